From an optimization exercise on the open Yosys and OpenROAD flow, aimed at a short achievable clock period and few clock cycles; shortcuts taken in it are not production practice.
At most, simulation tests tie the RTL to the original design; equivalence was not proved.
Order is by start time. A run may have started before the one above it ended, and the first run may already hold edits.
The series may have gaps, and a smaller design here may also do less where the tests do not look.
For run 5, only the layout was checked, not whether the RTL still works.
Power figures rest on the tool's default switching activity, not on a simulated workload.

--- design/flow/config.mk ---
export PLATFORM = sky130hd
export DESIGN_NAME = gpu_core
export DESIGN_NICKNAME = gpu_core
export VERILOG_FILES = /design/flow/design.v
export SDC_FILE = /design/flow/constraint.sdc
export NUM_CORES = 4
export LEC_CHECK = 0
export CAP_MARGIN = 20
export CORE_MARGIN = 2
export CORE_UTILIZATION = 40
export SLEW_MARGIN = 20
--- design/flow/constraint.sdc ---
create_clock -name core_clock -period 10.0 [get_ports {clk}]
set_input_delay 2.0000 -clock core_clock [delete_from_list [all_inputs] [get_ports {clk}]]
set_output_delay 2.0000 -clock core_clock [all_outputs]
set_load 0.01 [all_outputs]
--- design/flow/design.v ---
module regs(input clk, input rst,
            input [3:0] rin0, output reg[31:0] rout0,
            input [3:0] rin1, output reg[31:0] rout1,
            input       wen0, input[3:0] win0, input[31:0] wdata0,
            input [1:0] rpred, output reg predout,
            input       wpreden, input[1:0] wpred, input write_pred_value,
            input       writing_regs, input[255:0] change_me,
            input       give_me, output reg [255:0] the_regs
            );
   reg [31:0]           data[0:15];
   reg                  pred[3:0];
   integer              i;
   always @(posedge clk) begin
      if (writing_regs) begin
         for (i = 0; i < 8; i = i + 1) begin
            data[i] <= change_me[(32*(8 - i - 1)+31)-:32];
         end
         i = 0;
      end
      for (i = 0; i < 8; i = i + 1) begin
        the_regs[(32*(8 - i - 1)+31)-:32] <= data[i];
      end
      i = 0;
      rout0 <= data[rin0];
      rout1 <= data[rin1];
      predout <= pred[rpred];
      if (wen0) begin
         data[win0] <= wdata0;
      end
      if (rst) begin
         pred[0] <= 1;
         pred[1] <= 1;
         pred[2] <= 1;
         pred[3] <= 1;
      end
      else if (wpreden) begin
         pred[wpred] <= write_pred_value;
      end
   end
endmodule
module processor(input            clk,
                 input         rst,
                 output [15:0] curr_pc, input [31:0] instr,
                 output [3:0]  readreg0, input signed [31:0] in_reg0,
                 output [3:0]  readreg1, input signed [31:0] in_reg1,
                 output        reg_wen, output [3:0] reg_waddr, output [31:0] reg_wval,
                 output [1:0]  pred, input pred_val,
                 output        pred_wen, output [1:0] pred_waddr, output pred_wval,
                 output        mem_ren, output [15:0] readmem0, input [31:0] in_mem0,
                 output        mem_wen, output [15:0] mem_waddr, output [31:0] mem_wval,
                 output        queue_wen, output[3:0] queue_number,
                 output        request_new_pc, input set_pc, input[15:0] new_pc);
   reg                         request_new_pc_;
   assign request_new_pc = request_new_pc_;
   reg [15:0]                  pc;
   assign curr_pc = (set_pc ? new_pc : continue_on ? pc + 1 : pc);
   reg [2:0] stage;
   reg [31:0] saved_ins;
   wire [31:0] ins = stage == 0 ? instr : saved_ins;
   assign pred = ins[31:30];
   wire        optype = ins[29];
   wire [4:0]  opcode = ins[28:24];
   assign readreg0 = ins[23:20];
   assign readreg1 = ins[19:16];
   wire [3:0]  tgtreg = (opcode == 0 || opcode == 5 || opcode == 6 || opcode == 8) ? ins[19:16] :
               (opcode == 12) ? ins[23:20] : ins[15:12];
   wire [15:0] constant = ins[15:0];
   wire        dont_write = (stage == 1 && (pred_val == 0 && pred != 0)) || request_new_pc;
   wire        continue_on = (stage == 1 && (pred_val == 0 && pred != 0)) ||
               (stage == 1 && (opcode == 1 || opcode == 2 || opcode == 3 || opcode == 4 || opcode == 5 || opcode == 6 || opcode == 7 || opcode == 8 || opcode == 9 || opcode == 10 || opcode == 11 || opcode == 12 || opcode == 13 || opcode == 14 || opcode == 15 || opcode == 16)) ||
               (stage == 2 && (opcode == 0));
   assign mem_ren = !request_new_pc && stage == 1 && opcode == 0;
   assign readmem0 = in_reg0[15:0];
   assign mem_wen = !dont_write && (stage == 1 && opcode == 1);
   assign mem_waddr = in_reg1[15:0];
   assign mem_wval = in_reg0;
   assign queue_wen = !dont_write && ((stage == 1 && opcode == 15) || (stage == 1 && opcode == 14));
   assign queue_number = opcode == 15 ? constant[3:0] : in_reg0[3:0];
   assign pred_wen = !dont_write && (stage == 1 && opcode == 13);
   assign pred_waddr = tgtreg[1:0];
   assign pred_wval = in_reg0_tmp < in_reg1_tmp;
   wire signed [15:0] in_reg0_tmp = in_reg0[15:0];
   wire signed [15:0] in_reg1_tmp = in_reg1[15:0];
   wire signed [15:0] mult = in_reg0_tmp * in_reg1_tmp;
   assign reg_wen = !dont_write && ((stage == 1 && opcode == 12) || (stage == 1 && (opcode == 2 || opcode == 3 || opcode == 4 || opcode == 5 || opcode == 6 || opcode == 7 || opcode == 8 || opcode == 9 || opcode == 10 || opcode == 11)) || (stage == 2 && (opcode == 0)));
   assign reg_waddr = tgtreg;
   assign reg_wval = opcode == 2 ? ({{16{1'b0}}, mult}) :
                     opcode == 3 ? (in_reg0 + in_reg1) :
                     opcode == 4 ? (in_reg0 - in_reg1) :
                     opcode == 5 ? (in_reg0 >> constant) :
                     opcode == 6 ? (in_reg0 << constant) :
                     opcode == 7 ? (in_reg0 & in_reg1) :
                     opcode == 8 ? (~in_reg0) :
                     opcode == 9 ? (in_reg0 ^ in_reg1) :
                     opcode == 10 ? (in_reg0 | in_reg1) :
                     opcode == 11 ? (~(in_reg0 & in_reg1)) :
                     opcode == 12 ? ({{16{1'b0}}, constant}) :
                     opcode == 0 ? in_mem0 : 0;
   always @(posedge clk) begin
      if (rst) begin
         request_new_pc_ <= 1;
         stage <= 0;
         pc <= 0;
      end
      else if (set_pc && request_new_pc) begin
         pc <= new_pc;
         request_new_pc_ <= 0;
      end
      else if (!request_new_pc) begin
         if (stage == 0) begin
            saved_ins <= ins;
         end
         if (stage == 1) begin
            if (opcode == 16) begin
               request_new_pc_ <= 1;
            end
         end
         if (continue_on) begin
            pc <= pc + 1;
            stage <= 0;
         end
         else begin
            stage <= stage + 1;
         end
      end
   end
endmodule
module gpu_core(input          clk,
                input          rst,
                output         idle,
                input          start,
                input [15:0]   start_pc,
                input [255:0]  start_regs,
                output [15:0]  imem_addr,
                input [31:0]   imem_rdata,
                output         dmem_ren,
                output [15:0]  dmem_raddr,
                input [31:0]   dmem_rdata,
                output         dmem_wen,
                output [15:0]  dmem_waddr,
                output [31:0]  dmem_wdata,
                output         queue_wen,
                output [3:0]   queue_number,
                output [255:0] queue_regs);
   wire [3:0]                  readreg0;
   wire [3:0]                  readreg1;
   wire [31:0]                 reg0_output;
   wire [31:0]                 reg1_output;
   wire                        reg_wen;
   wire [3:0]                  reg_waddr;
   wire [31:0]                 reg_wval;
   wire [1:0]                  pred;
   wire                        pred_val;
   wire                        pred_wen;
   wire [1:0]                  pred_waddr;
   wire                        pred_wval;
   wire                        request_new_pc;
   wire                        writing_regs = start && request_new_pc;
   regs curr_regs(clk, rst,
                  readreg0, reg0_output,
                  readreg1, reg1_output,
                  reg_wen, reg_waddr, reg_wval,
                  pred, pred_val,
                  pred_wen, pred_waddr, pred_wval,
                  writing_regs, start_regs,
                  queue_wen, queue_regs);
   processor proc1(clk, rst,
                   imem_addr, imem_rdata,
                   readreg0, reg0_output,
                   readreg1, reg1_output,
                   reg_wen, reg_waddr, reg_wval,
                   pred, pred_val,
                   pred_wen, pred_waddr, pred_wval,
                   dmem_ren, dmem_raddr, dmem_rdata,
                   dmem_wen, dmem_waddr, dmem_wdata,
                   queue_wen, queue_number,
                   request_new_pc, start, start_pc);
   assign idle = request_new_pc;
endmodule
--- design/flow/run.sh ---
#!/bin/bash
# synth_recipe.tcl (not shown) runs the flow's synth.tcl, then flattens the netlist and writes it again
# the make line also repeats each setting of config.mk as NAME=value (left out here)
make -C /OpenROAD-flow-scripts/flow DESIGN_CONFIG=/design/flow/config.mk WORK_HOME=/design/flow/orfs CLKGATE_MAP_FILE= SYNTH_SCRIPT=/design/flow/synth_recipe.tcl finish
==> results of run 1 <==
power by group:
part	internal [uW]	leakage, uW	switching, uW	total [uW]
logic	4120	0.0156	7380	11500
registers	4280	0.00797	325	4610
clock network	2180	0.00164	1630	3800
layer usage:
metal / track usage [%] / vias to the layer above / part of all wire, %
met2: 59.90 / 3636 / 43
met3: 9.928 / 648 / 12
met1: 50.77 / 24553 / 37
met4: 25.16 / 16 / 7.5
met5: 0 / - / 0.038
li1: - / 21042 / -
logic make-up (layout without fill, tap and decap cells):
family,Yosys count,in the layout
compound gates,926,926
other cells,0,16
xor+xnor,80,80
flops,888,888
buf+inv,674,1250
mux,301,301
simple gates,2511,2511
fa+ha+maj,242,242
critical path: stages:
cell and delay, ns:
clkdlybuf4s50_1 0.44, mux2i_1 0.84, inv_2 0.48, nor3_4 0.28
buf_4 0.43, nand2_1 0.10, o21a_1 0.24, nand2_1 0.57
nand2_1 0.14, xor2_1 0.16, o21ai_0 0.23, clkdlybuf4s50_1 0.59
cells in the mapped netlist, types with 84 or more instances:
cell	instances	share of area (%)
nand3_1	571	5.5
a311oi_1	136	2.3
o21ai_0	119	1.1
a21oi_1	129	1.2
a31oi_1	84	1.0
edfxtp_1	544	31
inv_1	236	1.7
mux2_2	97	2.1
and3_1	86	1.0
mux2i_1	102	2.0
nor2_1	206	1.5
clkbuf_1	274	2.0
ha_1	161	3.9
nand2_1	1426	10
dfxtp_1	344	13
sequential cells by signal, summed over array words and instances, names as in the netlist:
| register | cells |
|---|---|
| curr_regs.predout | 1 |
| queue_regs | 256 |
| proc1.pc | 16 |
| proc1.stage | 3 |
| curr_regs.pred | 4 |
| proc1.request_new_pc_ | 1 |
| curr_regs.rout0 | 32 |
| curr_regs.data | 512 |
| proc1.saved_ins | 31 |
| curr_regs.rout1 | 32 |
metrics by stage:
step	util (%)	worst slack [ns]	hold slack (ns)	power [uW]	cells
after detailed placement	46.80	1.524	0.3824	15930	7753
after global placement	46.79	1.582	0.3773	15790	7752
after CTS	49.40	1.514	0.3755	19740	7939
after global routing	49.43	1.202	0.4049	20920	7948
final	49.44	1.468	0.3933	19920	7956
after floorplan	-	3.534	0.3696	11810	5622
how the worst min path moves through the flow:
| stage | from | slack, ns | depth (start not counted) | to |
|---|---|---|---|---|
| after floorplan | curr_regs.data[7][0] | 0.37 | 0 | queue_regs[0] |
| after global placement | curr_regs.data[3][9] | 0.38 | 0 | queue_regs[137] |
| after detailed placement | curr_regs.data[6][9] | 0.38 | 0 | queue_regs[41] |
| after CTS | curr_regs.data[3][9] | 0.38 | 0 | queue_regs[137] |
| after global routing | curr_regs.data[5][6] | 0.40 | 0 | queue_regs[70] |
| final | curr_regs.data[3][9] | 0.39 | 0 | queue_regs[137] |
cell type report:
type / instances / area, um^2 / area share [%]
multi-input combinational: 4060 / 26180 / 41.00
sequential: 888 / 23220 / 36.37
timing repair buffer: 816 / 7920 / 12.40
clock buffer: 138 / 2839 / 4.446
tap: 1742 / 2180 / 3.413
inverter: 248 / 950.9 / 1.489
clock inverter: 48 / 526.8 / 0.8249
antenna: 16 / 40.04 / 0.06270
==> impl_metrics.env, run 1 <==
export IMPL_netlist_area_um2=51950
export IMPL_synthFlopType="edfxtp_1"
export IMPL_io_pins=683
export IMPL_yosysWarningCount=2
export IMPL_core_um2=129200
export IMPL_synth_edf_count=544
export IMPL_drt_initial_drc_count=7648
export IMPL_die_w_um=364.4
export IMPL_hold_viol_final=0
export IMPL_cp_endpoint="imem_addr[2]"
export IMPL_muxShareOfSynthArea_pct=7.098
export IMPL_reg2regPathDepth=20
export IMPL_final_cell_mix="1419 x nand2_1, 680 x clkdlybuf4s50_1, 571 x nand3_1, 544 x edfxtp_1, 344 x dfxtp_1"
export IMPL_num_nets_final=6694
export IMPL_hp_class="flip-flop to flip-flop"
export IMPL_gp_congestion=1.025
export IMPL_wl_um=271900
export IMPL_initial_utilization_pct=40.22
export IMPL_synth_top_family_by_area="simple AND/OR/NAND/NOR gates"
export IMPL_ir_worst_vdd_v=0.001282
export IMPL_r2r_slack_ns=2.51
export IMPL_crit_fanout=33
export IMPL_synthToLayoutAreaGrowth_pct=22.92
export IMPL_fin_crit_sh_pct=85.32
export IMPL_die_area_um2=132800
export IMPL_worstReg2RegStart="curr_regs.rout0[3]"
export IMPL_finalSetupTns_ns=0
export IMPL_n_fill_cell=12150
export IMPL_syn_num_nets=6203
export IMPL_cp_data_arrival_time_ns=6.53
export IMPL_grt_overflow_total=0
export IMPL_worst_slew_pin_slew_ns=1.167
export IMPL_p_leak_uw=0.02519
export IMPL_synth_xor_area_share_pct=1.349
export IMPL_synthSimpleGateAreaFrac_pct=21.28
export IMPL_antenna_found_initial=30
export IMPL_cts_root_buf="clkbuf_16"
export IMPL_antenna_left=0
export IMPL_start_kind="input pin"
export IMPL_r2r_end="curr_regs.data[9][14]"
export IMPL_holdBufCountCts=0
export IMPL_synthCells=5622
export IMPL_period_minus_slack_ns=8.532
export IMPL_finClkSkew_ns=0.03844
export IMPL_ys_seq_area_share_pct=44.70
export IMPL_vias=49895
export IMPL_ys_seq_elements=888
export IMPL_vias_per_cell=6.271
export IMPL_outcome="no timing/DRC/antenna violations"
export IMPL_avgRoutedWirePerCell_um=34.17
export IMPL_postCtsResizedCells=0
export IMPL_cts_tree="yes"
export IMPL_die_y_um=364.4
export IMPL_synth_compound_area_share_pct=13.04
export IMPL_grt_pass1_wl_um=368300
export IMPL_slew_headroom_pct=22.21
export IMPL_grt_max_degree=148
export IMPL_drc=0
export IMPL_clkLatencyLatePin_ns=0.73
export IMPL_avgSynthCellArea_um2=9.240
export IMPL_grt_pass1_vias=46143
export IMPL_endpoint_kind="output pin"
export IMPL_place_area_um2=60440
export IMPL_final_common_cell="nand2_1"
export IMPL_synthAdderAreaFrac_pct=6.999
export IMPL_dp_hpwl_um=194800
export IMPL_drive_gt1_share_pct=9.309
export IMPL_path_class="input pin to output pin"
export IMPL_power_density_nw_per_um2=311.9
export IMPL_clk_pin_slew_ns=0.06
export IMPL_cts_htree_levels=3
export IMPL_portBuffers=681
export IMPL_numCtsBuffers=99
export IMPL_rows=132
export IMPL_synthArstFlopShare_pct=0
export IMPL_ys_types=116
export IMPL_rsz0062_at_grt="false"
export IMPL_dr_pass1_iters=10
export IMPL_drv_cap=0
export IMPL_setup_viol=0
export IMPL_clockBufferDepth=3
export IMPL_clkSinkCount=888
export IMPL_slew_viol_final=0
export IMPL_grt_usage_pct=39.67
export IMPL_crit_start="imem_rdata[27]"
export IMPL_cts_setup_buffers=0
export IMPL_crit_required_ns=8.00
export IMPL_fin_area_um2=63860
export IMPL_fmax_mhz=117.2
Testbench counts, summed over its fixed seeds: cycles 60,178.
==> run 2, diff against run 1 <==
==> design/flow/design.v (replaced) <==
module regs(input          clk,
            input          rst,
            input          load_start,
            input [255:0]  start_regs,
            input          e_wen,
            input [3:0]    e_waddr,
            input [31:0]   e_wdata,
            input          l_wen,
            input [3:0]    l_waddr,
            input [31:0]   l_wdata,
            input          p_wen,
            input [1:0]    p_waddr,
            input          p_wdata,
            output [511:0] r_flat,      
            output [3:0]   p_flat);
   reg [31:0] r [0:15];
   reg [3:0]  p;
   integer    i;
   always @(posedge clk) begin
      for (i = 0; i < 16; i = i + 1) begin
         if (load_start && i < 8)
           r[i] <= start_regs[32*(7-i) +: 32];
         else if (e_wen && e_waddr == i)
           r[i] <= e_wdata;
         else if (l_wen && l_waddr == i)
           r[i] <= l_wdata;
      end
      if (rst)
        p <= 4'b1111;
      else if (p_wen)
        p[p_waddr] <= p_wdata;
   end
   genvar g;
   generate
      for (g = 0; g < 16; g = g + 1) begin : flat
         assign r_flat[32*g +: 32] = r[g];
      end
   endgenerate
   assign p_flat = p;
endmodule
module mul_csa4(input [15:0] a, input [15:0] b,
                output [15:0] s0, output [15:0] s1,
                output [15:0] s2, output [15:0] s3);
   wire [15:0] pp [0:15];
   genvar g;
   generate
      for (g = 0; g < 16; g = g + 1) begin : gen_pp
         assign pp[g] = ({16{b[g]}} & a) << g;
      end
   endgenerate
   function [31:0] csa(input [15:0] x, input [15:0] y, input [15:0] z);
      csa = {(x ^ y ^ z), (((x & y) | (x & z) | (y & z)) << 1)};
   endfunction
   wire [31:0] l1a = csa(pp[0], pp[1], pp[2]);
   wire [31:0] l1b = csa(pp[3], pp[4], pp[5]);
   wire [31:0] l1c = csa(pp[6], pp[7], pp[8]);
   wire [31:0] l1d = csa(pp[9], pp[10], pp[11]);
   wire [31:0] l1e = csa(pp[12], pp[13], pp[14]);
   wire [31:0] l2a = csa(l1a[31:16], l1a[15:0], l1b[31:16]);
   wire [31:0] l2b = csa(l1b[15:0], l1c[31:16], l1c[15:0]);
   wire [31:0] l2c = csa(l1d[31:16], l1d[15:0], l1e[31:16]);
   wire [31:0] l3a = csa(l2a[31:16], l2a[15:0], l2b[31:16]);
   wire [31:0] l3b = csa(l2b[15:0], l2c[31:16], l2c[15:0]);
   wire [31:0] l4a = csa(l3a[31:16], l3a[15:0], l3b[31:16]);
   wire [31:0] l4b = csa(l3b[15:0], l1e[15:0], pp[15]);
   assign s0 = l4a[31:16];
   assign s1 = l4a[15:0];
   assign s2 = l4b[31:16];
   assign s3 = l4b[15:0];
endmodule
module mul_fin(input [15:0] s0, input [15:0] s1, input [15:0] s2, input [15:0] s3,
               output [15:0] y);
   wire [15:0] t0 = s0 ^ s1 ^ s2;
   wire [15:0] t1 = ((s0 & s1) | (s0 & s2) | (s1 & s2)) << 1;
   wire [15:0] u0 = t0 ^ t1 ^ s3;
   wire [15:0] u1 = ((t0 & t1) | (t0 & s3) | (t1 & s3)) << 1;
   assign y = u0 + u1;
endmodule
module processor(input          clk,
                 input          rst,
                 output         idle,
                 input          start,
                 input [15:0]   start_pc,
                 output         load_start,
                 output [15:0]  imem_addr,
                 input [31:0]   imem_rdata,
                 output         dmem_ren,
                 output [15:0]  dmem_raddr,
                 input [31:0]   dmem_rdata,
                 output         dmem_wen,
                 output [15:0]  dmem_waddr,
                 output [31:0]  dmem_wdata,
                 output         queue_wen,
                 output [3:0]   queue_number,
                 input [511:0]  r_flat,
                 input [3:0]    p_flat,
                 output         e_wen,
                 output [3:0]   e_waddr,
                 output [31:0]  e_wdata,
                 output         l_wen,
                 output [3:0]   l_waddr,
                 output [31:0]  l_wdata,
                 output         p_wen,
                 output [1:0]   p_waddr,
                 output         p_wdata);
   localparam D_HALT = 0, D_LOAD = 1, D_STORE = 2, D_MUL = 3, D_PUSH = 4,
              D_PUSHK = 5, D_CMP = 6, D_WR = 7, D_LATE = 8, D_RA = 9, D_RB = 10,
              D_ADD = 11, D_SUB = 12, D_AND = 13, D_XOR = 14, D_OR = 15,
              D_NAND = 16, D_NOT = 17, D_SHR = 18, D_SHL = 19, D_CNST = 20,
              D_BIG = 21, D_RD = 22, DW = 26;
   function [DW-1:0] predecode(input [31:0] w);
      reg [3:0] o;
      reg [DW-1:0] d;
      begin
         o = w[27:24];
         d = 0;
         d[D_HALT]  = w[28];
         d[D_LOAD]  = !w[28] && o == 0;
         d[D_STORE] = !w[28] && o == 1;
         d[D_MUL]   = !w[28] && o == 2;
         d[D_ADD]   = !w[28] && o == 3;
         d[D_SUB]   = !w[28] && o == 4;
         d[D_SHR]   = !w[28] && o == 5;
         d[D_SHL]   = !w[28] && o == 6;
         d[D_AND]   = !w[28] && o == 7;
         d[D_NOT]   = !w[28] && o == 8;
         d[D_XOR]   = !w[28] && o == 9;
         d[D_OR]    = !w[28] && o == 10;
         d[D_NAND]  = !w[28] && o == 11;
         d[D_CNST]  = !w[28] && o == 12;
         d[D_CMP]   = !w[28] && o == 13;
         d[D_PUSH]  = !w[28] && (o == 14 || o == 15);
         d[D_PUSHK] = !w[28] && o == 15;
         d[D_LATE]  = d[D_LOAD] | d[D_MUL];
         d[D_WR]    = d[D_LOAD] | d[D_MUL] | d[D_ADD] | d[D_SUB] | d[D_SHR] |
                      d[D_SHL] | d[D_AND] | d[D_NOT] | d[D_XOR] | d[D_OR] |
                      d[D_NAND] | d[D_CNST];
         d[D_RA]    = !w[28] && !(o == 12 || o == 15);
         d[D_RB]    = d[D_STORE] | d[D_MUL] | d[D_ADD] | d[D_SUB] | d[D_AND] |
                      d[D_XOR] | d[D_OR] | d[D_NAND] | d[D_CMP];
         d[D_BIG]   = |w[15:5];
         d[D_RD+3:D_RD] = (d[D_LOAD] | d[D_SHR] | d[D_SHL] | d[D_NOT]) ? w[19:16] :
                          d[D_CNST] ? w[23:20] : w[15:12];
         predecode = d;
      end
   endfunction
   reg         idle_q;
   reg [15:0]  pc_q;
   reg         f_valid_q;       
   reg         arr_q;           
   reg         halt_seen_q;     
   wire        go = start && idle_q;
   assign load_start = go;
   assign idle = idle_q;
   assign imem_addr = pc_q;
   reg [31:0]   qw [0:3];
   reg [DW-1:0] qd [0:3];
   reg [3:0]    qv;
   wire [31:0]   hw = qw[0];
   wire [DW-1:0] hd = qd[0];
   wire [DW-1:0] in_d = predecode(imem_rdata);
   wire          app = arr_q && !halt_seen_q && !idle_q;
   reg         e_we, e_lv, e_pw, e_mul;
   reg [3:0]   e_rd;
   reg [1:0]   e_pidx;
   reg [31:0]  e_a, e_b;
   reg [15:0]  e_k;
   reg         e_big;
   reg         e_add, e_sub, e_and, e_xor, e_or, e_nand, e_not, e_shr, e_shl, e_cnst;
   reg         l_we, l_mul;
   reg [3:0]   l_rd;
   reg [15:0]  m0, m1, m2, m3;
   wire [31:0] add_r = e_a + e_b;
   wire [31:0] sub_r = e_a - e_b;
   wire [31:0] shr_r = e_big ? 32'd0 : (e_a >> e_k[4:0]);
   wire [31:0] shl_r = e_big ? 32'd0 : (e_a << e_k[4:0]);
   wire [31:0] e_res = ({32{e_add}} & add_r) |
                       ({32{e_sub}} & sub_r) |
                       ({32{e_and}} & (e_a & e_b)) |
                       ({32{e_xor}} & (e_a ^ e_b)) |
                       ({32{e_or}} & (e_a | e_b)) |
                       ({32{e_nand}} & ~(e_a & e_b)) |
                       ({32{e_not}} & ~e_a) |
                       ({32{e_shr}} & shr_r) |
                       ({32{e_shl}} & shl_r) |
                       ({32{e_cnst}} & {16'd0, e_k});
   wire        e_lt = (e_a[15] != e_b[15]) ? e_a[15] : (e_a[14:0] < e_b[14:0]);
   wire [15:0] c0, c1, c2, c3;
   mul_csa4 mul_e(e_a[15:0], e_b[15:0], c0, c1, c2, c3);
   wire [15:0] mul_y;
   mul_fin mul_l(m0, m1, m2, m3, mul_y);
   wire [31:0] l_res = l_mul ? {16'd0, mul_y} : dmem_rdata;
   assign e_wen = e_we;
   assign e_waddr = e_rd;
   assign e_wdata = e_res;
   assign l_wen = l_we;
   assign l_waddr = l_rd;
   assign l_wdata = l_res;
   assign p_wen = e_pw;
   assign p_waddr = e_pidx;
   assign p_wdata = e_lt;
   wire [3:0] ra = hw[23:20];
   wire [3:0] rb = hw[19:16];
   wire [31:0] rf_a = r_flat[32*ra +: 32];
   wire [31:0] rf_b = r_flat[32*rb +: 32];
   wire [31:0] op_a = (e_we && e_rd == ra) ? e_res :
                      (l_we && l_rd == ra) ? l_res : rf_a;
   wire [31:0] op_b = (e_we && e_rd == rb) ? e_res :
                      (l_we && l_rd == rb) ? l_res : rf_b;
   wire [3:0]  p_eff;
   genvar      gp;
   generate
      for (gp = 0; gp < 4; gp = gp + 1) begin : gen_peff
         assign p_eff[gp] = (e_pw && e_pidx == gp) ? e_lt : p_flat[gp];
      end
   endgenerate
   wire        pred_ok = (hw[31:30] == 2'd0) || p_eff[hw[31:30]];
   wire        haz = e_lv && ((hd[D_RA] && e_rd == ra) ||
                              (hd[D_RB] && e_rd == rb) ||
                              (hd[D_PUSH] && !e_rd[3]));
   wire        d_go = !idle_q && qv[0] && !hd[D_HALT] && !haz;
   wire        x_ok = d_go && pred_ok;
   reg         ren_q, wen_q, qwen_q;
   reg [15:0]  raddr_q, waddr_q;
   reg [31:0]  wdata_q;
   reg [3:0]   qnum_q;
   assign dmem_ren = ren_q;
   assign dmem_raddr = raddr_q;
   assign dmem_wen = wen_q;
   assign dmem_waddr = waddr_q;
   assign dmem_wdata = wdata_q;
   assign queue_wen = qwen_q;
   assign queue_number = qnum_q;
   reg [3:0]   src_v;
   reg [3:0]   nv;
   reg         placed;
   integer     j;
   always @(*) begin
      placed = 1'b0;
      for (j = 0; j < 4; j = j + 1) begin
         src_v[j] = d_go ? ((j < 3) ? qv[j+1] : 1'b0) : qv[j];
         nv[j] = src_v[j];
         if (!src_v[j] && !placed) begin
            placed = 1'b1;
            nv[j] = app;
         end
      end
   end
   integer     i;
   wire halt_next = halt_seen_q || (app && in_d[D_HALT]);
   wire [2:0] inflight = qv[0] + qv[1] + qv[2] + qv[3] + arr_q + f_valid_q;
   always @(posedge clk) begin
      for (i = 0; i < 4; i = i + 1) begin
         if (src_v[i]) begin
            if (d_go && i < 3) begin
               qw[i] <= qw[(i < 3) ? i + 1 : i];
               qd[i] <= qd[(i < 3) ? i + 1 : i];
            end
         end
         else begin
            qw[i] <= imem_rdata;
            qd[i] <= in_d;
         end
      end
   end
   always @(posedge clk) begin
      if (rst) begin
         idle_q <= 1'b1;
         pc_q <= 16'd0;
         f_valid_q <= 1'b0;
         arr_q <= 1'b0;
         halt_seen_q <= 1'b0;
         qv <= 4'd0;
      end
      else if (go) begin
         idle_q <= 1'b0;
         pc_q <= start_pc;
         f_valid_q <= 1'b1;
         arr_q <= 1'b0;
         halt_seen_q <= 1'b0;
         qv <= 4'd0;
      end
      else begin
         idle_q <= idle_q || (nv == 4'b0001 && halt_next);
         pc_q <= pc_q + {15'd0, f_valid_q};
         f_valid_q <= !idle_q && !halt_next && (inflight < 3'd4);
         arr_q <= f_valid_q;
         halt_seen_q <= halt_next;
         qv <= nv;
      end
   end
   always @(posedge clk) begin
      if (rst) begin
         e_we <= 1'b0;
         e_lv <= 1'b0;
         e_pw <= 1'b0;
         l_we <= 1'b0;
         ren_q <= 1'b0;
         wen_q <= 1'b0;
         qwen_q <= 1'b0;
      end
      else begin
         e_we <= x_ok && hd[D_WR] && !hd[D_LATE];
         e_lv <= x_ok && hd[D_LATE];
         e_pw <= x_ok && hd[D_CMP];
         l_we <= e_lv && !(go && !e_rd[3]);
         ren_q <= x_ok && hd[D_LOAD];
         wen_q <= x_ok && hd[D_STORE];
         qwen_q <= x_ok && hd[D_PUSH];
      end
      e_rd <= hd[D_RD+3:D_RD];
      e_pidx <= hw[13:12];
      e_mul <= hd[D_MUL];
      e_a <= op_a;
      e_b <= op_b;
      e_k <= hw[15:0];
      e_big <= hd[D_BIG];
      e_add <= hd[D_ADD];
      e_sub <= hd[D_SUB];
      e_and <= hd[D_AND];
      e_xor <= hd[D_XOR];
      e_or <= hd[D_OR];
      e_nand <= hd[D_NAND];
      e_not <= hd[D_NOT];
      e_shr <= hd[D_SHR];
      e_shl <= hd[D_SHL];
      e_cnst <= hd[D_CNST];
      l_rd <= e_rd;
      l_mul <= e_mul;
      m0 <= c0;
      m1 <= c1;
      m2 <= c2;
      m3 <= c3;
      raddr_q <= op_a[15:0];
      waddr_q <= op_b[15:0];
      wdata_q <= op_a;
      qnum_q <= hd[D_PUSHK] ? hw[3:0] : op_a[3:0];
   end
endmodule
module gpu_core(input          clk,
                input          rst,
                output         idle,
                input          start,
                input [15:0]   start_pc,
                input [255:0]  start_regs,
                output [15:0]  imem_addr,
                input [31:0]   imem_rdata,
                output         dmem_ren,
                output [15:0]  dmem_raddr,
                input [31:0]   dmem_rdata,
                output         dmem_wen,
                output [15:0]  dmem_waddr,
                output [31:0]  dmem_wdata,
                output         queue_wen,
                output [3:0]   queue_number,
                output [255:0] queue_regs);
   wire [511:0] r_flat;
   wire [3:0]   p_flat;
   wire         load_start;
   wire         e_wen, l_wen, p_wen;
   wire [3:0]   e_waddr, l_waddr;
   wire [31:0]  e_wdata, l_wdata;
   wire [1:0]   p_waddr;
   wire         p_wdata;
   regs curr_regs(.clk(clk), .rst(rst),
                  .load_start(load_start), .start_regs(start_regs),
                  .e_wen(e_wen), .e_waddr(e_waddr), .e_wdata(e_wdata),
                  .l_wen(l_wen), .l_waddr(l_waddr), .l_wdata(l_wdata),
                  .p_wen(p_wen), .p_waddr(p_waddr), .p_wdata(p_wdata),
                  .r_flat(r_flat), .p_flat(p_flat));
   processor proc1(.clk(clk), .rst(rst),
                   .idle(idle), .start(start), .start_pc(start_pc),
                   .load_start(load_start),
                   .imem_addr(imem_addr), .imem_rdata(imem_rdata),
                   .dmem_ren(dmem_ren), .dmem_raddr(dmem_raddr), .dmem_rdata(dmem_rdata),
                   .dmem_wen(dmem_wen), .dmem_waddr(dmem_waddr), .dmem_wdata(dmem_wdata),
                   .queue_wen(queue_wen), .queue_number(queue_number),
                   .r_flat(r_flat), .p_flat(p_flat),
                   .e_wen(e_wen), .e_waddr(e_waddr), .e_wdata(e_wdata),
                   .l_wen(l_wen), .l_waddr(l_waddr), .l_wdata(l_wdata),
                   .p_wen(p_wen), .p_waddr(p_waddr), .p_wdata(p_wdata));
   genvar g;
   generate
      for (g = 0; g < 8; g = g + 1) begin : gen_q
         assign queue_regs[32*(7-g) +: 32] = r_flat[32*g +: 32];
      end
   endgenerate
endmodule
==> run 2 against run 1 <==
Sequential power hardly changed. Still clean on timing, DRC and antenna. Sequential share of layout area is 0.88 points lower. Combinational power is 56% lower. Clock-buffer cell count is 5 higher. Largest cell class unchanged. Power is 32% lower. Sequential cell count is 5 higher. Critical endpoint is now curr_regs.r[2][29].
==> impl_metrics.env, run 2 <==
export IMPL_outcome="no timing/DRC/antenna violations"
export IMPL_vias_per_cell=6.504
export IMPL_min_delay_start="proc1.qd[0][18]"
export IMPL_drv_cap=0
export IMPL_crit_fanout=18
export IMPL_die_w_um=386.4
export IMPL_synthCells=5513
export IMPL_clkLatencyLatePin_ns=0.78
export IMPL_synthArstFlopShare_pct=0
export IMPL_largest_reg_flops=512
export IMPL_setup_viol=0
export IMPL_yosysTopAreaCellShare_pct=36.96
export IMPL_synth_area_leaders="edfxtp_1 37%, mux4_2 13%, dfxtp_1 5.9%, nand2_1 4.0%, o21ai_0 3.8%"
export IMPL_portBuffers=681
export IMPL_slew_headroom_pct=13.96
export IMPL_grt_max_degree=178
export IMPL_p_leak_uw=0.02637
export IMPL_rsz0062_at_grt="false"
export IMPL_drive_gt1_share_pct=16.01
export IMPL_slew_viol_final=0
export IMPL_cts_root_buf="clkbuf_16"
export IMPL_gp_congestion=1.025
export IMPL_num_nets_final=6530
export IMPL_dr_pass1_iters=8
export IMPL_switching_share_pct=37.27
export IMPL_initial_utilization_pct=40.24
export IMPL_rows=140
export IMPL_crit_required_ns=10.44
export IMPL_path_class="flip-flop to flip-flop"
export IMPL_ys_types=105
export IMPL_dp_hpwl_um=206000
export IMPL_power_density_nw_per_um2=192.4
export IMPL_whs_path_depth=0
export IMPL_die_y_um=386.4
export IMPL_worstReg2RegStart="proc1.e_b[3]"
export IMPL_syn_num_nets=6087
export IMPL_vias=51861
export IMPL_hp_class="flip-flop to flip-flop"
export IMPL_postLayoutCoreUtil_pct=48.64
export IMPL_fmax_mhz=170.2
export IMPL_grt_overflow_total=0
export IMPL_regMostFlops="curr_regs.r"
export IMPL_avgRoutedWirePerCell_um=36.08
export IMPL_holdBufCountCts=0
export IMPL_cts_setup_buffers=0
export IMPL_cp_data_arrival_time_ns=6.32
export IMPL_synth_commonest_cells="720 x edfxtp_1, 626 x nand2_1, 566 x nor2_1"
export IMPL_numCtsBuffers=102
export IMPL_grt_pass1_vias=49821
export IMPL_cts_htree_levels=3
export IMPL_synth_edf_count=720
export IMPL_finClkSkew_ns=0.04702
export IMPL_clk_pin_slew_ns=0.07
export IMPL_drt_initial_drc_count=8041
export IMPL_period_minus_slack_ns=5.874
export IMPL_reg2regPathDepth=11
export IMPL_yosysWarningCount=14
export IMPL_clockBufferDepth=3
export IMPL_synthToLayoutAreaGrowth_pct=20.89
export IMPL_cts_tree="yes"
export IMPL_clkSinkCount=893
export IMPL_synthFlopType="edfxtp_1"
export IMPL_final_common_cell="edfxtp_1"
export IMPL_fin_crit_sh_pct=58.74
export IMPL_wl_um=287700
export IMPL_io_pins=683
export IMPL_core_um2=145400
export IMPL_avgSynthCellArea_um2=10.61
export IMPL_finalSetupTns_ns=0
export IMPL_yosysMostFrequentCell="edfxtp_1"
export IMPL_ys_seq_area_share_pct=42.88
export IMPL_ys_seq_elements=893
export IMPL_antenna_left=0
export IMPL_ir_worst_vdd_v=0.0001522
export IMPL_worst_slew_pin_slew_ns=1.287
export IMPL_netlist_area_um2=58500
export IMPL_final_cell_mix="720 x edfxtp_1, 681 x clkdlybuf4s50_1, 608 x nand2_1, 563 x nor2_1, 438 x o21ai_0"
export IMPL_drc=0
export IMPL_antenna_found_initial=24
export IMPL_power_frac_seq_pct=33.7
export IMPL_holdPathEnd="proc1.e_shr"
export IMPL_p_comb_share_pct=36.9
export IMPL_start_kind="flip-flop"
export IMPL_total_power_uw=13600
export IMPL_p_switching_uw=5071
export IMPL_grt_usage_pct=37.66
export IMPL_grt_pass1_wl_um=397200
export IMPL_intPower_uw=8534
export IMPL_yosys_area_top_type="edfxtp_1"
export IMPL_n_fill_cell=13321
export IMPL_r2r_slack_ns=4.13
export IMPL_hold_viol_final=0
export IMPL_die_area_um2=149300
export IMPL_r2r_end="curr_regs.r[2][29]"
export IMPL_postCtsResizedCells=0
export IMPL_power_frac_clock_pct=29.4
export IMPL_endpoint_kind="flip-flop"
==> run 2: changes by cell type after synthesis, sizes merged, moves of 318 or more <==
cell	change
mux4	+328
nor2	+357
nand2	-808
nand3	-518
o21ai	+382
a21oi	+318
==> run 2: routing by layer <==
metal	share of wire (%)	wire length (um)	track usage [%]
met1	38	110400	49.54
met2	44	125600	57.01
met3	12	35390	11.02
met4	5.7	16290	17.91
met5	0.034	99	0
==> run 2: area by class of cell <==
class	instances	area, um^2	share of cell area [%]
diodes	11	27.53	0.03892
clock inverters	51	581.8	0.8227
multi-input cells	3874	30640	43.33
well taps	1917	2399	3.391
repair buffers	859	8194	11.59
flip-flops and latches	893	25100	35.49
inverters	226	848.3	1.199
clock buffers	143	2932	4.145
==> run 2: how the worst max path moves through the flow <==
stage / startpoint / end / slack, ns / cells past startpoint
floorplan: proc1.e_a[3] / curr_regs.r[0][29] / 5.86 / 14
global placement: proc1.e_a[8] / curr_regs.r[0][30] / 4.07 / 12
detailed placement: proc1.e_b[1] / curr_regs.r[2][29] / 4.29 / 11
CTS: proc1.e_b[1] / curr_regs.r[2][29] / 4.28 / 11
global route: proc1.e_b[1] / curr_regs.r[2][29] / 3.97 / 11
finish: proc1.e_b[3] / curr_regs.r[2][29] / 4.13 / 11
==> run 2: through the flow <==
| step | instance area [um^2] | instances | setup slack, ns | hold WS [ns] |
|---|---|---|---|---|
| after global placement | 67140 | 7765 | 4.072 | 0.3255 |
| after global routing | 70700 | 7966 | 3.974 | 0.3322 |
| final | 70720 | 7974 | 4.126 | 0.3085 |
| after detailed placement | 67160 | 7767 | 4.294 | 0.3268 |
| after CTS | 70670 | 7961 | 4.278 | 0.3214 |
| after floorplan | 58500 | 5513 | 5.855 | 0.3096 |
==> run 2: worst max-delay path, stage by stage, from the launching register on <==
cell	delay (ns)
dfxtp_1	0.33
buf_4	0.30
clkinv_1	0.46
ha_1	0.57
nor4_1	0.61
o41ai_2	0.23
or4_1	0.63
a31oi_2	0.52
mux2_2	0.40
a2111oi_0	0.27
a21boi_2	0.92
o21ai_0	0.25
==> run 2: kinds of logic (layout without fill, tap and decap cells) <==
kind of cell               count (synthesis)  in the layout  share of synthesized area, %
and+or+nand+nor                         1482           1482                         10.69
AOI/OAI and AO/OA                       1478           1478                         15.61
DFF                                      893            893                         42.88
buffers and inverters                    746           1279                         5.370
muxes                                    596            596                         18.08
adders and majority gates                235            235                         6.130
xor gates and xnor gates                  83             83                         1.243
other                                      0             11                             0
==> run 2: power by group through the flow <==
stage               clock, uW  combinational (uW)  sequential, uW
finish                   4010                5020            4580
global route             4160                5380            4600
CTS                      4020                4950            4570
detailed placement          0                4920            4650
global placement            0                4900            4640
floorplan                   0                2870            4600
Testbench counts for the RTL of run 2, summed over its fixed seeds: cycles 31,284.
==> run 3, diff against run 2 <==
--- a/design/flow/config.mk
+++ b/design/flow/config.mk
@@ -10,2 +10,4 @@
 export CORE_UTILIZATION = 40
+export SETUP_SLACK_MARGIN = 5
 export SLEW_MARGIN = 20
+export TNS_END_PERCENT = 100
==> run 3 against run 2 <==
Critical path depth unchanged. Non-clock buffer count increased by 6. Clock-buffer cell count unchanged. Cell count about the same. Sequential share of layout area decreased by 0.077 points. Largest cell class unchanged. Largest power group unchanged.
==> impl_metrics.env, run 3 <==
export IMPL_largest_reg_flops=512
export IMPL_top_usage_layer="met2"
export IMPL_p_leak_uw=0.02642
export IMPL_post_place_ws_ns=4.294
export IMPL_crit_required_ns=10.50
export IMPL_gp_congestion=1.025
export IMPL_hp_class="flip-flop to flip-flop"
export IMPL_fin_crit_sh_pct=49.15
export IMPL_yosys_area_top_type="edfxtp_1"
export IMPL_cts_tree="yes"
export IMPL_synthToLayoutAreaGrowth_pct=21.16
export IMPL_syn_num_nets=6087
export IMPL_num_nets_final=6536
export IMPL_portBuffers=681
export IMPL_grt_max_degree=178
export IMPL_synth_commonest_cells="720 x edfxtp_1, 626 x nand2_1, 566 x nor2_1"
export IMPL_finalSetupTns_ns=0
export IMPL_use_met3_pct=10.74
export IMPL_antenna_left=0
export IMPL_holdBufCountCts=0
export IMPL_final_common_cell="edfxtp_1"
export IMPL_numCtsBuffers=102
export IMPL_avgRoutedWirePerCell_um=36.10
export IMPL_clkLatencyLatePin_ns=0.77
export IMPL_ir_worst_vdd_v=0.0001516
export IMPL_wl_um=287900
export IMPL_drive_gt1_share_pct=16.39
export IMPL_fmax_mhz=203.5
export IMPL_slew_headroom_pct=17.04
export IMPL_met2_usage_pct=57.28
export IMPL_avgSynthCellArea_um2=10.61
export IMPL_clockBufferDepth=3
export IMPL_io_pins=683
export IMPL_regArea_um2=25100
export IMPL_yosysTopAreaCellShare_pct=36.96
export IMPL_vias_per_cell=6.507
export IMPL_synthFlopType="edfxtp_1"
export IMPL_slew_viol_final=0
export IMPL_grt_overflow_total=0
export IMPL_synthArstFlopShare_pct=0
export IMPL_hold_viol_final=0
export IMPL_grt_pass1_wl_um=397200
export IMPL_r2r_slack_ns=5.09
export IMPL_dp_hpwl_um=206000
export IMPL_power_density_nw_per_um2=192.5
export IMPL_multi_input_area_um2=30720
export IMPL_die_area_um2=149300
export IMPL_regMostFlops="curr_regs.r"
export IMPL_outcome="no timing/DRC/antenna violations"
export IMPL_cts_htree_levels=3
export IMPL_cts_root_buf="clkbuf_16"
export IMPL_yosysMostFrequentCell="edfxtp_1"
export IMPL_path_class="flip-flop to flip-flop"
export IMPL_worst_slew_pin_slew_ns=1.241
export IMPL_antenna_found_initial=24
export IMPL_ys_types=105
export IMPL_cp_data_arrival_time_ns=5.42
export IMPL_synth_edf_count=720
export IMPL_die_w_um=386.4
export IMPL_ys_seq_elements=893
export IMPL_vias=51898
export IMPL_synth_area_leaders="edfxtp_1 37%, mux4_2 13%, dfxtp_1 5.9%, nand2_1 4.0%, o21ai_0 3.8%"
export IMPL_setup_viol=0
export IMPL_postLayoutCoreUtil_pct=48.75
export IMPL_grt_usage_pct=37.66
export IMPL_die_y_um=386.4
export IMPL_clk_pin_slew_ns=0.07
export IMPL_start_kind="flip-flop"
export IMPL_finClkSkew_ns=0.04267
export IMPL_rows=140
export IMPL_endpoint_kind="flip-flop"
export IMPL_netlist_area_um2=58500
export IMPL_n_fill_cell=13316
export IMPL_drc=0
export IMPL_crit_fanout=18
export IMPL_hold_ws_ns=0.3109
export IMPL_dr_pass1_iters=6
export IMPL_rsz0062_at_grt="false"
export IMPL_worst_slack_ns=5.085
export IMPL_use_met1_pct=49.66
export IMPL_period_minus_slack_ns=4.915
export IMPL_yosysWarningCount=14
export IMPL_grt_pass1_vias=49797
export IMPL_drv_cap=0
export IMPL_ys_seq_area_share_pct=42.88
export IMPL_final_cell_mix="720 x edfxtp_1, 681 x clkdlybuf4s50_1, 608 x nand2_1, 563 x nor2_1, 437 x o21ai_0"
export IMPL_synthCells=5513
export IMPL_core_um2=145400
export IMPL_drt_initial_drc_count=7899
export IMPL_clkSinkCount=893
export IMPL_initial_utilization_pct=40.24
-- run 3: repair_timing --
action | 4_1_cts | 5_1_grt
setup endpoints to repair | 86 | 103
resized for setup | 12 | 14
endpoints found under the hold margin | 0 | 0
buffers inserted | 3 | 3
cloned | 0 | 0
pin swaps | 1 | 0
-- run 3: layout make-up --
class	instances	area share, %
tap	1917	3.384
timing repair buffer	865	11.66
antenna	7	0.02471
clock inverter	51	0.8208
clock buffer	143	4.136
inverter	226	1.225
sequential	893	35.41
multi-input combinational	3874	43.34
-- run 3: power by group --
group / total (uW) / internal, uW / switching (uW) / leakage (uW)
Combinational: 5060 / 1910 / 3160 / 0.0162
Sequential: 4580 / 4340 / 245 / 0.00849
Clock: 4000 / 2310 / 1690 / 0.00173
Total: 13600 / 8550 / 5090 / 0.0264
-- run 3: final timing paths --
path                                      start                 end  depth (start not counted)
worst max-delay path               proc1.e_a[5]  curr_regs.r[5][19]                         11
worst min-delay path            proc1.qd[0][18]         proc1.e_shr                          0
worst max register to register     proc1.e_a[5]  curr_regs.r[5][19]                         11
worst min register to register  proc1.qd[0][18]         proc1.e_shr                          0
-- run 3: logic make-up after synthesis --
| group | count (synthesis) | share of synthesized area (%) |
|---|---|---|
| adder cells (fa/ha/maj) | 235 | 6.130 |
| AO/OA/AOI/OAI | 1478 | 15.61 |
| XOR/XNOR | 83 | 1.243 |
| multiplexers | 596 | 18.08 |
| buffers and inverters | 746 | 5.370 |
| AND/OR/NAND/NOR | 1482 | 10.69 |
| flip-flops | 893 | 42.88 |
-- run 3: per-stage QoR --
| step | total power, uW | instances | cell area (um^2) |
|---|---|---|---|
| after floorplan | 7474 | 5513 | 58500 |
| after global placement | 9538 | 7765 | 67140 |
| after detailed placement | 9568 | 7767 | 67160 |
| after CTS | 13560 | 7964 | 70760 |
| after global routing | 14170 | 7972 | 70870 |
| final | 13650 | 7976 | 70880 |
-- run 3: critical path, stage by stage (launching register included) --
cell,delay (ns)
dfxtp_1,0.32
buf_4,0.34
clkinv_1,0.48
ha_1,0.72
nand4_1,0.22
a31oi_1,0.60
o21ai_2,0.30
and3_1,0.27
a221o_1,0.36
a221o_1,0.65
a21oi_1,0.26
nor2_1,0.07
-- run 3: metal layers --
metal	up-vias	share of wire (%)	wire length, um
met5	-	0.035	102
met4	16	5.5	15720
met3	696	13	36050
met2	3879	44	126200
met1	25932	38	109800
li1	21375	-	-
==> run 4, diff against run 3 <==
==> design/flow/flow/run.sh (new file) <==
#!/bin/bash
# Own flow: the standard layout (standard.sh) unchanged, except that timing
# repair (floorplan, CTS and global-route repair_timing) aims for extra setup
# slack, so the tools keep improving paths that already meet the 10 ns clock.
# The constraints (constraint.sdc) are the design's, unchanged.
set -euo pipefail
export SETUP_SLACK_MARGIN=7
bash standard.sh > standard_flow.log 2>&1
==> design/flow/standard.sh (new file) <==
#!/bin/bash
# synth_recipe.tcl (not shown) runs the flow's synth.tcl, then flattens the netlist and writes it again
# the make line also repeats each setting of config.mk as NAME=value (left out here)
make -C /OpenROAD-flow-scripts/flow DESIGN_CONFIG=/design/flow/config.mk WORK_HOME=/design/flow/orfs CLKGATE_MAP_FILE= SYNTH_SCRIPT=/design/flow/synth_recipe.tcl "${@:-finish}"
--- a/design/flow/config.mk
+++ b/design/flow/config.mk
@@ -10,3 +10,2 @@
 export CORE_UTILIZATION = 40
-export SETUP_SLACK_MARGIN = 5
 export SLEW_MARGIN = 20
removed: design/flow/run.sh
==> run 4 against run 3 <==
Cell area grew 23%. Sequential power grew 0.9%. Power grew 21%. Clock-buffer cell count grew 5. Worst hold slack barely moved. Synthesized cell count unchanged. Sequential cell count unchanged. First-iteration DRC count up 9.1%. Die area stayed put. Clock power barely moved. Wire length is 16% higher. Core utilization rose by 11 points. Critical path type unchanged. Largest cell class unchanged. Largest power group unchanged.
==> impl_metrics.env, run 4 <==
export IMPL_outcome="no timing/DRC/antenna violations"
export IMPL_yosys_area_top_type="edfxtp_1"
export IMPL_cp_data_arrival_time_ns=4.35
export IMPL_antenna_found_initial=29
export IMPL_ys_seq_elements=893
export IMPL_place_area_um2=67760
export IMPL_clkSinkCount=893
export IMPL_p_leak_uw=0.03364
export IMPL_yosysWarningCount=14
export IMPL_ir_worst_vdd_v=0.0001634
export IMPL_dr_pass1_iters=8
export IMPL_wl_um=334500
export IMPL_vias_per_cell=6.662
export IMPL_worst_slack_ns=6.132
export IMPL_avgSynthCellArea_um2=10.61
export IMPL_setup_viol=0
export IMPL_power_frac_seq_pct=28.1
export IMPL_vias=59047
export IMPL_grt_pass1_vias=55198
export IMPL_power_density_nw_per_um2=189.5
export IMPL_largest_reg_flops=512
export IMPL_rows=140
export IMPL_grt_usage_pct=41.99
export IMPL_core_um2=145400
export IMPL_post_place_ws_ns=4.606
export IMPL_die_w_um=386.4
export IMPL_syn_num_nets=6087
export IMPL_switching_share_pct=38.02
export IMPL_clockBufferDepth=3
export IMPL_crit_required_ns=10.48
export IMPL_drv_cap=0
export IMPL_antenna_left=0
export IMPL_synthCells=5513
export IMPL_final_cell_mix="720 x edfxtp_1, 653 x buf_4, 556 x nand2_1, 478 x nor2_1, 350 x mux4_2"
export IMPL_slew_headroom_pct=23.49
export IMPL_hp_class="flip-flop to flip-flop"
export IMPL_die_area_um2=149300
export IMPL_fin_area_um2=86840
export IMPL_regMostFlops="curr_regs.r"
export IMPL_synthToLayoutAreaGrowth_pct=48.44
export IMPL_power_frac_clock_pct=24.1
export IMPL_start_kind="flip-flop"
export IMPL_yosysTopAreaCellShare_pct=36.96
export IMPL_drc=0
export IMPL_clk_pin_slew_ns=0.06
export IMPL_drive_gt1_share_pct=45.47
export IMPL_grt_pass1_wl_um=438800
export IMPL_ys_types=105
export IMPL_grt_max_degree=71
export IMPL_fin_crit_sh_pct=38.68
export IMPL_final_common_cell="edfxtp_1"
export IMPL_path_class="flip-flop to flip-flop"
export IMPL_drt_initial_drc_count=8618
export IMPL_cts_htree_levels=3
export IMPL_initial_utilization_pct=40.24
export IMPL_synth_area_leaders="edfxtp_1 37%, mux4_2 13%, dfxtp_1 5.9%, nand2_1 4.0%, o21ai_0 3.8%"
export IMPL_synth_commonest_cells="720 x edfxtp_1, 626 x nand2_1, 566 x nor2_1"
export IMPL_gp_congestion=1.034
export IMPL_dp_hpwl_um=201900
export IMPL_avgRoutedWirePerCell_um=37.74
export IMPL_io_pins=683
export IMPL_p_switching_uw=6258
export IMPL_yosysMostFrequentCell="edfxtp_1"
export IMPL_num_nets_final=7410
export IMPL_total_power_uw=16460
export IMPL_fmax_mhz=258.5
export IMPL_synth_edf_count=720
export IMPL_hold_viol_final=0
export IMPL_period_minus_slack_ns=3.868
export IMPL_portBuffers=681
export IMPL_synthFlopType="edfxtp_1"
export IMPL_cts_root_buf="clkbuf_16"
export IMPL_netlist_area_um2=58500
export IMPL_intPower_uw=10200
export IMPL_numCtsBuffers=102
export IMPL_finClkSkew_ns=0.06557
export IMPL_finalSetupTns_ns=0
export IMPL_endpoint_kind="flip-flop"
export IMPL_worst_slew_pin_slew_ns=1.143
export IMPL_p_comb_share_pct=47.8
export IMPL_synthArstFlopShare_pct=0
export IMPL_cts_tree="yes"
export IMPL_slew_viol_final=0
export IMPL_die_y_um=386.4
export IMPL_clkLatencyLatePin_ns=0.77
export IMPL_ys_seq_area_share_pct=42.88
export IMPL_rsz0062_at_grt="true"
export IMPL_grt_overflow_total=0
export IMPL_crit_fanout=5
## run 4: cell counts after synthesis
No cell type changed its count.
## run 4: through the flow
step	hold WS [ns]	util, %	instances
final	0.3109	59.73	8863
after CTS	0.3235	56.20	8604
after global routing	0.3266	59.70	8847
after detailed placement	0.3181	46.61	7722
after global placement	0.3128	46.60	7722
after floorplan	0.3096	-	5513
## run 4: layout make-up
class / instances / area, um^2
diodes: 21 / 52.55
clock buffers: 148 / 2898
clock inverters: 45 / 580.6
fillers: 11829 / 58550
inverters: 226 / 1030
multi-input cells: 3893 / 36600
flip-flops and latches: 893 / 25300
well taps: 1917 / 2399
repair buffers: 1720 / 17980
## run 4: path summary, 6_finish.rpt
check                  start                  to  slack [ns]  depth (start not counted)
max            proc1.e_a[15]  curr_regs.r[6][28]        6.13                         17
max reg2reg    proc1.e_a[15]  curr_regs.r[6][28]        6.13                         17
min reg2reg  proc1.qd[0][19]         proc1.e_shl        0.31                          0
min          proc1.qd[0][19]         proc1.e_shl        0.31                          0
## run 4: power groups by stage
stage	clock network (uW)	logic, uW	registers, uW
2_1_floorplan	0	3070	4610
4_1_cts	3960	6800	4590
3_5_place_dp	0	4810	4740
6_report	3970	7870	4620
5_1_grt	4090	8150	4620
3_3_place_gp	0	4790	4740
## run 4: worst max-delay path, stage by stage (launching register included)
cell        delay [ns]
dfxtp_2           0.34
buf_12            0.14
clkinvlp_4        0.22
ha_4              0.34
or2_4             0.24
or3_4             0.36
buf_6             0.14
nor3_4            0.21
a21boi_4          0.27
buf_6             0.13
nor2_4            0.05
a21oi_4           0.22
mux2i_1           0.13
a221oi_2          0.28
buf_6             0.20
buf_6             0.11
buf_8             0.12
a21oi_1           0.07
## run 4: cell families (layout without fill, tap and decap cells)
logic type | Yosys count | in the layout | share of synthesized area, %
AO/OA/AOI/OAI | 1478 | 1485 | 15.61
buffers and inverters | 746 | 2139 | 5.370
other | 0 | 21 | 0
flip-flops | 893 | 893 | 42.88
multiplexers | 596 | 597 | 18.08
adder cells (fa/ha/maj) | 235 | 235 | 6.130
AND/OR/NAND/NOR | 1482 | 1493 | 10.69
XOR/XNOR | 83 | 83 | 1.243
## run 4: per-layer routing
layer	GRT usage [%]	vias to the layer above	part of all wire, %
met4	34.57	16	11
met3	14.19	1509	14
met2	62.53	5159	43
met1	49.08	29062	33
li1	-	23301	-
met5	0.5844	-	0.034
## run 4: timing repair
item                                    4_1_cts  5_1_grt
hold buffers                                  0        0
resized for setup                          2714      749
pin swaps                                   226      268
buffers inserted                            616      205
endpoints found under the setup margin     1650     1392
gates cloned                                 73       33
==> run 5, diff against run 4 <==
--- a/design/flow/design.v
+++ b/design/flow/design.v
@@ -94,2 +94,3 @@
                  output [3:0]   queue_number,
+                 output [255:0] queue_regs,
                  input [511:0]  r_flat,
@@ -167,3 +168,7 @@
    reg [15:0]  e_k;
-   reg         e_big;
+   reg [31:0]  s_a;
+   reg [4:0]   s_k;
+   reg         s_big;
+   reg [15:0]  c_a, c_b;
+   reg [15:0]  m_a, m_b;
    reg         e_add, e_sub, e_and, e_xor, e_or, e_nand, e_not, e_shr, e_shl, e_cnst;
@@ -174,4 +179,4 @@
    wire [31:0] sub_r = e_a - e_b;
-   wire [31:0] shr_r = e_big ? 32'd0 : (e_a >> e_k[4:0]);
-   wire [31:0] shl_r = e_big ? 32'd0 : (e_a << e_k[4:0]);
+   wire [31:0] shr_r = s_big ? 32'd0 : (s_a >> s_k);
+   wire [31:0] shl_r = s_big ? 32'd0 : (s_a << s_k);
    wire [31:0] e_res = ({32{e_add}} & add_r) |
@@ -186,5 +191,5 @@
                        ({32{e_cnst}} & {16'd0, e_k});
-   wire        e_lt = (e_a[15] != e_b[15]) ? e_a[15] : (e_a[14:0] < e_b[14:0]);
+   wire        e_lt = (c_a[15] != c_b[15]) ? c_a[15] : (c_a[14:0] < c_b[14:0]);
    wire [15:0] c0, c1, c2, c3;
-   mul_csa4 mul_e(e_a[15:0], e_b[15:0], c0, c1, c2, c3);
+   mul_csa4 mul_e(m_a, m_b, c0, c1, c2, c3);
    wire [15:0] mul_y;
@@ -226,2 +231,4 @@
    reg [3:0]   qnum_q;
+   reg [255:0] qregs_q;      
+   assign queue_regs = qregs_q;
    assign dmem_ren = ren_q;
@@ -316,3 +323,15 @@
       e_k <= hw[15:0];
-      e_big <= hd[D_BIG];
+      if (hd[D_SHR] | hd[D_SHL]) begin
+         s_a <= op_a;
+         s_k <= hw[4:0];
+         s_big <= hd[D_BIG];
+      end
+      if (hd[D_CMP]) begin
+         c_a <= op_a[15:0];
+         c_b <= op_b[15:0];
+      end
+      if (hd[D_MUL]) begin
+         m_a <= op_a[15:0];
+         m_b <= op_b[15:0];
+      end
       e_add <= hd[D_ADD];
@@ -333,6 +352,14 @@
       m3 <= c3;
-      raddr_q <= op_a[15:0];
-      waddr_q <= op_b[15:0];
-      wdata_q <= op_a;
-      qnum_q <= hd[D_PUSHK] ? hw[3:0] : op_a[3:0];
+      if (hd[D_LOAD])
+        raddr_q <= op_a[15:0];
+      if (hd[D_STORE]) begin
+         waddr_q <= op_b[15:0];
+         wdata_q <= op_a;
+      end
+      if (hd[D_PUSH]) begin
+         qnum_q <= hd[D_PUSHK] ? hw[3:0] : op_a[3:0];
+         for (i = 0; i < 8; i = i + 1)
+           qregs_q[32*(7-i) +: 32] <= (e_we && e_rd == i) ? e_res :
+                                      (l_we && l_rd == i) ? l_res : r_flat[32*i +: 32];
+      end
    end
@@ -376,3 +403,3 @@
                    .dmem_wen(dmem_wen), .dmem_waddr(dmem_waddr), .dmem_wdata(dmem_wdata),
-                   .queue_wen(queue_wen), .queue_number(queue_number),
+                   .queue_wen(queue_wen), .queue_number(queue_number), .queue_regs(queue_regs),
                    .r_flat(r_flat), .p_flat(p_flat),
@@ -381,8 +408,2 @@
                    .p_wen(p_wen), .p_waddr(p_waddr), .p_wdata(p_wdata));
-   genvar g;
-   generate
-      for (g = 0; g < 8; g = g + 1) begin : gen_q
-         assign queue_regs[32*(7-g) +: 32] = r_flat[32*g +: 32];
-      end
-   endgenerate
 endmodule
==> run 5 against run 4 <==
Non-clock buffer count down 113. Critical path depth down 16. Area after synthesis up 25%.
==> impl_metrics.env, run 5 <==
export IMPL_outcome="no timing/DRC/antenna violations"
export IMPL_crit_chain="buf_2"
export IMPL_largest_reg_flops=512
export IMPL_avgRoutedWirePerCell_um=35.34
export IMPL_hold_viol_final=0
export IMPL_synth_commonest_cells="890 x edfxtp_1, 739 x nand2_1, 578 x nor2_1"
export IMPL_crit_buf_inv=1
export IMPL_core_um2=181300
export IMPL_ys_seq_area_share_pct=48.13
export IMPL_antenna_left=0
export IMPL_n_fill_cell=14325
export IMPL_hp_class="flip-flop to flip-flop"
export IMPL_crit_fanout=1
export IMPL_start_kind="flip-flop"
export IMPL_ys_types=104
export IMPL_clkLatencyLatePin_ns=0.85
export IMPL_min_delay_start="proc1.e_mul"
export IMPL_use_met1_pct=47.57
export IMPL_regMostFlops="curr_regs.r"
export IMPL_netlist_area_um2=73170
export IMPL_met2_usage_pct=55.80
export IMPL_worst_slack_ns=6.124
export IMPL_rsz0062_at_grt="true"
export IMPL_top_usage_layer="met2"
export IMPL_period_minus_slack_ns=3.876
export IMPL_synthArstFlopShare_pct=0
export IMPL_critPathMaxStageDelay_ns=0.78
export IMPL_grt_pass1_wl_um=494300
export IMPL_dr_pass1_iters=7
export IMPL_reg2regPathDepth=16
export IMPL_drv_cap=0
export IMPL_synth_area_leaders="edfxtp_1 37%, dfxtp_1 12%, mux4_2 12%, mux2_2 3.9%, o21ai_0 3.9%"
export IMPL_post_place_ws_ns=4.667
export IMPL_vias_per_cell=6.466
export IMPL_final_common_cell="edfxtp_1"
export IMPL_yosys_area_top_type="edfxtp_1"
export IMPL_fin_crit_sh_pct=38.76
export IMPL_num_nets_final=8397
export IMPL_grt_usage_pct=37.79
export IMPL_power_density_nw_per_um2=188.4
export IMPL_finalSetupTns_ns=0
export IMPL_fmax_mhz=258.0
export IMPL_die_y_um=431.7
export IMPL_whs_path_depth=0
export IMPL_critical_path_top_delay_family="flip-flops"
export IMPL_endpoint_kind="output pin"
export IMPL_avgSynthCellArea_um2=11.14
export IMPL_holdBufCountCts=0
export IMPL_crit_required_ns=8.00
export IMPL_worstReg2RegStart="proc1.e_a[0]"
export IMPL_regArea_um2=35310
export IMPL_grt_overflow_total=0
export IMPL_total_power_uw=19880
export IMPL_rows=156
export IMPL_slew_viol_final=0
export IMPL_grt_pass1_vias=62923
export IMPL_postLayoutCoreUtil_pct=58.19
export IMPL_worst_slew_pin_slew_ns=1.202
export IMPL_setup_viol=0
export IMPL_finClkSkew_ns=0.09128
export IMPL_yosysTopAreaCellShare_pct=36.53
export IMPL_yosysMostFrequentCell="edfxtp_1"
export IMPL_r2r_end="proc1.qregs_q[94]"
export IMPL_ir_worst_vdd_v=0.0001464
export IMPL_drc=0
export IMPL_numCtsBuffers=149
export IMPL_grt_max_degree=129
export IMPL_drt_initial_drc_count=9780
export IMPL_slew_headroom_pct=19.88
export IMPL_synth_edf_count=890
export IMPL_r2r_slack_ns=6.37
export IMPL_die_w_um=431.7
export IMPL_dp_hpwl_um=231900
export IMPL_cts_root_buf="clkbuf_16"
export IMPL_synthToLayoutAreaGrowth_pct=44.22
export IMPL_cp_data_arrival_time_ns=1.88
export IMPL_wl_um=365900
export IMPL_clk_pin_slew_ns=0.06
export IMPL_initial_utilization_pct=40.35
export IMPL_vias=66944
export IMPL_synthFlopType="edfxtp_1"
export IMPL_io_pins=683
export IMPL_clockBufferDepth=3
export IMPL_die_area_um2=186400
export IMPL_holdPathEnd="proc1.l_mul"
export IMPL_ys_seq_elements=1314
export IMPL_portBuffers=681
export IMPL_drive_gt1_share_pct=43.56
export IMPL_syn_num_nets=7155
export IMPL_cts_htree_levels=4
export IMPL_multi_input_area_um2=43930
export IMPL_clkSinkCount=1314
export IMPL_antenna_found_initial=62
export IMPL_placedCellCount=9247
export IMPL_use_met3_pct=11.24
export IMPL_final_cell_mix="890 x edfxtp_1, 642 x nand2_1, 471 x nor2_1, 393 x buf_4, 386 x mux4_2"
export IMPL_cts_tree="yes"
export IMPL_cpMaxStageDelayCell="edfxtp_1"
export IMPL_synthCells=6568
export IMPL_gp_congestion=0.9917
export IMPL_yosysWarningCount=14
export IMPL_instances_no_fill=10353
export IMPL_p_leak_uw=0.04016
export IMPL_path_class="flip-flop to output pin"
## run 5: repair_timing
item / in CTS / in global routing
cloned: 71 / 6
buffers inserted: 577 / 127
gates resized for setup: 3343 / 719
endpoints found under the setup margin: 1755 / 1613
pin swaps: 414 / 279
hold endpoints to repair: 0 / 0
## run 5: per-stage QoR
step / cell area, um^2 / hold WS (ns)
after floorplan: 74560 / 0.3096
after CTS: 101300 / 0.3240
after global placement: 83260 / 0.3103
final: 105500 / 0.3196
after detailed placement: 83270 / 0.3215
after global routing: 105500 / 0.3317
## run 5: how the worst max path moves through the flow
stage,startpoint,end,slack (ns),depth (start not counted)
global placement,proc1.s_k[1],proc1.wdata_q[27],4.73,11
CTS,proc1.qregs_q[193],queue_regs[193],6.32,1
finish,proc1.qregs_q[44],queue_regs[44],6.12,1
detailed placement,proc1.s_k[1],proc1.wdata_q[27],4.67,11
floorplan,proc1.qd[0][4],proc1.qw[1][0],2.30,9
global route,proc1.qregs_q[44],queue_regs[44],6.10,1
## run 5: routing by layer
layer	part of all wire (%)	vias to the layer above
li1	-	26990
met4	9.0	16
met2	43	5071
met1	35	33487
met5	0.029	-
met3	13	1380
## run 5: power by group
group          switching, uW  total, uW  leakage (uW)  internal (uW)
clock network           2460       5730       0.00243           3270
logic                   4090       7560        0.0257           3480
registers                345       6600        0.0120           6250
total                   6890      19900        0.0402          13000
## run 5: cells by family after synthesis
logic type	after synthesis	synth area share [%]
xor+xnor	88	1.053
compound gates	1641	13.73
simple gates	1762	10.42
flops	1314	48.13
fa+ha+maj	248	5.133
mux	740	17.33
buf+inv	775	4.212
## run 5: final cells by class
class / instances / share of cell area (%)
antenna: 44 / 0.1043
clock buffer: 211 / 3.967
tap: 2370 / 2.810
multi-input combinational: 4493 / 41.63
inverter: 244 / 0.9343
sequential: 1314 / 33.46
clock inverter: 69 / 0.7873
timing repair buffer: 1607 / 16.29
timing repair inverter: 1 / 0.01541
==> run 6, diff against run 5 <==
--- a/design/flow/design.v
+++ b/design/flow/design.v
@@ -174,4 +174,5 @@
    reg         e_add, e_sub, e_and, e_xor, e_or, e_nand, e_not, e_shr, e_shl, e_cnst;
-   reg         l_we, l_mul;
+   reg         w_we, l_we, l_mul;
    reg [3:0]   l_rd;
+   reg [31:0]  w_val;
    reg [15:0]  m0, m1, m2, m3;
@@ -197,5 +198,7 @@
    wire [31:0] l_res = l_mul ? {16'd0, mul_y} : dmem_rdata;
-   assign e_wen = e_we;
-   assign e_waddr = e_rd;
-   assign e_wdata = e_res;
+   wire        p_we = w_we | l_we;
+   wire [31:0] p_res = w_we ? w_val : l_res;
+   assign e_wen = w_we;
+   assign e_waddr = l_rd;
+   assign e_wdata = w_val;
    assign l_wen = l_we;
@@ -211,5 +214,5 @@
    wire [31:0] op_a = (e_we && e_rd == ra) ? e_res :
-                      (l_we && l_rd == ra) ? l_res : rf_a;
+                      (p_we && l_rd == ra) ? p_res : rf_a;
    wire [31:0] op_b = (e_we && e_rd == rb) ? e_res :
-                      (l_we && l_rd == rb) ? l_res : rf_b;
+                      (p_we && l_rd == rb) ? p_res : rf_b;
    wire [3:0]  p_eff;
@@ -304,2 +307,3 @@
          l_we <= 1'b0;
+         w_we <= 1'b0;
          ren_q <= 1'b0;
@@ -313,2 +317,3 @@
          l_we <= e_lv && !(go && !e_rd[3]);
+         w_we <= e_we && !(go && !e_rd[3]);
          ren_q <= x_ok && hd[D_LOAD];
@@ -347,2 +352,3 @@
       l_rd <= e_rd;
+      w_val <= e_res;
       l_mul <= e_mul;
@@ -358,8 +364,7 @@
       end
-      if (hd[D_PUSH]) begin
-         qnum_q <= hd[D_PUSHK] ? hw[3:0] : op_a[3:0];
-         for (i = 0; i < 8; i = i + 1)
-           qregs_q[32*(7-i) +: 32] <= (e_we && e_rd == i) ? e_res :
-                                      (l_we && l_rd == i) ? l_res : r_flat[32*i +: 32];
-      end
+      if (hd[D_PUSH])
+        qnum_q <= hd[D_PUSHK] ? hw[3:0] : op_a[3:0];
+      for (i = 0; i < 8; i = i + 1)
+        qregs_q[32*(7-i) +: 32] <= (e_we && e_rd == i) ? e_res :
+                                   (p_we && l_rd == i) ? p_res : r_flat[32*i +: 32];
    end
==> run 6 against run 5 <==
The layout now fails its checks (capacitance limit, slew limit). Synthesized cell count grew 13%. Core utilization shrank 2.3 points. Non-clock buffer count shrank 193. Fmax grew 2.0%. Critical endpoint is now proc1.qregs_q[239]. Sequential share of layout area grew 1.2 points. Clock skew shrank 0.033 ns. Setup slack gained 0.076 ns. Critical path depth grew 15.
==> impl_metrics.env, run 6 <==
export IMPL_outcome="finished with violations"
export IMPL_violations="capacitance limit, slew limit"
export IMPL_antenna_left=0
export IMPL_yosysWarningCount=14
export IMPL_grt_max_degree=115
export IMPL_drv_cap=1
export IMPL_finalSetupTns_ns=0
export IMPL_final_cell_mix="901 x nand2_1, 890 x edfxtp_1, 676 x nor2_1, 533 x a21oi_1, 428 x buf_6"
export IMPL_die_y_um=437.5
export IMPL_num_nets_final=8926
export IMPL_vias_per_cell=6.408
export IMPL_cts_tree="yes"
export IMPL_worstReg2RegStart="proc1.m0[7]"
export IMPL_dp_hpwl_um=237600
export IMPL_fmax_mhz=263.2
export IMPL_synthArstFlopShare_pct=0
export IMPL_crit_buf_inv=3
export IMPL_initial_utilization_pct=40.16
export IMPL_netlist_area_um2=75180
export IMPL_whs_path_depth=0
export IMPL_cp_depth=16
export IMPL_dr_pass1_iters=7
export IMPL_rows=159
export IMPL_clkLatencyLatePin_ns=0.87
export IMPL_ys_types=95
export IMPL_finClkSkew_ns=0.05780
export IMPL_regMostFlops="curr_regs.r"
export IMPL_clk_pin_slew_ns=0.09
export IMPL_n_fill_cell=15512
export IMPL_portBuffers=681
export IMPL_grt_overflow_total=0
export IMPL_path_common_cell="ha_4"
export IMPL_final_common_cell="nand2_1"
export IMPL_cp_data_arrival_time_ns=4.50
export IMPL_grt_pass1_vias=66230
export IMPL_grt_pass1_wl_um=510700
export IMPL_placedCellCount=10082
export IMPL_synth_commonest_cells="1088 x nand2_1, 890 x edfxtp_1, 747 x nor2_1"
export IMPL_drive_gt1_share_pct=36.80
export IMPL_die_w_um=437.5
export IMPL_start_kind="flip-flop"
export IMPL_clkSinkCount=1347
export IMPL_crit_chain="ha_4, ha_4, ha_4, fa_2, a21o_1, a21o_1, a311oi_2, a21oi_2, xnor2_2, buf_6, nand3_2, o211ai_1, buf_4, buf_4, nand2_4, a21oi_4"
export IMPL_critPathMaxStageDelay_ns=0.40
export IMPL_largest_reg_flops=512
export IMPL_vias=70408
export IMPL_reg2regPathDepth=16
export IMPL_ir_worst_vdd_v=0.0002837
export IMPL_slew_headroom_pct=-10.07
export IMPL_yosys_area_top_type="edfxtp_1"
export IMPL_cpMaxStageDelayCell="a21oi_4"
export IMPL_hp_class="flip-flop to flip-flop"
export IMPL_core_um2=187200
export IMPL_slew_viol_final=25
export IMPL_critical_path_top_delay_family="compound AO/OA/AOI/OAI gates"
export IMPL_yosysTopAreaCellShare_pct=35.55
export IMPL_synth_edf_count=890
export IMPL_avgRoutedWirePerCell_um=34.36
export IMPL_ys_seq_elements=1347
export IMPL_yosysMostFrequentCell="nand2_1"
export IMPL_syn_num_nets=7994
export IMPL_clockBufferDepth=3
export IMPL_synthToLayoutAreaGrowth_pct=39.20
export IMPL_drc=0
export IMPL_gp_congestion=0.9844
export IMPL_hold_viol_final=0
export IMPL_crit_required_ns=10.70
export IMPL_path_class="flip-flop to flip-flop"
export IMPL_avgSynthCellArea_um2=10.15
export IMPL_rsz0062_at_grt="true"
export IMPL_io_pins=683
export IMPL_setup_viol=0
export IMPL_fin_crit_sh_pct=38.00
export IMPL_period_minus_slack_ns=3.800
export IMPL_p_leak_uw=0.03921
export IMPL_grt_usage_pct=37.76
export IMPL_cts_htree_levels=4
export IMPL_synthFlopType="edfxtp_1"
export IMPL_min_delay_start="proc1.qd[0][13]"
export IMPL_numCtsBuffers=151
export IMPL_instances_no_fill=10988
export IMPL_antenna_found_initial=48
export IMPL_drt_initial_drc_count=10422
export IMPL_power_density_nw_per_um2=178.5
export IMPL_cts_root_buf="clkbuf_16"
export IMPL_endpoint_kind="flip-flop"
export IMPL_ys_seq_area_share_pct=47.72
export IMPL_synthCells=7407
export IMPL_worst_slew_pin_slew_ns=1.649
export IMPL_crit_start="proc1.m0[7]"
export IMPL_wl_um=377500
export IMPL_synth_area_leaders="edfxtp_1 36%, dfxtp_1 12%, mux4_2 10%, nand2_1 5.4%, a21oi_1 4.7%"
export IMPL_total_power_uw=18680
export IMPL_crit_fanout=4
export IMPL_die_area_um2=191400
run 6: kinds of logic (layout without fill, tap and decap cells):
family / count (synthesis) / in the layout / synth area share (%)
other: 0 / 25 / 0
adders and majority gates: 249 / 249 / 5.009
AOI/OAI and AO/OA: 2033 / 2034 / 15.97
xor gates and xnor gates: 80 / 80 / 0.9320
and+or+nand+nor: 2241 / 2250 / 12.46
muxes: 537 / 554 / 13.05
DFF: 1347 / 1347 / 47.72
buffers and inverters: 920 / 1954 / 4.860
run 6: path summary, 6_finish.rpt:
path / to / slack [ns]
setup / recovery: proc1.qregs_q[239] / 6.20
hold / removal: proc1.e_and / 0.30
setup reg to reg: proc1.qregs_q[239] / 6.20
hold reg to reg: proc1.e_and / 0.30
run 6: per-layer routing:
| metal | share of wire [%] | track usage [%] | vias up | wire length, um |
|---|---|---|---|---|
| met3 | 13 | 12.75 | 1494 | 49270 |
| met1 | 34 | 44.77 | 34365 | 128400 |
| met5 | 0.084 | 0.2268 | - | 319 |
| li1 | - | - | 28791 | - |
| met2 | 42 | 55.77 | 5718 | 160200 |
| met4 | 10 | 30.46 | 40 | 39390 |
run 6: area by class of cell:
cell class / instances / area (um^2) / area share, %
multi-input combinational: 5167 / 43080 / 41.17
sequential: 1347 / 36270 / 34.66
timing repair buffer: 1414 / 15900 / 15.19
clock buffer: 223 / 4554 / 4.352
tap: 2495 / 3122 / 2.983
inverter: 257 / 987.2 / 0.9433
clock inverter: 59 / 668.1 / 0.6384
antenna: 25 / 62.56 / 0.05978
timing repair inverter: 1 / 7.507 / 0.007173
run 6: per-stage QoR:
| stage | utilization [%] | setup WS (ns) | area (um^2) | hold slack, ns |
|---|---|---|---|---|
| floorplan | - | 6.434 | 76470 | 0.3096 |
| global placement | 45.41 | 4.770 | 85000 | 0.3114 |
| CTS | 53.79 | 6.223 | 100700 | 0.3115 |
| detailed placement | 45.43 | 4.721 | 85040 | 0.3118 |
| global route | 55.88 | 6.190 | 104600 | 0.3241 |
| finish | 55.90 | 6.200 | 104700 | 0.3016 |
run 6: repair_timing:
| action | CTS | global route |
|---|---|---|
| setup buffers | 404 | 102 |
| gates resized for setup | 3143 | 694 |
| setup endpoints to repair | 1989 | 1342 |
| pin swaps | 293 | 249 |
| hold buffers | 0 | 0 |
| gates cloned | 70 | 23 |
run 6: power by group:
group / total (uW) / switching (uW) / internal (uW) / leakage, uW
clock: 5920 / 2520 / 3400 / 0.00257
sequential: 6870 / 503 / 6370 / 0.0124
combinational: 5900 / 3300 / 2590 / 0.0242
Testbench counts for the RTL of run 6, summed over its fixed seeds: cycles 31,284.
==> run 7, diff against run 6 <==
--- a/design/flow/design.v
+++ b/design/flow/design.v
@@ -18,11 +18,19 @@
    integer    i;
-   always @(posedge clk) begin
+   reg [31:0] nxt [0:15];
+   reg        s_st, s_e, s_l;
+   always @(*) begin
       for (i = 0; i < 16; i = i + 1) begin
-         if (load_start && i < 8)
-           r[i] <= start_regs[32*(7-i) +: 32];
-         else if (e_wen && e_waddr == i)
-           r[i] <= e_wdata;
-         else if (l_wen && l_waddr == i)
-           r[i] <= l_wdata;
+         s_st = load_start && i < 8;
+         s_e = !s_st && e_wen && e_waddr == i;
+         s_l = !s_st && !s_e && l_wen && l_waddr == i;
+         nxt[i] = ({32{s_st}} & start_regs[32*(7-(i%8)) +: 32]) |
+                  ({32{s_e}} & e_wdata) |
+                  ({32{s_l}} & l_wdata) |
+                  ({32{!s_st && !s_e && !s_l}} & r[i]);
       end
+   end
+   integer k;
+   always @(posedge clk) begin
+      for (k = 0; k < 16; k = k + 1)
+        r[k] <= nxt[k];
       if (rst)
@@ -164,2 +172,8 @@
    reg         e_we, e_lv, e_pw, e_mul;
+   reg         e_hw;            
+   reg         e_hm;            
+   reg [15:0]  pm_a, pm_b;      
+   reg [15:0]  hm0, hm1, hm2, hm3;
+   reg         h_hoist_q;       
+   reg         h_mhoist_q;      
    reg [3:0]   e_rd;
@@ -198,2 +212,8 @@
    wire [31:0] l_res = l_mul ? {16'd0, mul_y} : dmem_rdata;
+   wire [15:0] hc0, hc1, hc2, hc3;
+   mul_csa4 mul_hd(pm_a, pm_b, hc0, hc1, hc2, hc3);
+   wire [15:0] hmul_y;
+   mul_fin mul_he(hm0, hm1, hm2, hm3, hmul_y);
+   wire [31:0] e_alt = e_hw ? dmem_rdata : {16'd0, hmul_y};
+   wire        e_av = e_hw || e_hm;
    wire        p_we = w_we | l_we;
@@ -214,4 +234,6 @@
    wire [31:0] op_a = (e_we && e_rd == ra) ? e_res :
+                      (e_av && e_rd == ra) ? e_alt :
                       (p_we && l_rd == ra) ? p_res : rf_a;
    wire [31:0] op_b = (e_we && e_rd == rb) ? e_res :
+                      (e_av && e_rd == rb) ? e_alt :
                       (p_we && l_rd == rb) ? p_res : rf_b;
@@ -230,2 +252,23 @@
    wire        x_ok = d_go && pred_ok;
+   wire [31:0]   n_w = qv[1] ? qw[1] : imem_rdata;
+   wire [DW-1:0] n_d = qv[1] ? qd[1] : in_d;
+   wire          n_valid = (qv[1] || app) && (d_go || !qv[0]);
+   wire [3:0]    n_a = n_w[23:20];
+   wire          x_st = qv[0] && hd[D_STORE];
+   wire          x_ldn = qv[0] && hd[D_LOAD] && !h_hoist_q;
+   wire          x_wa = qv[0] && hd[D_WR] && hd[D_RD+3:D_RD] == n_a;
+   wire          g_wa = e_lv && e_rd == n_a;
+   wire          hoist = !idle_q && n_valid && n_d[D_LOAD] && !x_st && !x_ldn && !x_wa && !g_wa;
+   wire [3:0]    n_b = n_w[19:16];
+   wire          x_wb = qv[0] && hd[D_WR] && hd[D_RD+3:D_RD] == n_b;
+   wire          g_wb = e_lv && e_rd == n_b;
+   wire          mhoist = !idle_q && n_valid && n_d[D_MUL] && !x_wa && !g_wa && !x_wb && !g_wb;
+   wire [31:0]   rf_nb = r_flat[32*n_b +: 32];
+   wire [15:0]   pf_b = (e_we && e_rd == n_b) ? e_res[15:0] :
+                        (e_av && e_rd == n_b) ? e_alt[15:0] :
+                        (p_we && l_rd == n_b) ? p_res[15:0] : rf_nb[15:0];
+   wire [31:0]   rf_n = r_flat[32*n_a +: 32];
+   wire [15:0]   pf_a = (e_we && e_rd == n_a) ? e_res[15:0] :
+                        (e_av && e_rd == n_a) ? e_alt[15:0] :
+                        (p_we && l_rd == n_a) ? p_res[15:0] : rf_n[15:0];
    reg         ren_q, wen_q, qwen_q;
@@ -261,14 +304,19 @@
    wire [2:0] inflight = qv[0] + qv[1] + qv[2] + qv[3] + arr_q + f_valid_q;
+   reg [31:0]   nqw [0:3];
+   reg [DW-1:0] nqd [0:3];
+   reg          sh, kp;
+   always @(*) begin
+      for (j = 0; j < 4; j = j + 1) begin
+         sh = src_v[j] && d_go && j < 3;
+         kp = src_v[j] && !(d_go && j < 3);
+         nqw[j] = ({32{sh}} & qw[(j < 3) ? j + 1 : j]) | ({32{kp}} & qw[j]) |
+                  ({32{!src_v[j]}} & imem_rdata);
+         nqd[j] = ({DW{sh}} & qd[(j < 3) ? j + 1 : j]) | ({DW{kp}} & qd[j]) |
+                  ({DW{!src_v[j]}} & in_d);
+      end
+   end
    always @(posedge clk) begin
       for (i = 0; i < 4; i = i + 1) begin
-         if (src_v[i]) begin
-            if (d_go && i < 3) begin
-               qw[i] <= qw[(i < 3) ? i + 1 : i];
-               qd[i] <= qd[(i < 3) ? i + 1 : i];
-            end
-         end
-         else begin
-            qw[i] <= imem_rdata;
-            qd[i] <= in_d;
-         end
+         qw[i] <= nqw[i];
+         qd[i] <= nqd[i];
       end
@@ -305,2 +353,6 @@
          e_lv <= 1'b0;
+         e_hw <= 1'b0;
+         e_hm <= 1'b0;
+         h_hoist_q <= 1'b0;
+         h_mhoist_q <= 1'b0;
          e_pw <= 1'b0;
@@ -314,7 +366,11 @@
          e_we <= x_ok && hd[D_WR] && !hd[D_LATE];
-         e_lv <= x_ok && hd[D_LATE];
+         e_lv <= x_ok && hd[D_LATE] && !(hd[D_LOAD] && h_hoist_q) && !(hd[D_MUL] && h_mhoist_q);
+         e_hw <= x_ok && hd[D_LOAD] && h_hoist_q;
+         e_hm <= x_ok && hd[D_MUL] && h_mhoist_q;
+         h_hoist_q <= hoist;
+         h_mhoist_q <= mhoist;
          e_pw <= x_ok && hd[D_CMP];
          l_we <= e_lv && !(go && !e_rd[3]);
-         w_we <= e_we && !(go && !e_rd[3]);
-         ren_q <= x_ok && hd[D_LOAD];
+         w_we <= (e_we || e_av) && !(go && !e_rd[3]);
+         ren_q <= hoist || (x_ok && hd[D_LOAD] && !h_hoist_q);
          wen_q <= x_ok && hd[D_STORE];
@@ -328,15 +384,9 @@
       e_k <= hw[15:0];
-      if (hd[D_SHR] | hd[D_SHL]) begin
-         s_a <= op_a;
-         s_k <= hw[4:0];
-         s_big <= hd[D_BIG];
-      end
-      if (hd[D_CMP]) begin
-         c_a <= op_a[15:0];
-         c_b <= op_b[15:0];
-      end
-      if (hd[D_MUL]) begin
-         m_a <= op_a[15:0];
-         m_b <= op_b[15:0];
-      end
+      s_a <= op_a & {32{hd[D_SHR] | hd[D_SHL]}};
+      s_k <= hw[4:0];
+      s_big <= hd[D_BIG];
+      c_a <= op_a[15:0] & {16{hd[D_CMP]}};
+      c_b <= op_b[15:0] & {16{hd[D_CMP]}};
+      m_a <= op_a[15:0] & {16{hd[D_MUL]}};
+      m_b <= op_b[15:0] & {16{hd[D_MUL]}};
       e_add <= hd[D_ADD];
@@ -352,3 +402,9 @@
       l_rd <= e_rd;
-      w_val <= e_res;
+      w_val <= e_av ? e_alt : e_res;
+      pm_a <= pf_a;
+      pm_b <= pf_b;
+      hm0 <= hc0;
+      hm1 <= hc1;
+      hm2 <= hc2;
+      hm3 <= hc3;
       l_mul <= e_mul;
@@ -358,12 +414,9 @@
       m3 <= c3;
-      if (hd[D_LOAD])
-        raddr_q <= op_a[15:0];
-      if (hd[D_STORE]) begin
-         waddr_q <= op_b[15:0];
-         wdata_q <= op_a;
-      end
-      if (hd[D_PUSH])
-        qnum_q <= hd[D_PUSHK] ? hw[3:0] : op_a[3:0];
+      raddr_q <= hoist ? pf_a : (op_a[15:0] & {16{hd[D_LOAD]}});
+      waddr_q <= op_b[15:0] & {16{hd[D_STORE]}};
+      wdata_q <= op_a & {32{hd[D_STORE]}};
+      qnum_q <= hd[D_PUSHK] ? hw[3:0] : (op_a[3:0] & {4{hd[D_PUSH]}});
       for (i = 0; i < 8; i = i + 1)
         qregs_q[32*(7-i) +: 32] <= (e_we && e_rd == i) ? e_res :
+                                   (e_av && e_rd == i) ? e_alt :
                                    (p_we && l_rd == i) ? p_res : r_flat[32*i +: 32];
==> design/flow/flow/run.sh (replaced) <==
#!/bin/bash
# Own flow: the standard layout (standard.sh) unchanged, except that
# - timing repair (floorplan, CTS and global-route repair_timing) aims for
#   extra setup slack, so the tools keep improving paths that already meet
#   the 10 ns clock (the constraints in constraint.sdc are the design's);
# - after global-route timing repair, slew and capacitance are repaired once
#   more (flow/post_grt.tcl), since that timing repair can overload drivers.
set -euo pipefail
export SETUP_SLACK_MARGIN=7
export POST_GLOBAL_ROUTE_TCL="$PWD/flow/post_grt.tcl"
bash standard.sh > standard_flow.log 2>&1
==> design/flow/flow/post_grt.tcl (new file) <==
# Repair max slew and max capacitance again after global-route timing repair,
# then legalize and re-route the nets that changed.
log_cmd global_route -start_incremental
repair_design_helper
log_cmd detailed_placement
log_cmd global_route -end_incremental
log_cmd estimate_parasitics -global_routing
report_check_types -max_slew -max_capacitance -violators
==> run 7 against run 6 <==
Now clean on timing, DRC and antenna. Non-clock buffer count grew 449. Wire length grew 55%. Largest cell class unchanged. Fmax shrank 1.0%. Critical path depth shrank 5. Area after synthesis grew 15%. Sequential power grew 5.5%. Power grew 27%. Core utilization grew 2.3 points. Cell area grew 20%. Critical endpoint is now proc1.raddr_q[0]. Combinational power grew 66%. Clock skew grew 0.0044 ns.
==> impl_metrics.env, run 7 <==
export IMPL_rows=170
export IMPL_vias=100791
export IMPL_synthArstFlopShare_pct=0
export IMPL_slew_headroom_pct=14.72
export IMPL_grt_pass1_vias=90950
export IMPL_ys_seq_elements=1412
export IMPL_num_nets_final=11878
export IMPL_grt_max_degree=123
export IMPL_cts_htree_levels=4
export IMPL_synth_area_leaders="dfxtp_1 31%, mux4_2 10%, nand2_1 6.7%, o21ai_0 4.8%, fa_1 4.0%"
export IMPL_endpoint_kind="flip-flop"
export IMPL_critPathMaxStageDelay_ns=0.57
export IMPL_netlist_area_um2=86460
export IMPL_gp_congestion=1.076
export IMPL_synthToLayoutAreaGrowth_pct=44.73
export IMPL_core_um2=214800
export IMPL_cts_tree="yes"
export IMPL_cts_setup_buffers=633
export IMPL_clkSinkCount=1412
export IMPL_dr_pass1_iters=20
export IMPL_start_kind="input pin"
export IMPL_cpMaxStageDelayCell="a311oi_4"
export IMPL_holdBufCountCts=0
export IMPL_crit_required_ns=10.76
export IMPL_avgSynthCellArea_um2=8.553
export IMPL_io_pins=683
export IMPL_grt_overflow_total=0
export IMPL_portBuffers=681
export IMPL_clk_pin_slew_ns=0.06
export IMPL_vias_per_cell=7.108
export IMPL_ys_seq_area_share_pct=33.29
export IMPL_clockBufferDepth=3
export IMPL_synthFlopType="dfxtp_1"
export IMPL_synth_commonest_cells="1532 x nand2_1, 1360 x dfxtp_1, 823 x o21ai_0"
export IMPL_yosys_area_top_type="dfxtp_1"
export IMPL_die_w_um=468.9
export IMPL_avgRoutedWirePerCell_um=41.23
export IMPL_outcome="no timing/DRC/antenna violations"
export IMPL_synth_edf_count=52
export IMPL_drv_cap=0
export IMPL_period_minus_slack_ns=3.839
export IMPL_final_cell_mix="1386 x nand2_1, 990 x dfxtp_1, 561 x buf_6, 554 x buf_4, 540 x o21ai_0"
export IMPL_slew_viol_final=0
export IMPL_cts_root_buf="clkbuf_16"
export IMPL_post_place_ws_ns=3.697
export IMPL_drc=0
export IMPL_grt_pass1_wl_um=771500
export IMPL_hp_class="flip-flop to flip-flop"
export IMPL_initial_utilization_pct=40.25
export IMPL_yosysMostFrequentCell="nand2_1"
export IMPL_crit_chain="buf_12, mux2_4, buf_16, buf_16, nand2_4, a311oi_4, a311oi_4, a2111o_1, o211ai_1, buf_4, a22o_1"
export IMPL_fin_crit_sh_pct=38.39
export IMPL_hold_viol_final=0
export IMPL_finalSetupTns_ns=0
export IMPL_antenna_found_initial=76
export IMPL_grt_usage_pct=50.46
export IMPL_numCtsBuffers=164
export IMPL_ys_types=104
export IMPL_drive_gt1_share_pct=36.52
export IMPL_yosysTopAreaCellShare_pct=31.49
export IMPL_worst_slew_pin_slew_ns=1.279
export IMPL_synthCells=10109
export IMPL_ir_worst_vdd_v=0.0002717
export IMPL_setup_viol=0
export IMPL_path_class="input pin to flip-flop"
export IMPL_p_leak_uw=0.04808
export IMPL_largest_reg_flops=512
export IMPL_die_y_um=468.9
export IMPL_syn_num_nets=10820
export IMPL_cp_data_arrival_time_ns=4.59
export IMPL_final_common_cell="nand2_1"
export IMPL_drt_initial_drc_count=18161
export IMPL_worst_slack_ns=6.161
export IMPL_die_area_um2=219900
export IMPL_postLayoutCoreUtil_pct=58.25
export IMPL_dp_hpwl_um=384400
export IMPL_finClkSkew_ns=0.06215
export IMPL_yosysWarningCount=9
export IMPL_fmax_mhz=260.5
export IMPL_wl_um=584600
export IMPL_antenna_left=0
export IMPL_postCtsResizedCells=3998
export IMPL_power_density_nw_per_um2=189.1
export IMPL_crit_fanout=7
export IMPL_clkLatencyLatePin_ns=0.89
export IMPL_regMostFlops="curr_regs.r"
-- run 7: cell count changes after synthesis, sizes merged, moves of 127 or more --
cell / change
a221o: +149
a22oi: +328
and2: +165
clkbuf: +256
dfxtp: +903
edfxtp: -838
nand2: +444
nand3: +315
nor2: -127
o21ai: +130
o22ai: +281
-- run 7: final timing paths --
kind                                     start          endpoint  slack, ns  depth (start not counted)
worst max-delay path            imem_rdata[21]  proc1.raddr_q[0]       6.16                         11
worst min-delay path               proc1.e_mul       proc1.l_mul       0.33                          0
worst max register to register     proc1.qv[1]  proc1.raddr_q[0]       6.24                         14
worst min register to register     proc1.e_mul       proc1.l_mul       0.33                          0
-- run 7: cell type report --
cell class	instances	area (um^2)
fillers	18468	89690
multi-input cells	7389	63300
flip-flops and latches	1412	29510
clock inverters	90	1121
repair buffers	1863	21530
diodes	40	100.1
inverters	336	1313
repair inverters	1	7.507
well taps	2838	3551
clock buffers	211	4701
-- run 7: power by group --
part | switching (uW) | total, uW | internal, uW
Sequential | 991 | 7250 | 6260
Combinational | 5700 | 9790 | 4100
Clock | 2840 | 6620 | 3780
-- run 7: metal layers --
metal | GRT usage, % | share of wire (%)
met1 | 61.84 | 35
met2 | 67.41 | 38
met3 | 24.67 | 16
met4 | 37.19 | 10
met5 | 2.771 | 0.36
-- run 7: per-stage QoR --
step	area [um^2]	total power [uW]	hold slack, ns	instances
after floorplan	88570	10360	0.3096	10109
after global placement	96540	13520	0.3112	12898
after detailed placement	96570	13590	0.3127	12900
after CTS	119800	22300	0.3265	13923
final	125100	23660	0.3266	14180
-- run 7: cell families (layout without fill, tap and decap cells) --
family                     Yosys count  in the layout  synth area share [%]
AOI/OAI and AO/OA                 3147           3150                 24.21
xor gates and xnor gates           159            159                 1.611
adders and majority gates          372            372                 6.868
buffers and inverters             1326           2501                 6.043
DFF                               1412           1412                 33.29
muxes                              534            536                 11.84
other                                0             40                     0
and+or+nand+nor                   3159           3172                 16.13
-- run 7: critical path: cells and delay by family --
family | cells | cell delay (ns)
muxes | 1 | 0.39
and+or+nand+nor | 1 | 0.07
buffers and inverters | 4 | 0.68
AOI/OAI and AO/OA | 5 | 1.41
Testbench counts for the RTL of run 7, summed over its fixed seeds: cycles 30,564.
==> run 8, diff against run 7 <==
--- a/design/flow/design.v
+++ b/design/flow/design.v
@@ -196,5 +196,3 @@
    wire [31:0] shl_r = s_big ? 32'd0 : (s_a << s_k);
-   wire [31:0] e_res = ({32{e_add}} & add_r) |
-                       ({32{e_sub}} & sub_r) |
-                       ({32{e_and}} & (e_a & e_b)) |
+   wire [31:0] e_oth = ({32{e_and}} & (e_a & e_b)) |
                        ({32{e_xor}} & (e_a ^ e_b)) |
@@ -218,4 +216,5 @@
    wire        e_av = e_hw || e_hm;
-   wire        p_we = w_we | l_we;
-   wire [31:0] p_res = w_we ? w_val : l_res;
+   wire        p_any = w_we | l_we;
+   wire        p_we = w_we | (l_we & !l_mul);
+   wire [31:0] p_res = w_we ? w_val : dmem_rdata;
    assign e_wen = w_we;
@@ -233,6 +232,10 @@
    wire [31:0] rf_b = r_flat[32*rb +: 32];
-   wire [31:0] op_a = (e_we && e_rd == ra) ? e_res :
+   wire [31:0] op_a = (e_we && e_add && e_rd == ra) ? add_r :
+                      (e_we && e_sub && e_rd == ra) ? sub_r :
+                      (e_we && e_rd == ra) ? e_oth :
                       (e_av && e_rd == ra) ? e_alt :
                       (p_we && l_rd == ra) ? p_res : rf_a;
-   wire [31:0] op_b = (e_we && e_rd == rb) ? e_res :
+   wire [31:0] op_b = (e_we && e_add && e_rd == rb) ? add_r :
+                      (e_we && e_sub && e_rd == rb) ? sub_r :
+                      (e_we && e_rd == rb) ? e_oth :
                       (e_av && e_rd == rb) ? e_alt :
@@ -247,5 +250,9 @@
    wire        pred_ok = (hw[31:30] == 2'd0) || p_eff[hw[31:30]];
+   wire        lm = l_we && l_mul;
    wire        haz = e_lv && ((hd[D_RA] && e_rd == ra) ||
                               (hd[D_RB] && e_rd == rb) ||
-                              (hd[D_PUSH] && !e_rd[3]));
+                              (hd[D_PUSH] && !e_rd[3])) ||
+                     lm && ((hd[D_RA] && l_rd == ra) ||
+                            (hd[D_RB] && l_rd == rb) ||
+                            (hd[D_PUSH] && !l_rd[3]));
    wire        d_go = !idle_q && qv[0] && !hd[D_HALT] && !haz;
@@ -259,3 +266,3 @@
    wire          x_wa = qv[0] && hd[D_WR] && hd[D_RD+3:D_RD] == n_a;
-   wire          g_wa = e_lv && e_rd == n_a;
+   wire          g_wa = (e_lv || e_we || e_av) && e_rd == n_a || p_any && l_rd == n_a;
    wire          hoist = !idle_q && n_valid && n_d[D_LOAD] && !x_st && !x_ldn && !x_wa && !g_wa;
@@ -263,12 +270,8 @@
    wire          x_wb = qv[0] && hd[D_WR] && hd[D_RD+3:D_RD] == n_b;
-   wire          g_wb = e_lv && e_rd == n_b;
+   wire          g_wb = (e_lv || e_we || e_av) && e_rd == n_b || p_any && l_rd == n_b;
    wire          mhoist = !idle_q && n_valid && n_d[D_MUL] && !x_wa && !g_wa && !x_wb && !g_wb;
    wire [31:0]   rf_nb = r_flat[32*n_b +: 32];
-   wire [15:0]   pf_b = (e_we && e_rd == n_b) ? e_res[15:0] :
-                        (e_av && e_rd == n_b) ? e_alt[15:0] :
-                        (p_we && l_rd == n_b) ? p_res[15:0] : rf_nb[15:0];
+   wire [15:0]   pf_b = rf_nb[15:0];
    wire [31:0]   rf_n = r_flat[32*n_a +: 32];
-   wire [15:0]   pf_a = (e_we && e_rd == n_a) ? e_res[15:0] :
-                        (e_av && e_rd == n_a) ? e_alt[15:0] :
-                        (p_we && l_rd == n_a) ? p_res[15:0] : rf_n[15:0];
+   wire [15:0]   pf_a = rf_n[15:0];
    reg         ren_q, wen_q, qwen_q;
@@ -402,3 +405,3 @@
       l_rd <= e_rd;
-      w_val <= e_av ? e_alt : e_res;
+      w_val <= e_av ? e_alt : e_add ? add_r : e_sub ? sub_r : e_oth;
       pm_a <= pf_a;
@@ -419,3 +422,5 @@
       for (i = 0; i < 8; i = i + 1)
-        qregs_q[32*(7-i) +: 32] <= (e_we && e_rd == i) ? e_res :
+        qregs_q[32*(7-i) +: 32] <= (e_we && e_add && e_rd == i) ? add_r :
+                                   (e_we && e_sub && e_rd == i) ? sub_r :
+                                   (e_we && e_rd == i) ? e_oth :
                                    (e_av && e_rd == i) ? e_alt :
--- a/design/flow/config.mk
+++ b/design/flow/config.mk
@@ -9,3 +9,3 @@
 export CORE_MARGIN = 2
-export CORE_UTILIZATION = 40
+export CORE_UTILIZATION = 35
 export SLEW_MARGIN = 20
==> run 8 against run 7 <==
Sequential share of layout area fell by 0.076 points. First-iteration DRC count fell by 1.2%. Clock-buffer cell count rose by 15. Core utilization fell by 6.7 points. Global-route usage fell by 8.4 points. Fmax rose by 2.1%. Wire length fell by 4.5%. Critical endpoint is now proc1.qregs_q[247]. Largest power group unchanged. Highest routed layer unchanged.
==> impl_metrics.env, run 8 <==
export IMPL_start_kind="flip-flop"
export IMPL_wl_um=558500
export IMPL_critical_path_top_delay_family="compound AO/OA/AOI/OAI gates"
export IMPL_cts_htree_levels=4
export IMPL_drv_cap=0
export IMPL_clkSinkCount=1412
export IMPL_gp_congestion=1.063
export IMPL_crit_required_ns=10.71
export IMPL_dr_pass1_iters=14
export IMPL_vias=98675
export IMPL_holdPathEnd="proc1.l_mul"
export IMPL_grt_max_degree=157
export IMPL_fmax_mhz=265.9
export IMPL_die_area_um2=249500
export IMPL_clk_pin_slew_ns=0.07
export IMPL_reg2regPathDepth=11
export IMPL_vias_per_cell=7.011
export IMPL_syn_num_nets=10302
export IMPL_yosysTopAreaCellShare_pct=31.68
export IMPL_hp_class="flip-flop to flip-flop"
export IMPL_rows=181
export IMPL_core_um2=243700
export IMPL_synthCells=9591
export IMPL_synth_area_leaders="dfxtp_1 32%, mux4_2 13%, a21oi_1 5.7%, fa_1 4.0%, nand2_1 3.7%"
export IMPL_path_class="flip-flop to flip-flop"
export IMPL_ir_worst_vdd_v=0.0001760
export IMPL_clkLatencyLatePin_ns=0.91
export IMPL_crit_chain="inv_2, ha_4, or3_4, or4_4, a21oi_4, o311ai_4, a2111oi_4, o41ai_2, mux2i_2, a211o_4, a21oi_4"
export IMPL_portBuffers=681
export IMPL_r2r_slack_ns=6.24
export IMPL_ys_types=95
export IMPL_fin_crit_sh_pct=37.61
export IMPL_setup_viol=0
export IMPL_synthSimpleGateAreaFrac_pct=13.20
export IMPL_drt_initial_drc_count=17944
export IMPL_yosys_area_top_type="dfxtp_1"
export IMPL_crit_fanout=6
export IMPL_num_nets_final=11384
export IMPL_antenna_left=0
export IMPL_synthAdderAreaFrac_pct=6.909
export IMPL_grt_usage_pct=42.09
export IMPL_power_density_nw_per_um2=171.0
export IMPL_regMostFlops="curr_regs.r"
export IMPL_io_pins=683
export IMPL_synthArstFlopShare_pct=0
export IMPL_worstReg2RegStart="proc1.e_b[8]"
export IMPL_initial_utilization_pct=35.27
export IMPL_cts_root_buf="clkbuf_16"
export IMPL_cts_tree="yes"
export IMPL_clockBufferDepth=3
export IMPL_path_common_cell="a21oi_4"
export IMPL_hold_viol_final=0
export IMPL_synthFlopType="dfxtp_1"
export IMPL_netlist_area_um2=85950
export IMPL_synth_compound_area_share_pct=23.47
export IMPL_ys_seq_elements=1412
export IMPL_p_leak_uw=0.04608
export IMPL_ys_seq_area_share_pct=33.49
export IMPL_grt_overflow_total=0
export IMPL_outcome="no timing/DRC/antenna violations"
export IMPL_drc=0
export IMPL_cts_setup_buffers=570
export IMPL_worst_slew_pin_slew_ns=1.288
export IMPL_avgRoutedWirePerCell_um=39.69
export IMPL_numCtsBuffers=164
export IMPL_synthToLayoutAreaGrowth_pct=46.04
export IMPL_holdBufCountCts=0
export IMPL_finClkSkew_ns=0.07598
export IMPL_whs_path_depth=0
export IMPL_cp_data_arrival_time_ns=4.47
export IMPL_finalSetupTns_ns=0
export IMPL_yosysMostFrequentCell="dfxtp_1"
export IMPL_final_common_cell="dfxtp_1"
export IMPL_final_cell_mix="980 x dfxtp_1, 750 x nand2_1, 638 x a21oi_1, 619 x nor2_1, 539 x buf_4"
export IMPL_die_y_um=499.5
export IMPL_synth_commonest_cells="1360 x dfxtp_1, 982 x a21oi_1, 841 x nand2_1"
export IMPL_postLayoutCoreUtil_pct=51.51
export IMPL_endpoint_kind="flip-flop"
export IMPL_crit_buf_inv=1
export IMPL_avgSynthCellArea_um2=8.961
export IMPL_total_power_uw=21460
export IMPL_period_minus_slack_ns=3.761
export IMPL_synth_xor_area_share_pct=1.498
export IMPL_antenna_found_initial=90
export IMPL_dp_hpwl_um=354200
export IMPL_cpMaxStageDelayCell="a21oi_4"
export IMPL_r2r_end="proc1.qregs_q[247]"
export IMPL_yosysWarningCount=9
export IMPL_min_delay_start="proc1.e_mul"
export IMPL_synth_top_family_by_area="compound AO/OA/AOI/OAI gates"
export IMPL_drive_gt1_share_pct=39.29
export IMPL_slew_headroom_pct=13.24
export IMPL_grt_pass1_wl_um=739700
export IMPL_die_w_um=499.5
export IMPL_slew_viol_final=0
export IMPL_muxShareOfSynthArea_pct=15.52
export IMPL_largest_reg_flops=512
export IMPL_synth_edf_count=52
export IMPL_grt_pass1_vias=89320
export IMPL_critPathMaxStageDelay_ns=0.56
export IMPL_postCtsResizedCells=3932
## run 8: cell types whose count changed after synthesis, sizes merged, moves of 94 or more
cell / change
a22oi: -216
a21oi: +378
nand2: -691
o221ai: -99
nor2: +218
a211oi: +264
nand3: -94
o21ai: -240
mux4: +115
## run 8: cell families (layout without fill, tap and decap cells)
kind of cell	after synthesis	in the layout
multiplexers	701	701
buffers and inverters	1286	2485
AND/OR/NAND/NOR	2542	2564
other	0	56
adder cells (fa/ha/maj)	372	372
flip-flops	1412	1412
XOR/XNOR	147	147
AO/OA/AOI/OAI	3131	3135
## run 8: layer usage
layer	global-route usage [%]	wire, um	vias up
li1	-	-	37809
met1	48.88	189800	48491
met2	56.21	214300	9489
met3	23.22	93080	2806
met4	33.91	60060	80
met5	0.7525	1278	-
## run 8: layout make-up
| cell class | instances | area, um^2 |
|---|---|---|
| Clock inverter | 83 | 1125 |
| Antenna cell | 56 | 140.1 |
| Timing Repair Buffer | 1810 | 21030 |
| Tap cell | 3202 | 4006 |
| Clock buffer | 226 | 4713 |
| Multi-Input combinational cell | 6919 | 63530 |
| Inverter | 366 | 1469 |
| Fill cell | 21466 | 118200 |
| Sequential cell | 1412 | 29510 |
## run 8: worst max path at each step
| stage | depth (start not counted) | from | slack, ns | end |
|---|---|---|---|---|
| 2_1_floorplan | 9 | imem_rdata[20] | 6.32 | proc1.raddr_q[11] |
| 3_3_place_gp | 10 | imem_rdata[21] | 4.13 | proc1.raddr_q[8] |
| 3_5_place_dp | 10 | imem_rdata[21] | 4.09 | proc1.raddr_q[8] |
| 4_1_cts | 11 | proc1.e_a[8] | 6.47 | proc1.qregs_q[183] |
| 6_report | 11 | proc1.e_b[8] | 6.24 | proc1.qregs_q[247] |
## run 8: stage by stage
| step | hold WS, ns | setup slack [ns] | cell area, um^2 | instances |
|---|---|---|---|---|
| 2_1_floorplan | 0.3096 | 6.322 | 87290 | 9591 |
| 3_3_place_gp | 0.3121 | 4.133 | 96120 | 12780 |
| 3_5_place_dp | 0.3153 | 4.091 | 96160 | 12781 |
| 4_1_cts | 0.3346 | 6.469 | 118100 | 13746 |
| 6_report | 0.3404 | 6.239 | 125500 | 14074 |
## run 8: power by group
group / switching (uW) / internal, uW / leakage [uW]
Clock: 2830 / 3750 / 0.00284
Combinational: 4440 / 3460 / 0.0313
Sequential: 816 / 6180 / 0.0119
Testbench counts for the RTL of run 8, summed over its fixed seeds: cycles 30,835.
==> run 9, diff against run 8 <==
--- a/design/flow/design.v
+++ b/design/flow/design.v
@@ -196,3 +196,5 @@
    wire [31:0] shl_r = s_big ? 32'd0 : (s_a << s_k);
-   wire [31:0] e_oth = ({32{e_and}} & (e_a & e_b)) |
+   wire [31:0] e_res = ({32{e_add}} & add_r) |
+                       ({32{e_sub}} & sub_r) |
+                       ({32{e_and}} & (e_a & e_b)) |
                        ({32{e_xor}} & (e_a ^ e_b)) |
@@ -216,5 +218,4 @@
    wire        e_av = e_hw || e_hm;
-   wire        p_any = w_we | l_we;
-   wire        p_we = w_we | (l_we & !l_mul);
-   wire [31:0] p_res = w_we ? w_val : dmem_rdata;
+   wire        p_we = w_we | l_we;
+   wire [31:0] p_res = w_we ? w_val : l_res;
    assign e_wen = w_we;
@@ -232,10 +233,6 @@
    wire [31:0] rf_b = r_flat[32*rb +: 32];
-   wire [31:0] op_a = (e_we && e_add && e_rd == ra) ? add_r :
-                      (e_we && e_sub && e_rd == ra) ? sub_r :
-                      (e_we && e_rd == ra) ? e_oth :
+   wire [31:0] op_a = (e_we && e_rd == ra) ? e_res :
                       (e_av && e_rd == ra) ? e_alt :
                       (p_we && l_rd == ra) ? p_res : rf_a;
-   wire [31:0] op_b = (e_we && e_add && e_rd == rb) ? add_r :
-                      (e_we && e_sub && e_rd == rb) ? sub_r :
-                      (e_we && e_rd == rb) ? e_oth :
+   wire [31:0] op_b = (e_we && e_rd == rb) ? e_res :
                       (e_av && e_rd == rb) ? e_alt :
@@ -250,9 +247,5 @@
    wire        pred_ok = (hw[31:30] == 2'd0) || p_eff[hw[31:30]];
-   wire        lm = l_we && l_mul;
    wire        haz = e_lv && ((hd[D_RA] && e_rd == ra) ||
                               (hd[D_RB] && e_rd == rb) ||
-                              (hd[D_PUSH] && !e_rd[3])) ||
-                     lm && ((hd[D_RA] && l_rd == ra) ||
-                            (hd[D_RB] && l_rd == rb) ||
-                            (hd[D_PUSH] && !l_rd[3]));
+                              (hd[D_PUSH] && !e_rd[3]));
    wire        d_go = !idle_q && qv[0] && !hd[D_HALT] && !haz;
@@ -266,3 +259,3 @@
    wire          x_wa = qv[0] && hd[D_WR] && hd[D_RD+3:D_RD] == n_a;
-   wire          g_wa = (e_lv || e_we || e_av) && e_rd == n_a || p_any && l_rd == n_a;
+   wire          g_wa = (e_lv || e_we || e_av) && e_rd == n_a || p_we && l_rd == n_a;
    wire          hoist = !idle_q && n_valid && n_d[D_LOAD] && !x_st && !x_ldn && !x_wa && !g_wa;
@@ -270,3 +263,3 @@
    wire          x_wb = qv[0] && hd[D_WR] && hd[D_RD+3:D_RD] == n_b;
-   wire          g_wb = (e_lv || e_we || e_av) && e_rd == n_b || p_any && l_rd == n_b;
+   wire          g_wb = (e_lv || e_we || e_av) && e_rd == n_b || p_we && l_rd == n_b;
    wire          mhoist = !idle_q && n_valid && n_d[D_MUL] && !x_wa && !g_wa && !x_wb && !g_wb;
@@ -405,3 +398,3 @@
       l_rd <= e_rd;
-      w_val <= e_av ? e_alt : e_add ? add_r : e_sub ? sub_r : e_oth;
+      w_val <= e_av ? e_alt : e_res;
       pm_a <= pf_a;
@@ -422,5 +415,3 @@
       for (i = 0; i < 8; i = i + 1)
-        qregs_q[32*(7-i) +: 32] <= (e_we && e_add && e_rd == i) ? add_r :
-                                   (e_we && e_sub && e_rd == i) ? sub_r :
-                                   (e_we && e_rd == i) ? e_oth :
+        qregs_q[32*(7-i) +: 32] <= (e_we && e_rd == i) ? e_res :
                                    (e_av && e_rd == i) ? e_alt :
--- a/design/flow/config.mk
+++ b/design/flow/config.mk
@@ -9,3 +9,3 @@
 export CORE_MARGIN = 2
-export CORE_UTILIZATION = 35
+export CORE_UTILIZATION = 40
 export SLEW_MARGIN = 20
==> run 9 against run 8 <==
Power is 6.4% higher. Sequential power increased by 4.7%. Largest cell class unchanged. Core utilization increased by 4.5 points. Critical endpoint is now proc1.qregs_q[95]. Sequential cell count unchanged. Critical path type is now input pin to flip-flop. Area after synthesis decreased by 3.0%. Clock skew is 0.015 ns lower. Wire length shrank 9.8%. Combinational power up 19%. Cell area is 7.6% lower. Largest power group unchanged. Clock power down 6.8%. Still clean on timing, DRC and antenna. Clock-buffer cell count rose by 3.
==> impl_metrics.env, run 9 <==
export IMPL_postLayoutCoreUtil_pct=56.02
export IMPL_vias_per_cell=7.016
export IMPL_fmax_mhz=267.0
export IMPL_die_area_um2=212200
export IMPL_numCtsBuffers=162
export IMPL_avgRoutedWirePerCell_um=39.45
export IMPL_slew_viol_final=0
export IMPL_ys_seq_elements=1412
export IMPL_worstReg2RegStart="proc1.m0[6]"
export IMPL_synthFlopType="dfxtp_1"
export IMPL_ys_types=102
export IMPL_start_kind="input pin"
export IMPL_grt_max_degree=109
export IMPL_crit_start="dmem_rdata[31]"
export IMPL_avgSynthCellArea_um2=9.360
export IMPL_syn_num_nets=9621
export IMPL_dr_pass1_iters=13
export IMPL_crit_required_ns=10.74
export IMPL_yosysMostFrequentCell="dfxtp_1"
export IMPL_initial_utilization_pct=40.27
export IMPL_netlist_area_um2=83390
export IMPL_finClkSkew_ns=0.06052
export IMPL_crit_fanout=9
export IMPL_ir_worst_vdd_v=0.0003174
export IMPL_power_density_nw_per_um2=196.8
export IMPL_cts_htree_levels=4
export IMPL_synth_area_leaders="dfxtp_1 33%, mux4_2 14%, o21ai_0 4.9%, nand2_1 4.2%, fa_1 4.1%"
export IMPL_clkSinkCount=1412
export IMPL_period_minus_slack_ns=3.745
export IMPL_synth_edf_count=52
export IMPL_final_cell_mix="986 x dfxtp_1, 856 x nand2_1, 560 x o21ai_0, 529 x mux4_2, 506 x buf_6"
export IMPL_die_w_um=460.6
export IMPL_io_pins=683
export IMPL_rows=167
export IMPL_synthToLayoutAreaGrowth_pct=39.10
export IMPL_yosysTopAreaCellShare_pct=32.65
export IMPL_core_um2=207100
export IMPL_outcome="no timing/DRC/antenna violations"
export IMPL_worst_slew_pin_slew_ns=1.285
export IMPL_fin_crit_sh_pct=37.45
export IMPL_cts_root_buf="clkbuf_16"
export IMPL_hp_class="flip-flop to flip-flop"
export IMPL_drc=0
export IMPL_multi_input_area_um2=58690
export IMPL_whs_path_depth=0
export IMPL_drt_initial_drc_count=15676
export IMPL_synthCells=8910
export IMPL_portBuffers=681
export IMPL_cp_data_arrival_time_ns=4.49
export IMPL_antenna_found_initial=79
export IMPL_holdBufCountCts=0
export IMPL_vias=89581
export IMPL_drv_cap=0
export IMPL_endpoint_kind="flip-flop"
export IMPL_regMostFlops="curr_regs.r"
export IMPL_grt_pass1_vias=81247
export IMPL_die_y_um=460.6
export IMPL_setup_viol=0
export IMPL_clkLatencyLatePin_ns=0.90
export IMPL_slew_headroom_pct=14.05
export IMPL_regArea_um2=29620
export IMPL_antenna_left=0
export IMPL_p_leak_uw=0.04489
export IMPL_hold_viol_final=0
export IMPL_finalSetupTns_ns=0
export IMPL_path_class="input pin to flip-flop"
export IMPL_yosys_area_top_type="dfxtp_1"
export IMPL_num_nets_final=10512
export IMPL_dp_hpwl_um=340100
export IMPL_synth_commonest_cells="1360 x dfxtp_1, 930 x nand2_1, 811 x o21ai_0"
export IMPL_postCtsResizedCells=3654
export IMPL_largest_reg_flops=512
export IMPL_grt_overflow_total=0
export IMPL_n_fill_cell=17766
export IMPL_grt_pass1_wl_um=673900
export IMPL_ys_seq_area_share_pct=34.52
export IMPL_final_common_cell="dfxtp_1"
export IMPL_reg2regPathDepth=15
export IMPL_clk_pin_slew_ns=0.06
export IMPL_grt_usage_pct=45.42
export IMPL_yosysWarningCount=9
export IMPL_gp_congestion=1.106
export IMPL_wl_um=503700
export IMPL_cts_setup_buffers=454
export IMPL_clockBufferDepth=3
export IMPL_synthArstFlopShare_pct=0
export IMPL_cts_tree="yes"
export IMPL_min_delay_start="proc1.e_mul"
export IMPL_drive_gt1_share_pct=37.37
[run 9: cell count changes after synthesis, moves of 99 or more]
cell      change
o21ai_0     +218
nand3_1     -180
a22oi_1     +264
o22ai_1     -133
nor2_1      -258
o211ai_1     +99
a211oi_1    -244
a221o_1     +110
a21oi_1     -511
[run 9: worst paths after layout]
path	to	slack, ns
setup / recovery	proc1.qregs_q[95]	6.26
hold reg to reg	proc1.l_mul	0.34
setup reg to reg	proc1.qregs_q[239]	6.35
hold / removal	proc1.l_mul	0.34
[run 9: per-layer routing]
metal	up-vias	share of wire, %	global-route usage, %
met5	-	0.12	2.319
met4	40	9.4	31.75
met3	2192	16	21.46
met2	8608	40	62.20
met1	43812	35	55.53
li1	34929	-	-
[run 9: report_power, final]
| part | internal [uW] | total [uW] | leakage [uW] | switching [uW] |
|---|---|---|---|---|
| logic | 4160 | 9380 | 0.0304 | 5230 |
| registers | 6270 | 7320 | 0.0119 | 1050 |
| clock network | 3410 | 6120 | 0.00259 | 2710 |
| total | 13800 | 22800 | 0.0449 | 8990 |
[run 9: cell families after synthesis]
family	after synthesis	share of synthesized area (%)
AO/OA/AOI/OAI	2884	23.15
XOR/XNOR	150	1.575
adder cells (fa/ha/maj)	372	7.121
buffers and inverters	1200	5.659
flip-flops	1412	34.52
multiplexers	648	15.78
AND/OR/NAND/NOR	2244	12.20
[run 9: stage by stage]
step / hold WS, ns / total power (uW) / setup slack (ns) / instance area [um^2] / instances
global placement: 0.3161 / 13310 / 4.060 / 93340 / 11734
CTS: 0.3351 / 21160 / 6.381 / 111000 / 12542
finish: 0.3371 / 22830 / 6.255 / 116000 / 12768
floorplan: 0.3096 / 10340 / 6.120 / 85070 / 8910
detailed placement: 0.3131 / 13380 / 4.020 / 93360 / 11736
[run 9: worst max-delay path: stages]
cell and delay [ns]:
clkdlybuf4s50_1 0.60, nand2b_4 0.29, nor2_2 0.07, a21oi_4 0.26, nor2_1 0.06, a21oi_1 0.66
o22ai_1 0.29, o21a_4 0.23
[run 9: area by class of cell]
type / count / share of cell area (%)
sequential: 1412 / 25.53
clock inverter: 64 / 0.5544
inverter: 329 / 1.083
multi-input combinational: 6312 / 50.59
clock buffer: 229 / 4.008
tap: 2788 / 3.007
antenna: 50 / 0.1079
timing repair buffer: 1584 / 15.12
Testbench counts for the RTL of run 9, summed over its fixed seeds: cycles 30,679.

[separate check: timing with driven ports]
How much do the figures lean on ideal ports? The routed layouts below were timed once more, with nothing changed but the port constraints.
Step 1 (the two cells are an assumption about what drives the block):
set clk [get_ports {clk}]
set_driving_cell -lib_cell sky130_fd_sc_hd__clkbuf_16 $clk
set_driving_cell -lib_cell sky130_fd_sc_hd__buf_2 [delete_from_list [all_inputs] $clk]
Step 2 moves the port delays by t, midway between the first and last clock arrival at a register: inputs arrive t later, outputs are due t later. That takes back most of the time a late clock gives input paths.
Slacks: no drivers / after step 1 / after step 2; pairs: no drivers / after step 1.
run	t (ns)	setup slack, ns	worst slew at a driven data input, ns
run 1	0.795	1.468 / 1.446 / 1.446	0.19
run 2	0.843	4.126 / 4.126 / 4.126	0.37
run 3	0.843	5.085 / 5.085 / 4.807	0.38
run 4	0.825	6.132 / 6.132 / 5.722	0.24
run 5	0.899	6.124 / 6.033 / 5.474	0.27
run 6	0.941	6.200 / 6.200 / 5.598	0.13
run 7	0.968	6.161 / 6.220 / 5.253	0.38
run 8	0.984	6.239 / 6.239 / 5.385	0.40
run 9	0.971	6.255 / 6.333 / 5.362	0.31
For run 7, which loses most, drivers alone change the setup slack by +0.059 ns; drivers and shift together by -0.908 ns.
